Context: an optimization exercise on an open-source flow, tuned for small area, a short achievable clock period and few clock cycles per item. The choices shown serve that exercise and are no tape-out recipe. Only simulation tests tie the RTL to the original design; equivalence was not proved. Order is by start time. A run may have started before the one above it ended, and the first run may already hold edits. Not every run is shown, and edits may drop behaviour that the tests do not exercise.

==> flow/design.v <==
module ray_triangle_unit #(
    parameter int FP_W    = 32,
    parameter int FP_FRAC = 16
) (
    clk,
    rst,
    req_valid,
    req_ready,
    req_ray,
    req_tri,
    resp_valid,
    resp_ready,
    resp_hit,
    resp_t_hit
);
    typedef struct packed {
        logic signed [FP_W-1:0] x;
        logic signed [FP_W-1:0] y;
        logic signed [FP_W-1:0] z;
    } vec3_t;
    typedef struct packed {
        vec3_t origin;
        vec3_t dir;
        vec3_t inv_dir;
        logic signed [FP_W-1:0] t_min;
        logic signed [FP_W-1:0] t_max;
    } ray_t;
    typedef struct packed {
        vec3_t v0;
        vec3_t v1;
        vec3_t v2;
    } triangle_t;
    input  logic                   clk;
    input  logic                   rst;
    input  logic                   req_valid;
    output logic                   req_ready;
    input  logic [11*FP_W-1:0]     req_ray;
    input  logic [9*FP_W-1:0]      req_tri;
    output logic                   resp_valid;
    input  logic                   resp_ready;
    output logic                   resp_hit;
    output logic signed [FP_W-1:0] resp_t_hit;
    localparam logic signed [FP_W-1:0] EPS    = (1 <<< (FP_FRAC - 8));
    localparam logic signed [FP_W-1:0] ONE_FP = (1 <<< FP_FRAC);
    function automatic logic signed [FP_W-1:0]
      fp_mul (input logic signed [FP_W-1:0] a,
              input logic signed [FP_W-1:0] b);
        logic signed [(2*FP_W)-1:0] prod;
        begin
            prod  = a * b;
            fp_mul = prod >>> FP_FRAC;
        end
    endfunction
    function automatic logic signed [FP_W-1:0]
      fp_inv (input logic signed [FP_W-1:0] x);
        logic signed [63:0] num;
        begin
            if (x == '0) begin
                fp_inv = '0;
            end else begin
                num    = 64'sd1 <<< (2*FP_FRAC);
                fp_inv = num / x;
            end
        end
    endfunction
    function automatic logic [3*FP_W-1:0] vec_sub(input vec3_t a, input vec3_t b);
        vec3_t r;
        begin
            r.x = a.x - b.x;
            r.y = a.y - b.y;
            r.z = a.z - b.z;
            vec_sub = r;
        end
    endfunction
    function automatic logic [3*FP_W-1:0] vec_cross(input vec3_t a, input vec3_t b);
        vec3_t r;
        begin
            r.x = fp_mul(a.y, b.z) - fp_mul(a.z, b.y);
            r.y = fp_mul(a.z, b.x) - fp_mul(a.x, b.z);
            r.z = fp_mul(a.x, b.y) - fp_mul(a.y, b.x);
            vec_cross = r;
        end
    endfunction
    function automatic logic signed [FP_W-1:0]
      vec_dot(input vec3_t a, input vec3_t b);
        logic signed [FP_W-1:0] axbx, ayby, azbz;
        begin
            axbx = fp_mul(a.x, b.x);
            ayby = fp_mul(a.y, b.y);
            azbz = fp_mul(a.z, b.z);
            vec_dot = axbx + ayby + azbz;
        end
    endfunction
    function automatic logic signed [FP_W-1:0]
      fp_abs (input logic signed [FP_W-1:0] x);
        begin
            if (x[FP_W-1] == 1'b1)
                fp_abs = -x;
            else
                fp_abs = x;
        end
    endfunction
    ray_t      ray;
    triangle_t tri_in;
    assign ray    = req_ray;
    assign tri_in = req_tri;
    assign req_ready = (!resp_valid) || (resp_valid && resp_ready);
    vec3_t e1, e2, pvec, tvec, qvec;
    logic signed [FP_W-1:0] det, inv_det;
    logic signed [FP_W-1:0] u, v, t;
    logic                   w_hit;
    always @(*) begin
        e1 = '0; e2 = '0; pvec = '0; tvec = '0; qvec = '0;
        det = '0; inv_det = '0; u = '0; v = '0; t = '0;
        w_hit = 1'b0;
        e1 = vec_sub(tri_in.v1, tri_in.v0);
        e2 = vec_sub(tri_in.v2, tri_in.v0);
        pvec = vec_cross(ray.dir, e2);
        det = vec_dot(e1, pvec);
        if (fp_abs(det) > EPS) begin
            inv_det = fp_inv(det);
            tvec = vec_sub(ray.origin, tri_in.v0);
            u = fp_mul(vec_dot(tvec, pvec), inv_det);
            if (!(u < '0 || u > ONE_FP)) begin
                qvec = vec_cross(tvec, e1);
                v = fp_mul(vec_dot(ray.dir, qvec), inv_det);
                if (!(v < '0 || (u + v) > ONE_FP)) begin
                    t = fp_mul(vec_dot(e2, qvec), inv_det);
                    if (t >= ray.t_min && t <= ray.t_max)
                        w_hit = 1'b1;
                end
            end
        end
    end
    always_ff @(posedge clk or posedge rst) begin
        if (rst) begin
            resp_valid <= 1'b0;
            resp_hit   <= 1'b0;
            resp_t_hit <= '0;
        end else begin
            if (req_valid && req_ready) begin
                resp_valid <= 1'b1;
                resp_hit   <= w_hit;
                resp_t_hit <= t;
            end else if (resp_valid && resp_ready) begin
                resp_valid <= 1'b0;
            end
        end
    end
endmodule
==> flow/run.sh <==
#!/bin/bash
# synth_recipe.tcl (not shown) runs the flow's synth.tcl, then flattens the netlist and writes it again
# the make line also repeats each setting of config.mk as NAME=value (left out here)
make -C /OpenROAD-flow-scripts/flow DESIGN_CONFIG=/design/flow/config.mk WORK_HOME=/design/flow/orfs CLKGATE_MAP_FILE= SYNTH_SCRIPT=/design/flow/synth_recipe.tcl finish
==> flow/config.mk <==
export PLATFORM = sky130hd
export DESIGN_NAME = ray_triangle_unit
export DESIGN_NICKNAME = ray_triangle_unit
export VERILOG_FILES = /design/flow/design.v
export SDC_FILE = /design/flow/constraint.sdc
export NUM_CORES = 8
export LEC_CHECK = 0
export CAP_MARGIN = 20
export CORE_MARGIN = 2
export CORE_UTILIZATION = 40
export SLEW_MARGIN = 20
==> flow/constraint.sdc <==
create_clock -name core_clock -period 350.0 [get_ports {clk}]
set_input_delay 70.0000 -clock core_clock [delete_from_list [all_inputs] [get_ports {clk}]]
set_output_delay 70.0000 -clock core_clock [all_outputs]
set_load 0.01 [all_outputs]
==> flow_metrics.env, run 1 <==
export IMPL_io_pins=679
export IMPL_synthTopCellsByArea="fa_1, inv_1, ha_1, nand2_1, nor2_1"
export IMPL_fp_coreArea_um2=2290000
export IMPL_multi_input_area_um2=812000
export IMPL_yosysWarningCount=1
export IMPL_clk_path_buf_depth=2
export IMPL_required_ns=350.22
export IMPL_drive_above_1_share=0.101
export IMPL_drc=0
export IMPL_final_common_cell="inv_1"
export IMPL_synth_main_ff_cell="dfrtp_1"
export IMPL_worst_pin_slew_ns=1.38
export IMPL_grt_pass1_wl_um=6270000
export IMPL_synth_top_area_frac=0.497
export IMPL_fmax_mhz=3.00
export IMPL_yosysSeqAreaShare=0.000927
export IMPL_vias=801314
export IMPL_cts_tree="done"
export IMPL_outcome="timing/DRC/antenna clean"
export IMPL_reg2reg_slack_ns=345.45
export IMPL_io_buffers=582
export IMPL_first_iter_violations=77667
export IMPL_grt_max_degree=88
export IMPL_wl_um=4490000
export IMPL_antenna_found_initial=794
export IMPL_period_share=0.953
export IMPL_worstSetupPathDepth=1096
export IMPL_cts_hold_buf=0
export IMPL_fill_cells=226347
export IMPL_period_needed_ns=333.43
export IMPL_drv_slew=0
export IMPL_clkLatencyLatePin_ns=0.29
export IMPL_nets=145632
export IMPL_holdWs_ns=0.502
export IMPL_hold_class="flip-flop to flip-flop"
export IMPL_cp_arrival_ns=333.65
export IMPL_synth_top_cell_by_area="fa_1"
export IMPL_seq_area_um2=851
export IMPL_synthCells=110381
export IMPL_worstReg2RegStart="resp_valid"
export IMPL_grt_met3_usage=0.160
export IMPL_clk_pin_slew_ns=0.06
export IMPL_crit_family="compound AO/OA/AOI/OAI gates"
export IMPL_dp_cells=145338
export IMPL_ys_async_sr_fraction=1.00
export IMPL_yosys_cell_types_count=135
export IMPL_min_path_cells=1
export IMPL_die_h_um=1520
export IMPL_root_buffer="clkbuf_16"
export IMPL_skew_ns=0.00751
export IMPL_drtAntennaViolNets=0
export IMPL_worstSetupPathType="input port to flip-flop"
export IMPL_rows=556
export IMPL_crit_end="resp_hit"
export IMPL_cp_buffers_inverters=108
export IMPL_htreeDepth=2
export IMPL_min_from="resp_t_hit[0]"
export IMPL_grt_usage=0.387
export IMPL_drt_pass1_iterations=6
export IMPL_crit_slowest_cell="buf_2"
export IMPL_grt_overflow_total=0
export IMPL_synth_seq_cells=34
export IMPL_dieArea_um2=2310000
export IMPL_cp_max_fo=41
export IMPL_avgSynthCellArea_um2=8.31
export IMPL_reg2reg_depth=15
export IMPL_stdcell_count=146915
export IMPL_dp_hpwl_um=3750000
export IMPL_cap_violations=0
export IMPL_slowest_delay_ns=0.86
export IMPL_place_congestion=1.08
export IMPL_grt_pass1_vias=822319
export IMPL_syn2layout_area_growth_pct=12.7
export IMPL_cp_end_kind="flip-flop"
export IMPL_post_drt_wl_per_cell_um=30.5
export IMPL_start_util=0.401
export IMPL_numCtsBuffers=5
export IMPL_r2r_end="resp_hit"
export IMPL_via_per_inst=5.45
export IMPL_synth_edf_count=0
export IMPL_hold_end="resp_t_hit[0]"
export IMPL_hold_violations=0
export IMPL_final_cell_mix="inv_1, fa_1, nand2_1, buf_4, ha_1"
export IMPL_setup_violations_final=0
export IMPL_cts_sinks=34
export IMPL_met2_usage=0.549
export IMPL_cp_start_kind="input port"
export IMPL_startpoint="req_tri[256]"
export IMPL_netlist_area_um2=917000
export IMPL_tns_ns=0
export IMPL_grt_met1_usage=0.453
export IMPL_die_w_um=1520
export IMPL_grt_busiest_layer="met2"
export IMPL_slew_headroom=0.0708
## cell type report
type	count	share of cell area
inverter	27444	0.0996
timing repair buffer	9473	0.0741
multi-input combinational	78120	0.785
tap	30411	0.0368
clock inverter	2	0.0000363
clock buffer	6	0.000125
antenna	1424	0.00345
sequential	34	0.000823
timing repair inverter	1	0.00000484
## per-stage QoR
stage	utilization	cell area [um2]	setup WS, ns
detailed placement	0.448	1030000	-7.80
floorplan	-	919000	26.10
finish	0.452	1030000	16.57
global route	0.451	1030000	-0.516
global placement	0.448	1030000	-11.36
CTS	0.448	1030000	0.0808
## repair_timing
item	4_1_cts	5_1_grt
gates cloned	0	5
setup endpoints to repair	33	33
resized for setup	87	856
buffers inserted	16	110
pin swaps	14	89
## synthesized netlist by cell type (all sizes together), types with 410 or more instances
cell type,instances
o21ai,2124
fa,22770
nand2,18247
a21oi,2583
nor2,7149
clkbuf,4984
a21o,1555
inv,27439
xnor2,2811
nand3,471
nor3,712
a21boi,447
and2,3856
ha,7139
xor2,1134
nor2b,1006
o21bai,410
o21a,763
nand2b,556
## logic make-up after synthesis
kind of cell,synth area share
simple gates,0.158
buf+inv,0.134
fa+ha+maj,0.594
compound gates,0.0693
xor+xnor,0.0390
mux,0.00409
flops,0.000927
other cells,0.00000819
## metal layers
metal | vias to the layer above | routed length (um)
met3 | 10651 | 590000
met2 | 45390 | 1830000
met1 | 411924 | 1590000
met4 | 330 | 474000
li1 | 333019 | -
met5 | - | 3740
## state kept, by name, indices dropped and copies added, names as in the netlist
name	count
resp_t_hit	32
resp_valid	1
resp_hit	1
Testbench counts, summed over its fixed seeds: cycles 8,008, items 8,000.
Power of run 1 is not shown: the default activity estimate is doubtful for this run.
--- run 2: outline of the changes from run 1 ---
flow/design.v: 150 -> 3435 lines; modules unchanged: 0
  ray_triangle_unit: edited, 150 -> 268 lines
  rt_fa: new, 3 lines
  rt_ha: new, 3 lines
  rt_renc: new, 9 lines
  rt_x3: new, 11 lines
  rt_sub32: new, 9 lines
  rt_add32: new, 8 lines
  rt_ge: new, 10 lines
  rt_divit: new, 14 lines
  rt_dot3: new, 1520 lines, shown in part
  rt_crs2: new, 1107 lines, not shown
  rt_mulq: new, 473 lines, not shown
==> module ray_triangle_unit as of run 2 <==
module ray_triangle_unit #(
    parameter int FP_W    = 32,
    parameter int FP_FRAC = 16
) (
    clk,
    rst,
    req_valid,
    req_ready,
    req_ray,
    req_tri,
    resp_valid,
    resp_ready,
    resp_hit,
    resp_t_hit
);
    input  logic                   clk;
    input  logic                   rst;
    input  logic                   req_valid;
    output logic                   req_ready;
    input  logic [11*FP_W-1:0]     req_ray;
    input  logic [9*FP_W-1:0]      req_tri;
    output logic                   resp_valid;
    input  logic                   resp_ready;
    output logic                   resp_hit;
    output logic signed [FP_W-1:0] resp_t_hit;
    logic [31:0] s0_ox, s0_oy, s0_oz, s0_dx, s0_dy, s0_dz, s0_tmin, s0_tmax;
    logic [31:0] s0_v0x, s0_v0y, s0_v0z, s0_v1x, s0_v1y, s0_v1z, s0_v2x, s0_v2y, s0_v2z;
    always_ff @(posedge clk) begin
        {s0_ox, s0_oy, s0_oz, s0_dx, s0_dy, s0_dz} <= req_ray[351:160];
        {s0_tmin, s0_tmax} <= req_ray[63:0];
        {s0_v0x, s0_v0y, s0_v0z, s0_v1x, s0_v1y, s0_v1z, s0_v2x, s0_v2y, s0_v2z} <= req_tri;
    end
    logic [31:0] e1x, e1y, e1z, e2x, e2y, e2z, tvx, tvy, tvz;
    rt_sub32 u_e1x(s0_v1x, s0_v0x, e1x);
    rt_sub32 u_e1y(s0_v1y, s0_v0y, e1y);
    rt_sub32 u_e1z(s0_v1z, s0_v0z, e1z);
    rt_sub32 u_e2x(s0_v2x, s0_v0x, e2x);
    rt_sub32 u_e2y(s0_v2y, s0_v0y, e2y);
    rt_sub32 u_e2z(s0_v2z, s0_v0z, e2z);
    rt_sub32 u_tvx(s0_ox, s0_v0x, tvx);
    rt_sub32 u_tvy(s0_oy, s0_v0y, tvy);
    rt_sub32 u_tvz(s0_oz, s0_v0z, tvz);
    logic [33:0] x3_dx;
    rt_x3 u_x3_dx(s0_dx, x3_dx);
    logic [33:0] x3_dy;
    rt_x3 u_x3_dy(s0_dy, x3_dy);
    logic [33:0] x3_dz;
    rt_x3 u_x3_dz(s0_dz, x3_dz);
    logic [33:0] x3_tvx;
    rt_x3 u_x3_tvx(tvx, x3_tvx);
    logic [33:0] x3_tvy;
    rt_x3 u_x3_tvy(tvy, x3_tvy);
    logic [33:0] x3_tvz;
    rt_x3 u_x3_tvz(tvz, x3_tvz);
    logic [33:0] x3_e1x;
    rt_x3 u_x3_e1x(e1x, x3_e1x);
    logic [33:0] x3_e1y;
    rt_x3 u_x3_e1y(e1y, x3_e1y);
    logic [33:0] x3_e1z;
    rt_x3 u_x3_e1z(e1z, x3_e1z);
    logic [33:0] x3_e2x;
    rt_x3 u_x3_e2x(e2x, x3_e2x);
    logic [33:0] x3_e2y;
    rt_x3 u_x3_e2y(e2y, x3_e2y);
    logic [33:0] x3_e2z;
    rt_x3 u_x3_e2z(e2z, x3_e2z);
    logic [31:0] px, py, pz, qx, qy, qz, ndet, nxu, nxv, nxt;
    logic [15:0] g_e2x_1, g_e2x_2, g_e2x_3;
    rt_renc #(16) u_enc_e2x(e2x, g_e2x_1, g_e2x_2, g_e2x_3);
    logic [15:0] g_e2y_1, g_e2y_2, g_e2y_3;
    rt_renc #(16) u_enc_e2y(e2y, g_e2y_1, g_e2y_2, g_e2y_3);
    logic [15:0] g_e2z_1, g_e2z_2, g_e2z_3;
    rt_renc #(16) u_enc_e2z(e2z, g_e2z_1, g_e2z_2, g_e2z_3);
    logic [15:0] g_e1x_1, g_e1x_2, g_e1x_3;
    rt_renc #(16) u_enc_e1x(e1x, g_e1x_1, g_e1x_2, g_e1x_3);
    logic [15:0] g_e1y_1, g_e1y_2, g_e1y_3;
    rt_renc #(16) u_enc_e1y(e1y, g_e1y_1, g_e1y_2, g_e1y_3);
    logic [15:0] g_e1z_1, g_e1z_2, g_e1z_3;
    rt_renc #(16) u_enc_e1z(e1z, g_e1z_1, g_e1z_2, g_e1z_3);
    logic [15:0] g_px_1, g_px_2, g_px_3;
    rt_renc #(16) u_enc_px(px, g_px_1, g_px_2, g_px_3);
    logic [15:0] g_py_1, g_py_2, g_py_3;
    rt_renc #(16) u_enc_py(py, g_py_1, g_py_2, g_py_3);
    logic [15:0] g_pz_1, g_pz_2, g_pz_3;
    rt_renc #(16) u_enc_pz(pz, g_pz_1, g_pz_2, g_pz_3);
    logic [15:0] g_qx_1, g_qx_2, g_qx_3;
    rt_renc #(16) u_enc_qx(qx, g_qx_1, g_qx_2, g_qx_3);
    logic [15:0] g_qy_1, g_qy_2, g_qy_3;
    rt_renc #(16) u_enc_qy(qy, g_qy_1, g_qy_2, g_qy_3);
    logic [15:0] g_qz_1, g_qz_2, g_qz_3;
    rt_renc #(16) u_enc_qz(qz, g_qz_1, g_qz_2, g_qz_3);
    rt_crs2 c_px(s0_dy, x3_dy, g_e2z_1, g_e2z_2, g_e2z_3, e2z[31], s0_dz, x3_dz, g_e2y_1, g_e2y_2, g_e2y_3, e2y[31], px);
    rt_crs2 c_py(s0_dz, x3_dz, g_e2x_1, g_e2x_2, g_e2x_3, e2x[31], s0_dx, x3_dx, g_e2z_1, g_e2z_2, g_e2z_3, e2z[31], py);
    rt_crs2 c_pz(s0_dx, x3_dx, g_e2y_1, g_e2y_2, g_e2y_3, e2y[31], s0_dy, x3_dy, g_e2x_1, g_e2x_2, g_e2x_3, e2x[31], pz);
    rt_crs2 c_qx(tvy, x3_tvy, g_e1z_1, g_e1z_2, g_e1z_3, e1z[31], tvz, x3_tvz, g_e1y_1, g_e1y_2, g_e1y_3, e1y[31], qx);
    rt_crs2 c_qy(tvz, x3_tvz, g_e1x_1, g_e1x_2, g_e1x_3, e1x[31], tvx, x3_tvx, g_e1z_1, g_e1z_2, g_e1z_3, e1z[31], qy);
    rt_crs2 c_qz(tvx, x3_tvx, g_e1y_1, g_e1y_2, g_e1y_3, e1y[31], tvy, x3_tvy, g_e1x_1, g_e1x_2, g_e1x_3, e1x[31], qz);
    rt_dot3 d_det(e1x, x3_e1x, g_px_1, g_px_2, g_px_3, px[31], e1y, x3_e1y, g_py_1, g_py_2, g_py_3, py[31], e1z, x3_e1z, g_pz_1, g_pz_2, g_pz_3, pz[31], ndet);
    rt_dot3 d_xu(tvx, x3_tvx, g_px_1, g_px_2, g_px_3, px[31], tvy, x3_tvy, g_py_1, g_py_2, g_py_3, py[31], tvz, x3_tvz, g_pz_1, g_pz_2, g_pz_3, pz[31], nxu);
    rt_dot3 d_xv(s0_dx, x3_dx, g_qx_1, g_qx_2, g_qx_3, qx[31], s0_dy, x3_dy, g_qy_1, g_qy_2, g_qy_3, qy[31], s0_dz, x3_dz, g_qz_1, g_qz_2, g_qz_3, qz[31], nxv);
    rt_dot3 d_xt(e2x, x3_e2x, g_qx_1, g_qx_2, g_qx_3, qx[31], e2y, x3_e2y, g_qy_1, g_qy_2, g_qy_3, qy[31], e2z, x3_e2z, g_qz_1, g_qz_2, g_qz_3, qz[31], nxt);
    logic [31:0] xu, xv, xt;
    assign xu = ~nxu;
    assign xv = ~nxv;
    assign xt = ~nxt;
    logic sg, dok;
    logic [31:0] dnd, ndpre;
    assign sg = ~ndet[31];
    assign ndpre[0] = 1'b1;
    genvar gi;
    generate for (gi = 1; gi < 32; gi = gi + 1) begin : g_abs
        assign ndpre[gi] = ndpre[gi-1] & ndet[gi-1];
    end endgenerate
    assign dnd = ndet ^ ({32{sg}} & ~ndpre);
    assign dok = dnd[31] & (~(&dnd[30:9]) | (~dnd[8] & ~(&dnd[7:0])));
    logic [30:0] dnd0;
    assign dnd0 = dnd[30:0];
    logic dq23; logic [9:0] dr23;
    rt_divit #(10) u_div23(9'd256, dnd0[9:0], ~(&dnd0[30:10]), dq23, dr23);
    logic dq22; logic [10:0] dr22;
    rt_divit #(11) u_div22(dr23, dnd0[10:0], ~(&dnd0[30:11]), dq22, dr22);
    logic dq21; logic [11:0] dr21;
    rt_divit #(12) u_div21(dr22, dnd0[11:0], ~(&dnd0[30:12]), dq21, dr21);
    logic [30:0] s1_nd; logic s1_sg, s1_dok; logic [11:0] s1_r; logic [2:0] s1_q;
    logic [31:0] s1_xu, s1_xv, s1_xt, s1_tmin, s1_tmax;
    always_ff @(posedge clk) begin
        s1_nd <= dnd0; s1_sg <= sg; s1_dok <= dok;
        s1_r <= dr21[11:0]; s1_q <= {dq23, dq22, dq21};
        s1_xu <= xu; s1_xv <= xv; s1_xt <= xt;
        s1_tmin <= s0_tmin; s1_tmax <= s0_tmax;
    end
    logic dq20; logic [12:0] dr20;
    rt_divit #(13) u_div20(s1_r, s1_nd[12:0], ~(&s1_nd[30:13]), dq20, dr20);
    logic dq19; logic [13:0] dr19;
    rt_divit #(14) u_div19(dr20, s1_nd[13:0], ~(&s1_nd[30:14]), dq19, dr19);
    logic dq18; logic [14:0] dr18;
    rt_divit #(15) u_div18(dr19, s1_nd[14:0], ~(&s1_nd[30:15]), dq18, dr18);
    logic dq17; logic [15:0] dr17;
    rt_divit #(16) u_div17(dr18, s1_nd[15:0], ~(&s1_nd[30:16]), dq17, dr17);
    logic dq16; logic [16:0] dr16;
    rt_divit #(17) u_div16(dr17, s1_nd[16:0], ~(&s1_nd[30:17]), dq16, dr16);
    logic dq15; logic [17:0] dr15;
    rt_divit #(18) u_div15(dr16, s1_nd[17:0], ~(&s1_nd[30:18]), dq15, dr15);
    logic dq14; logic [18:0] dr14;
    rt_divit #(19) u_div14(dr15, s1_nd[18:0], ~(&s1_nd[30:19]), dq14, dr14);
    logic dq13; logic [19:0] dr13;
    rt_divit #(20) u_div13(dr14, s1_nd[19:0], ~(&s1_nd[30:20]), dq13, dr13);
    logic [30:0] s2_nd; logic s2_sg, s2_dok; logic [19:0] s2_r; logic [10:0] s2_q;
    logic [31:0] s2_xu, s2_xv, s2_xt, s2_tmin, s2_tmax;
    always_ff @(posedge clk) begin
        s2_nd <= s1_nd; s2_sg <= s1_sg; s2_dok <= s1_dok;
        s2_r <= dr13[19:0]; s2_q <= {s1_q, dq20, dq19, dq18, dq17, dq16, dq15, dq14, dq13};
        s2_xu <= s1_xu; s2_xv <= s1_xv; s2_xt <= s1_xt;
        s2_tmin <= s1_tmin; s2_tmax <= s1_tmax;
    end
    logic dq12; logic [20:0] dr12;
    rt_divit #(21) u_div12(s2_r, s2_nd[20:0], ~(&s2_nd[30:21]), dq12, dr12);
    logic dq11; logic [21:0] dr11;
    rt_divit #(22) u_div11(dr12, s2_nd[21:0], ~(&s2_nd[30:22]), dq11, dr11);
    logic dq10; logic [22:0] dr10;
    rt_divit #(23) u_div10(dr11, s2_nd[22:0], ~(&s2_nd[30:23]), dq10, dr10);
    logic dq9; logic [23:0] dr9;
    rt_divit #(24) u_div9(dr10, s2_nd[23:0], ~(&s2_nd[30:24]), dq9, dr9);
    logic dq8; logic [24:0] dr8;
    rt_divit #(25) u_div8(dr9, s2_nd[24:0], ~(&s2_nd[30:25]), dq8, dr8);
    logic dq7; logic [25:0] dr7;
    rt_divit #(26) u_div7(dr8, s2_nd[25:0], ~(&s2_nd[30:26]), dq7, dr7);
    logic [30:0] s3_nd; logic s3_sg, s3_dok; logic [25:0] s3_r; logic [16:0] s3_q;
    logic [31:0] s3_xu, s3_xv, s3_xt, s3_tmin, s3_tmax;
    always_ff @(posedge clk) begin
        s3_nd <= s2_nd; s3_sg <= s2_sg; s3_dok <= s2_dok;
        s3_r <= dr7[25:0]; s3_q <= {s2_q, dq12, dq11, dq10, dq9, dq8, dq7};
        s3_xu <= s2_xu; s3_xv <= s2_xv; s3_xt <= s2_xt;
        s3_tmin <= s2_tmin; s3_tmax <= s2_tmax;
    end
    logic dq6; logic [26:0] dr6;
    rt_divit #(27) u_div6(s3_r, s3_nd[26:0], ~(&s3_nd[30:27]), dq6, dr6);
    logic dq5; logic [27:0] dr5;
    rt_divit #(28) u_div5(dr6, s3_nd[27:0], ~(&s3_nd[30:28]), dq5, dr5);
    logic dq4; logic [28:0] dr4;
    rt_divit #(29) u_div4(dr5, s3_nd[28:0], ~(&s3_nd[30:29]), dq4, dr4);
    logic dq3; logic [29:0] dr3;
    rt_divit #(30) u_div3(dr4, s3_nd[29:0], ~(&s3_nd[30:30]), dq3, dr3);
    logic dq2; logic [30:0] dr2;
    rt_divit #(31) u_div2(dr3, s3_nd[30:0], 1'b0, dq2, dr2);
    logic [30:0] s4_nd; logic s4_sg, s4_dok; logic [30:0] s4_r; logic [21:0] s4_q;
    logic [31:0] s4_xu, s4_xv, s4_xt, s4_tmin, s4_tmax;
    always_ff @(posedge clk) begin
        s4_nd <= s3_nd; s4_sg <= s3_sg; s4_dok <= s3_dok;
        s4_r <= dr2[30:0]; s4_q <= {s3_q, dq6, dq5, dq4, dq3, dq2};
        s4_xu <= s3_xu; s4_xv <= s3_xv; s4_xt <= s3_xt;
        s4_tmin <= s3_tmin; s4_tmax <= s3_tmax;
    end
    logic dq1; logic [31:0] dr1;
    rt_divit #(32) u_div1(s4_r, {1'b1, s4_nd}, 1'b0, dq1, dr1);
    logic dq0; logic [31:0] dr0;
    rt_divit #(32) u_div0(dr1[30:0], {1'b1, s4_nd}, 1'b0, dq0, dr0);
    logic [23:0] qq;
    assign qq = {s4_q, dq1, dq0};
    logic [11:0] g_q_1, g_q_2, g_q_3;
    rt_renc #(12) u_enc_q(qq, g_q_1, g_q_2, g_q_3);
    logic [33:0] x3_u, x3_v, x3_t;
    rt_x3 u_x3_u(s4_xu, x3_u);
    rt_x3 u_x3_v(s4_xv, x3_v);
    rt_x3 u_x3_t(s4_xt, x3_t);
    logic [31:0] u, v, t, uv;
    rt_mulq m_u(s4_xu, x3_u, g_q_1, g_q_2, g_q_3, s4_sg, u);
    rt_mulq m_v(s4_xv, x3_v, g_q_1, g_q_2, g_q_3, s4_sg, v);
    rt_mulq m_t(s4_xt, x3_t, g_q_1, g_q_2, g_q_3, s4_sg, t);
    rt_add32 a_uv(u, v, uv);
    logic u_gt, uv_gt, t_ge, t_le, ok, f_hit;
    logic [31:0] f_t;
    assign u_gt  = ~u[31] & ((|u[30:17]) | (u[16] & (|u[15:0])));
    assign uv_gt = ~uv[31] & ((|uv[30:17]) | (uv[16] & (|uv[15:0])));
    rt_ge g_min(t, s4_tmin, t_ge);
    rt_ge g_max(s4_tmax, t, t_le);
    assign ok = s4_dok & ~u_gt & ~uv_gt;
    assign f_hit = ok & t_ge & t_le;
    assign f_t = ok ? t : 32'd0;
    logic [4:0] vld;
    logic acc, pop, free, from_f, byp, push;
    logic [2:0] cnt, cnt_n;
    logic rdy;
    assign req_ready = rdy;
    assign acc = req_valid & rdy;
    assign pop = resp_valid & resp_ready;
    assign cnt_n = cnt + {2'd0, acc} - {2'd0, pop};
    always_ff @(posedge clk or posedge rst) begin
        if (rst) begin
            vld <= '0;
            cnt <= '0;
            rdy <= 1'b1;
        end else begin
            vld <= {vld[3:0], acc};
            cnt <= cnt_n;
            rdy <= (cnt_n < 3'd7);
        end
    end
    logic [32:0] fq [6];
    logic [2:0] wp, rp;
    logic [2:0] fn;
    logic in_v;
    logic [32:0] in_d;
    assign in_v = vld[4];
    assign in_d = {f_hit, f_t};
    assign free = ~resp_valid | resp_ready;
    assign from_f = free & (fn != '0);
    assign byp = free & (fn == '0) & in_v;
    assign push = in_v & ~byp;
    always_ff @(posedge clk or posedge rst) begin
        if (rst) begin
            resp_valid <= 1'b0;
            wp <= '0;
            rp <= '0;
            fn <= '0;
        end else begin
            if (free) resp_valid <= from_f | in_v;
            if (push) wp <= (wp == 3'd5) ? '0 : wp + 1'b1;
            if (from_f) rp <= (rp == 3'd5) ? '0 : rp + 1'b1;
            fn <= fn + {2'd0, push} - {2'd0, from_f};
        end
    end
    always_ff @(posedge clk) begin
        if (push) fq[wp] <= in_d;
        if (from_f) {resp_hit, resp_t_hit} <= fq[rp];
        else if (byp) {resp_hit, resp_t_hit} <= in_d;
    end
endmodule
==> module rt_fa as of run 2 <==
module rt_fa(input a, input b, input c, output s, output co);
  assign {co, s} = a + b + c;
endmodule
==> module rt_ha as of run 2 <==
module rt_ha(input a, input b, output s, output co);
  assign {co, s} = a + b;
endmodule
==> module rt_renc as of run 2 <==
module rt_renc #(parameter N = 16) (input [2*N-1:0] b, output [N-1:0] s1,
                                    output [N-1:0] s2, output [N-1:0] s3);
  genvar k;
  generate for (k = 0; k < N; k = k + 1) begin : g
    assign s1[k] = b[2*k] & ~b[2*k+1];
    assign s2[k] = ~b[2*k] & b[2*k+1];
    assign s3[k] = b[2*k] & b[2*k+1];
  end endgenerate
endmodule
==> module rt_x3 as of run 2 <==
module rt_x3(input [31:0] a, output [33:0] y);
  wire [33:0] p = {{2{a[31]}}, a};
  wire [33:0] q = {a[31], a, 1'b0};
  wire [34:0] c;
  assign y[0] = a[0];
  rt_ha h1(p[1], q[1], y[1], c[2]);
  genvar j;
  generate for (j = 2; j < 34; j = j + 1) begin : g
    rt_fa f(p[j], q[j], c[j], y[j], c[j+1]);
  end endgenerate
endmodule
==> module rt_sub32 as of run 2 <==
module rt_sub32(input [31:0] a, input [31:0] b, output [31:0] y);
  wire [32:0] c;
  assign y[0] = a[0] ^ b[0];
  assign c[1] = a[0] | ~b[0];
  genvar j;
  generate for (j = 1; j < 32; j = j + 1) begin : g
    rt_fa f(a[j], ~b[j], c[j], y[j], c[j+1]);
  end endgenerate
endmodule
==> module rt_add32 as of run 2 <==
module rt_add32(input [31:0] a, input [31:0] b, output [31:0] y);
  wire [32:0] c;
  rt_ha h0(a[0], b[0], y[0], c[1]);
  genvar j;
  generate for (j = 1; j < 32; j = j + 1) begin : g
    rt_fa f(a[j], b[j], c[j], y[j], c[j+1]);
  end endgenerate
endmodule
==> module rt_ge as of run 2 <==
module rt_ge(input [31:0] a, input [31:0] b, output ge);
  wire [32:0] c;
  assign c[0] = 1'b1;
  genvar j;
  generate for (j = 0; j < 31; j = j + 1) begin : g
    assign c[j+1] = (a[j] & ~b[j]) | (a[j] & c[j]) | (~b[j] & c[j]);
  end endgenerate
  assign c[32] = (~a[31] & b[31]) | (~a[31] & c[31]) | (b[31] & c[31]);
  assign ge = c[32];
endmodule
==> module rt_divit as of run 2 <==
module rt_divit #(parameter W = 10) (input [W-2:0] r, input [W-1:0] nd, input hi,
                                     output q, output [W-1:0] rn);
  wire [W-1:0] tr = {r, 1'b0};
  wire [W:0] c;
  wire [W-1:0] s;
  assign s[0] = ~nd[0];
  assign c[1] = nd[0];
  genvar j;
  generate for (j = 1; j < W; j = j + 1) begin : g
    rt_fa f(tr[j], nd[j], c[j], s[j], c[j+1]);
  end endgenerate
  assign q = c[W] & ~hi;
  assign rn = q ? s : tr;
endmodule
==> module rt_dot3 as of run 2, first 20 of 1520 lines <==
module rt_dot3(input [31:0] a0, input [33:0] a0x3, input [15:0] d01, input [15:0] d02, input [15:0] d03, input d0b, input [31:0] a1, input [33:0] a1x3, input [15:0] d11, input [15:0] d12, input [15:0] d13, input d1b, input [31:0] a2, input [33:0] a2x3, input [15:0] d21, input [15:0] d22, input [15:0] d23, input d2b, output [31:0] ny);
wire [2807:0] w;
wire [33:0] p0ae = {{2{a0[31]}}, a0};
wire [33:0] p0a2 = {a0[31], a0, 1'b0};
wire [32:0] p0r0 = ~(({33{d01[0]}} & p0ae[32:0]) | ({33{d02[0]}} & p0a2[32:0]) | ({33{d03[0]}} & a0x3[32:0]));
wire p0s0 = (d01[0] | d02[0] | d03[0]) & a0[31];
wire [32:0] p0r1 = ~(({33{d01[1]}} & p0ae[32:0]) | ({33{d02[1]}} & p0a2[32:0]) | ({33{d03[1]}} & a0x3[32:0]));
wire p0s1 = (d01[1] | d02[1] | d03[1]) & a0[31];
wire [32:0] p0r2 = ~(({33{d01[2]}} & p0ae[32:0]) | ({33{d02[2]}} & p0a2[32:0]) | ({33{d03[2]}} & a0x3[32:0]));
wire p0s2 = (d01[2] | d02[2] | d03[2]) & a0[31];
wire [32:0] p0r3 = ~(({33{d01[3]}} & p0ae[32:0]) | ({33{d02[3]}} & p0a2[32:0]) | ({33{d03[3]}} & a0x3[32:0]));
wire p0s3 = (d01[3] | d02[3] | d03[3]) & a0[31];
wire [32:0] p0r4 = ~(({33{d01[4]}} & p0ae[32:0]) | ({33{d02[4]}} & p0a2[32:0]) | ({33{d03[4]}} & a0x3[32:0]));
wire p0s4 = (d01[4] | d02[4] | d03[4]) & a0[31];
wire [32:0] p0r5 = ~(({33{d01[5]}} & p0ae[32:0]) | ({33{d02[5]}} & p0a2[32:0]) | ({33{d03[5]}} & a0x3[32:0]));
wire p0s5 = (d01[5] | d02[5] | d03[5]) & a0[31];
wire [32:0] p0r6 = ~(({33{d01[6]}} & p0ae[32:0]) | ({33{d02[6]}} & p0a2[32:0]) | ({33{d03[6]}} & a0x3[32:0]));
wire p0s6 = (d01[6] | d02[6] | d03[6]) & a0[31];
wire [32:0] p0r7 = ~(({33{d01[7]}} & p0ae[32:0]) | ({33{d02[7]}} & p0a2[32:0]) | ({33{d03[7]}} & a0x3[32:0]));
wire p0s7 = (d01[7] | d02[7] | d03[7]) & a0[31];
removed: flow/run.sh
==> flow/flow/run.sh (new file) <==
#!/bin/bash
set -euo pipefail
W=$(pwd)
F="$W/flow"
export RT_MAP_FILE="$F/rt_map.v"
export RT_ABC_SCRIPT="$F/rt_abc.script"
{
  cat <<'EOS'
set ::rt_mapped 0
proc synth {args} {
  if {!$::rt_mapped} {
    yosys techmap -map $::env(RT_MAP_FILE)
    set ::rt_mapped 1
  }
  yosys synth -nofsm -noshare {*}$args
}
proc abc {args} {
  set i [lsearch -exact $args -script]
  if {$i >= 0} {
    set args [lreplace $args [expr {$i + 1}] [expr {$i + 1}] $::env(RT_ABC_SCRIPT)]
  }
  yosys abc {*}$args
}
EOS
  tail -n +2 synth_recipe.tcl
} > rt_synth.tcl
sed 's#synth_recipe\.tcl#rt_synth.tcl#g' standard.sh > rt_standard.sh
grep -q 'rt_synth\.tcl' rt_standard.sh
bash rt_standard.sh > rt_flow.log 2>&1
==> flow/flow/rt_abc.script (new file) <==
strash; dch; amap; topo
==> flow/flow/rt_map.v (new file) <==
module rt_fa(input a, input b, input c, output s, output co);
  sky130_fd_sc_hd__fa_1 _TECHMAP_REPLACE_ (.A(a), .B(b), .CIN(c), .SUM(s), .COUT(co));
endmodule
module rt_ha(input a, input b, output s, output co);
  sky130_fd_sc_hd__ha_1 _TECHMAP_REPLACE_ (.A(a), .B(b), .SUM(s), .COUT(co));
endmodule
==> flow/standard.sh (new file) <==
#!/bin/bash
# synth_recipe.tcl (not shown) runs the flow's synth.tcl, then flattens the netlist and writes it again
# the make line also repeats each setting of config.mk as NAME=value (left out here)
make -C /OpenROAD-flow-scripts/flow DESIGN_CONFIG=/design/flow/config.mk WORK_HOME=/design/flow/orfs CLKGATE_MAP_FILE= SYNTH_SCRIPT=/design/flow/synth_recipe.tcl "${@:-finish}"
--- a/flow/config.mk
+++ b/flow/config.mk
@@ -5,7 +5,9 @@
 export SDC_FILE = /design/flow/constraint.sdc
 export NUM_CORES = 8
 export LEC_CHECK = 0
+export ABC_AREA = 1
 export CAP_MARGIN = 20
 export CORE_MARGIN = 2
-export CORE_UTILIZATION = 40
+export CORE_UTILIZATION = 55
+export PLACE_DENSITY = 0.65
 export SLEW_MARGIN = 20
==> flow_metrics.env, run 2 <==
export IMPL_outcome="did not finish"
export IMPL_haltStage="global routing"
export IMPL_error="[ERROR GRT-0116] Global routing finished with congestion. Check the congestion regions in the DRC Viewer."
export IMPL_synthTopCellsByArea="fa_1, a222oi_1, dfxtp_1, clkinv_1, edfxtp_1"
export IMPL_synthMostInstantiatedCell="fa_1"
export IMPL_root_buffer="clkbuf_16"
export IMPL_rows=330
export IMPL_yosys_cell_types_count=44
export IMPL_dp_cells=47039
export IMPL_io_pins=679
export IMPL_grt_max_degree=99
export IMPL_dp_hpwl_um=2450000
export IMPL_yosysWarningCount=1
export IMPL_postCtsResizedCells=0
export IMPL_synthCells=32613
export IMPL_cts_hold_buf=0
export IMPL_die_w_um=904
export IMPL_die_h_um=904
export IMPL_cts_sinks=1708
export IMPL_start_util=0.552
export IMPL_ys_async_sr_fraction=0.0111
export IMPL_synth_common_cells="fa_1, a222oi_1, clkinv_1"
export IMPL_synth_top_cell_by_area="fa_1"
export IMPL_postCtsSetupRepairBufs=0
export IMPL_synth_main_ff_cell="dfxtp_1"
export IMPL_clk_path_buf_depth=4
export IMPL_htreeDepth=4
export IMPL_synth_seq_cells=1708
export IMPL_synth_edf_count=231
export IMPL_yosysSeqAreaShare=0.0821
export IMPL_numCtsBuffers=175
export IMPL_io_buffers=582
export IMPL_avgSynthCellArea_um2=13.7
export IMPL_synth_top_area_frac=0.585
export IMPL_netlist_area_um2=446000
export IMPL_place_congestion=1.40
-- run 2: changes by cell type after synthesis, sizes merged, moves of 1925 or more --
cell	change
fa	-9732
clkbuf	-4984
ha	-6619
xnor2	-2811
and2	-3853
clkinv	+2178
o21ai	-1925
nand2	-17472
a222oi	+11439
a21oi	-2321
inv	-27439
nor2	-5827
-- run 2: worst max path at each step --
stage	cells after the start	end	slack [ns]
2_1_floorplan	4	resp_hit	276.13
3_3_place_gp	11	resp_t_hit[1]	277.09
3_5_place_dp	11	resp_t_hit[25]	277.05
4_1_cts	1	req_ready	277.85
-- run 2: kinds of logic after synthesis --
group           count (synthesis)  share of synthesized area
compound gates              12870                      0.279
buf+inv                      2183                     0.0184
xor+xnor                        3                  0.0000589
other cells                     2                  0.0000168
simple gates                 2289                     0.0203
fa+ha+maj                   13558                      0.600
flops                        1708                     0.0821
-- run 2: stage by stage --
step                      area [um2]  worst slack [ns]
after global placement        496000            277.09
after floorplan               446000            276.13
after detailed placement      496000            277.05
after CTS                     502000            277.85
Testbench counts for the RTL of run 2, summed over its fixed seeds: cycles 8,048, items 8,000.
==> inputs of run 3 (changes only) <==
--- a/flow/flow/run.sh
+++ b/flow/flow/run.sh
@@ -24,6 +24,9 @@
 EOS
   tail -n +2 synth_recipe.tcl
 } > rt_synth.tcl
-sed 's#synth_recipe\.tcl#rt_synth.tcl#g' standard.sh > rt_standard.sh
+sed -e 's#synth_recipe\.tcl#rt_synth.tcl#g' \
+    -e 's#CLKGATE_MAP_FILE= #CLKGATE_MAP_FILE= "BUFFER_PORTS_ARGS=-buffer_cell sky130_fd_sc_hd__buf_1" #' \
+    standard.sh > rt_standard.sh
 grep -q 'rt_synth\.tcl' rt_standard.sh
+grep -q 'BUFFER_PORTS_ARGS' rt_standard.sh
 bash rt_standard.sh > rt_flow.log 2>&1
--- a/flow/config.mk
+++ b/flow/config.mk
@@ -8,6 +8,5 @@
 export ABC_AREA = 1
 export CAP_MARGIN = 20
 export CORE_MARGIN = 2
-export CORE_UTILIZATION = 55
-export PLACE_DENSITY = 0.65
+export CORE_UTILIZATION = 42
 export SLEW_MARGIN = 20
==> flow_metrics.env, run 3 <==
export IMPL_postCtsSetupRepairBufs=0
export IMPL_synth_top_area_frac=0.585
export IMPL_root_buffer="clkbuf_16"
export IMPL_synth_top_cell_by_area="fa_1"
export IMPL_rows=378
export IMPL_synthCells=32613
export IMPL_io_buffers=582
export IMPL_io_pins=679
export IMPL_cts_sinks=1708
export IMPL_synthTopCellsByArea="fa_1, a222oi_1, dfxtp_1, clkinv_1, edfxtp_1"
export IMPL_ys_async_sr_fraction=0.0111
export IMPL_die_h_um=1030
export IMPL_synth_seq_cells=1708
export IMPL_avgSynthCellArea_um2=13.7
export IMPL_yosysWarningCount=1
export IMPL_start_util=0.421
export IMPL_place_congestion=1.33
export IMPL_synth_common_cells="fa_1, a222oi_1, clkinv_1"
export IMPL_dp_cells=50824
export IMPL_yosys_cell_types_count=44
export IMPL_die_w_um=1030
export IMPL_dp_hpwl_um=2920000
export IMPL_outcome="did not finish"
export IMPL_haltStage="global routing"
export IMPL_postCtsResizedCells=0
export IMPL_pre_cts_ws_ns=277.24
export IMPL_synth_main_ff_cell="dfxtp_1"
export IMPL_yosysSeqAreaShare=0.0821
export IMPL_htreeDepth=4
export IMPL_synth_edf_count=231
export IMPL_clk_path_buf_depth=5
export IMPL_error="[ERROR GRT-0116] Global routing finished with congestion. Check the congestion regions in the DRC Viewer."
export IMPL_cts_hold_buf=0
export IMPL_synthMostInstantiatedCell="fa_1"
export IMPL_numCtsBuffers=191
export IMPL_grt_max_degree=123
export IMPL_netlist_area_um2=446000
-- run 3: stage by stage --
| step | area, um2 | util |
|---|---|---|
| floorplan | 446000 | - |
| global placement | 500000 | 0.473 |
| detailed placement | 501000 | 0.473 |
| CTS | 507000 | 0.479 |
-- run 3: kinds of logic after synthesis --
logic type | count (synthesis) | synth area share
xor+xnor | 3 | 0.0000589
other cells | 2 | 0.0000168
simple gates | 2289 | 0.0203
flops | 1708 | 0.0821
buf+inv | 2183 | 0.0184
compound gates | 12870 | 0.279
fa+ha+maj | 13558 | 0.600
-- run 3: how the worst max path moves through the flow --
| stage | endpoint |
|---|---|
| after CTS | resp_t_hit[10] |
| after detailed placement | resp_t_hit[13] |
| after global placement | resp_t_hit[13] |
| after floorplan | resp_hit |
==> inputs of run 4 (changes only) <==
==> flow/run.sh (new file) <==
#!/bin/bash
# synth_recipe.tcl (not shown) runs the flow's synth.tcl, then flattens the netlist and writes it again
# the make line also repeats each setting of config.mk as NAME=value (left out here)
make -C /OpenROAD-flow-scripts/flow DESIGN_CONFIG=/design/flow/config.mk WORK_HOME=/design/flow/orfs CLKGATE_MAP_FILE= SYNTH_SCRIPT=/design/flow/synth_recipe.tcl finish
--- a/flow/config.mk
+++ b/flow/config.mk
@@ -8,5 +8,5 @@
 export ABC_AREA = 1
 export CAP_MARGIN = 20
 export CORE_MARGIN = 2
-export CORE_UTILIZATION = 42
+export CORE_UTILIZATION = 40
 export SLEW_MARGIN = 20
removed: flow/flow/run.sh
removed: flow/flow/rt_abc.script
removed: flow/flow/rt_map.v
removed: flow/standard.sh
==> flow_metrics.env, run 4 <==
export IMPL_start_util=0.401
export IMPL_cts_sinks=1708
export IMPL_synth_top_area_frac=0.481
export IMPL_ys_async_sr_fraction=0.0111
export IMPL_synth_edf_count=231
export IMPL_yosys_cell_types_count=57
export IMPL_synth_compound_area_frac=0.233
export IMPL_synth_top_cell_by_area="fa_1"
export IMPL_yosys_area_share_simple=0.0773
export IMPL_error="[ERROR GRT-0116] Global routing finished with congestion. Check the congestion regions in the DRC Viewer."
export IMPL_yosysWarningCount=1
export IMPL_muxShareOfSynthArea=0.00161
export IMPL_place_congestion=1.32
export IMPL_clk_path_buf_depth=5
export IMPL_synthTopCellsByArea="fa_1, o221ai_1, nand2_1, o22ai_1, dfxtp_1"
export IMPL_postCtsResizedCells=0
export IMPL_io_buffers=582
export IMPL_numCtsBuffers=201
export IMPL_htreeDepth=4
export IMPL_synth_seq_cells=1708
export IMPL_synth_common_cells="fa_1, nand2_1, inv_1"
export IMPL_synth_fa_ha_area_frac=0.502
export IMPL_synthCells=58070
export IMPL_dp_hpwl_um=3550000
export IMPL_yosysSeqAreaShare=0.0709
export IMPL_haltStage="global routing"
export IMPL_synthMostInstantiatedCell="fa_1"
export IMPL_synth_xor_area_frac=0.00828
export IMPL_rows=417
export IMPL_outcome="did not finish"
export IMPL_synth_top_family_by_area="adder cells"
export IMPL_avgSynthCellArea_um2=8.89
export IMPL_die_h_um=1140
export IMPL_postCtsSetupRepairBufs=0
export IMPL_netlist_area_um2=516000
export IMPL_synth_main_ff_cell="dfxtp_1"
export IMPL_die_w_um=1140
export IMPL_io_pins=679
export IMPL_root_buffer="clkbuf_16"
export IMPL_grt_max_degree=85
export IMPL_cts_hold_buf=0
-- run 4: cell types whose count changed after synthesis, moves of 288 or more --
cell / change
ha_1: +380
clkinv_1: -1954
o21ai_0: +374
inv_1: +7030
o22ai_1: +4642
nand2_1: +7787
buf_1: +876
a222oi_1: -11442
clkbuf_1: +6140
a21oi_1: +4617
xor2_1: +288
o221ai_1: +6567
fa_1: -645
-- run 4: cell families after synthesis --
logic type                 count (synthesis)
muxes                                     83
and+or+nand+nor                        10375
adders and majority gates              13293
xor gates and xnor gates                 488
DFF                                     1708
buffers and inverters                  14579
AOI/OAI and AO/OA                      17544
-- run 4: worst max-delay path by stage --
stage,endpoint,slack (ns),cells after the start
2_1_floorplan,fq[0][0],276.68,7
3_3_place_gp,resp_t_hit[27],276.56,9
3_5_place_dp,resp_t_hit[27],276.55,9
4_1_cts,resp_t_hit[7],277.51,1
-- run 4: through the flow --
stage | utilization | setup WS (ns) | area (um2) | hold WS (ns) | std cells
CTS | 0.434 | 277.51 | 559000 | 0.262 | 73226
detailed placement | 0.429 | 276.55 | 553000 | 0.312 | 72869
global placement | 0.429 | 276.56 | 553000 | 0.310 | 72863
floorplan | - | 276.68 | 516000 | 0.310 | 58070
--- run 5: outline of the changes from run 4 ---
flow/design.v: 3435 -> 4414 lines; modules unchanged: 10
  ray_triangle_unit: edited, 268 -> 229 lines
  rt_div4: new, 29 lines
  rt_fin: new, 1462 lines, shown in part
  removed: rt_mulq
==> module ray_triangle_unit as of run 5 <==
module ray_triangle_unit #(
    parameter int FP_W    = 32,
    parameter int FP_FRAC = 16
) (
    clk,
    rst,
    req_valid,
    req_ready,
    req_ray,
    req_tri,
    resp_valid,
    resp_ready,
    resp_hit,
    resp_t_hit
);
    input  logic                   clk;
    input  logic                   rst;
    input  logic                   req_valid;
    output logic                   req_ready;
    input  logic [11*FP_W-1:0]     req_ray;
    input  logic [9*FP_W-1:0]      req_tri;
    output logic                   resp_valid;
    input  logic                   resp_ready;
    output logic                   resp_hit;
    output logic signed [FP_W-1:0] resp_t_hit;
    logic [31:0] s0_ox, s0_oy, s0_oz, s0_dx, s0_dy, s0_dz, s0_tmin, s0_tmax;
    logic [31:0] s0_v0x, s0_v0y, s0_v0z, s0_v1x, s0_v1y, s0_v1z, s0_v2x, s0_v2y, s0_v2z;
    always_ff @(posedge clk) begin
        {s0_ox, s0_oy, s0_oz, s0_dx, s0_dy, s0_dz} <= req_ray[351:160];
        {s0_tmin, s0_tmax} <= req_ray[63:0];
        {s0_v0x, s0_v0y, s0_v0z, s0_v1x, s0_v1y, s0_v1z, s0_v2x, s0_v2y, s0_v2z} <= req_tri;
    end
    logic [31:0] e1x, e1y, e1z, e2x, e2y, e2z, tvx, tvy, tvz;
    rt_sub32 u_e1x(s0_v1x, s0_v0x, e1x);
    rt_sub32 u_e1y(s0_v1y, s0_v0y, e1y);
    rt_sub32 u_e1z(s0_v1z, s0_v0z, e1z);
    rt_sub32 u_e2x(s0_v2x, s0_v0x, e2x);
    rt_sub32 u_e2y(s0_v2y, s0_v0y, e2y);
    rt_sub32 u_e2z(s0_v2z, s0_v0z, e2z);
    rt_sub32 u_tvx(s0_ox, s0_v0x, tvx);
    rt_sub32 u_tvy(s0_oy, s0_v0y, tvy);
    rt_sub32 u_tvz(s0_oz, s0_v0z, tvz);
    logic [33:0] x3_dx;
    rt_x3 u_x3_dx(s0_dx, x3_dx);
    logic [33:0] x3_dy;
    rt_x3 u_x3_dy(s0_dy, x3_dy);
    logic [33:0] x3_dz;
    rt_x3 u_x3_dz(s0_dz, x3_dz);
    logic [33:0] x3_tvx;
    rt_x3 u_x3_tvx(tvx, x3_tvx);
    logic [33:0] x3_tvy;
    rt_x3 u_x3_tvy(tvy, x3_tvy);
    logic [33:0] x3_tvz;
    rt_x3 u_x3_tvz(tvz, x3_tvz);
    logic [33:0] x3_e1x;
    rt_x3 u_x3_e1x(e1x, x3_e1x);
    logic [33:0] x3_e1y;
    rt_x3 u_x3_e1y(e1y, x3_e1y);
    logic [33:0] x3_e1z;
    rt_x3 u_x3_e1z(e1z, x3_e1z);
    logic [33:0] x3_e2x;
    rt_x3 u_x3_e2x(e2x, x3_e2x);
    logic [33:0] x3_e2y;
    rt_x3 u_x3_e2y(e2y, x3_e2y);
    logic [33:0] x3_e2z;
    rt_x3 u_x3_e2z(e2z, x3_e2z);
    logic [31:0] px, py, pz, qx, qy, qz, ndet, nxu, nxv, nxt;
    logic [15:0] g_e2x_1, g_e2x_2, g_e2x_3;
    rt_renc #(16) u_enc_e2x(e2x, g_e2x_1, g_e2x_2, g_e2x_3);
    logic [15:0] g_e2y_1, g_e2y_2, g_e2y_3;
    rt_renc #(16) u_enc_e2y(e2y, g_e2y_1, g_e2y_2, g_e2y_3);
    logic [15:0] g_e2z_1, g_e2z_2, g_e2z_3;
    rt_renc #(16) u_enc_e2z(e2z, g_e2z_1, g_e2z_2, g_e2z_3);
    logic [15:0] g_e1x_1, g_e1x_2, g_e1x_3;
    rt_renc #(16) u_enc_e1x(e1x, g_e1x_1, g_e1x_2, g_e1x_3);
    logic [15:0] g_e1y_1, g_e1y_2, g_e1y_3;
    rt_renc #(16) u_enc_e1y(e1y, g_e1y_1, g_e1y_2, g_e1y_3);
    logic [15:0] g_e1z_1, g_e1z_2, g_e1z_3;
    rt_renc #(16) u_enc_e1z(e1z, g_e1z_1, g_e1z_2, g_e1z_3);
    logic [15:0] g_px_1, g_px_2, g_px_3;
    rt_renc #(16) u_enc_px(px, g_px_1, g_px_2, g_px_3);
    logic [15:0] g_py_1, g_py_2, g_py_3;
    rt_renc #(16) u_enc_py(py, g_py_1, g_py_2, g_py_3);
    logic [15:0] g_pz_1, g_pz_2, g_pz_3;
    rt_renc #(16) u_enc_pz(pz, g_pz_1, g_pz_2, g_pz_3);
    logic [15:0] g_qx_1, g_qx_2, g_qx_3;
    rt_renc #(16) u_enc_qx(qx, g_qx_1, g_qx_2, g_qx_3);
    logic [15:0] g_qy_1, g_qy_2, g_qy_3;
    rt_renc #(16) u_enc_qy(qy, g_qy_1, g_qy_2, g_qy_3);
    logic [15:0] g_qz_1, g_qz_2, g_qz_3;
    rt_renc #(16) u_enc_qz(qz, g_qz_1, g_qz_2, g_qz_3);
    rt_crs2 c_px(s0_dy, x3_dy, g_e2z_1, g_e2z_2, g_e2z_3, e2z[31], s0_dz, x3_dz, g_e2y_1, g_e2y_2, g_e2y_3, e2y[31], px);
    rt_crs2 c_py(s0_dz, x3_dz, g_e2x_1, g_e2x_2, g_e2x_3, e2x[31], s0_dx, x3_dx, g_e2z_1, g_e2z_2, g_e2z_3, e2z[31], py);
    rt_crs2 c_pz(s0_dx, x3_dx, g_e2y_1, g_e2y_2, g_e2y_3, e2y[31], s0_dy, x3_dy, g_e2x_1, g_e2x_2, g_e2x_3, e2x[31], pz);
    rt_crs2 c_qx(tvy, x3_tvy, g_e1z_1, g_e1z_2, g_e1z_3, e1z[31], tvz, x3_tvz, g_e1y_1, g_e1y_2, g_e1y_3, e1y[31], qx);
    rt_crs2 c_qy(tvz, x3_tvz, g_e1x_1, g_e1x_2, g_e1x_3, e1x[31], tvx, x3_tvx, g_e1z_1, g_e1z_2, g_e1z_3, e1z[31], qy);
    rt_crs2 c_qz(tvx, x3_tvx, g_e1y_1, g_e1y_2, g_e1y_3, e1y[31], tvy, x3_tvy, g_e1x_1, g_e1x_2, g_e1x_3, e1x[31], qz);
    rt_dot3 d_det(e1x, x3_e1x, g_px_1, g_px_2, g_px_3, px[31], e1y, x3_e1y, g_py_1, g_py_2, g_py_3, py[31], e1z, x3_e1z, g_pz_1, g_pz_2, g_pz_3, pz[31], ndet);
    rt_dot3 d_xu(tvx, x3_tvx, g_px_1, g_px_2, g_px_3, px[31], tvy, x3_tvy, g_py_1, g_py_2, g_py_3, py[31], tvz, x3_tvz, g_pz_1, g_pz_2, g_pz_3, pz[31], nxu);
    rt_dot3 d_xv(s0_dx, x3_dx, g_qx_1, g_qx_2, g_qx_3, qx[31], s0_dy, x3_dy, g_qy_1, g_qy_2, g_qy_3, qy[31], s0_dz, x3_dz, g_qz_1, g_qz_2, g_qz_3, qz[31], nxv);
    rt_dot3 d_xt(e2x, x3_e2x, g_qx_1, g_qx_2, g_qx_3, qx[31], e2y, x3_e2y, g_qy_1, g_qy_2, g_qy_3, qy[31], e2z, x3_e2z, g_qz_1, g_qz_2, g_qz_3, qz[31], nxt);
    logic [31:0] xu, xv, xt;
    assign xu = ~nxu;
    assign xv = ~nxv;
    assign xt = ~nxt;
    logic sg, dok;
    logic [31:0] dnd, ndpre;
    assign sg = ~ndet[31];
    assign ndpre[0] = 1'b1;
    genvar gi;
    generate for (gi = 1; gi < 32; gi = gi + 1) begin : g_abs
        assign ndpre[gi] = ndpre[gi-1] & ndet[gi-1];
    end endgenerate
    assign dnd = ndet ^ ({32{sg}} & ~ndpre);
    assign dok = dnd[31] & (~(&dnd[30:9]) | (~dnd[8] & ~(&dnd[7:0])));
    logic [30:0] dd;
    logic [33:0] dd3;
    assign dd = ~dnd[30:0];
    logic [32:0] dd3x;
    rt_x3 u_dd3({1'b0, dd}, dd3);
    assign dd3x = dd3[32:0];
    logic dg1_0, dg2_0, dg3_0; logic [10:0] dr_0;
    rt_div4 #(11) u_dv0(9'd256, ~dd[10:0], {~dd[9:0], 1'b1}, ~dd3x[10:0], (|dd[30:11]), (|dd[30:10]), (|dd3x[32:11]), dg1_0, dg2_0, dg3_0, dr_0);
    logic dg1_1, dg2_1, dg3_1; logic [12:0] dr_1;
    rt_div4 #(13) u_dv1(dr_0, ~dd[12:0], {~dd[11:0], 1'b1}, ~dd3x[12:0], (|dd[30:13]), (|dd[30:12]), (|dd3x[32:13]), dg1_1, dg2_1, dg3_1, dr_1);
    logic [30:0] s1_d; logic [32:0] s1_d3; logic s1_sg, s1_dok; logic [12:0] s1_r; logic [3:0] s1_q;
    logic [31:0] s1_xu, s1_xv, s1_xt, s1_tmin, s1_tmax;
    always_ff @(posedge clk) begin
        s1_d <= dd; s1_d3 <= dd3x; s1_sg <= sg; s1_dok <= dok;
        s1_r <= dr_1[12:0]; s1_q <= {dg2_0, dg3_0 | (dg1_0 & ~dg2_0), dg2_1, dg3_1 | (dg1_1 & ~dg2_1)};
        s1_xu <= xu; s1_xv <= xv; s1_xt <= xt;
        s1_tmin <= s0_tmin; s1_tmax <= s0_tmax;
    end
    logic dg1_2, dg2_2, dg3_2; logic [14:0] dr_2;
    rt_div4 #(15) u_dv2(s1_r, ~s1_d[14:0], {~s1_d[13:0], 1'b1}, ~s1_d3[14:0], (|s1_d[30:15]), (|s1_d[30:14]), (|s1_d3[32:15]), dg1_2, dg2_2, dg3_2, dr_2);
    logic dg1_3, dg2_3, dg3_3; logic [16:0] dr_3;
    rt_div4 #(17) u_dv3(dr_2, ~s1_d[16:0], {~s1_d[15:0], 1'b1}, ~s1_d3[16:0], (|s1_d[30:17]), (|s1_d[30:16]), (|s1_d3[32:17]), dg1_3, dg2_3, dg3_3, dr_3);
    logic dg1_4, dg2_4, dg3_4; logic [18:0] dr_4;
    rt_div4 #(19) u_dv4(dr_3, ~s1_d[18:0], {~s1_d[17:0], 1'b1}, ~s1_d3[18:0], (|s1_d[30:19]), (|s1_d[30:18]), (|s1_d3[32:19]), dg1_4, dg2_4, dg3_4, dr_4);
    logic dg1_5, dg2_5, dg3_5; logic [20:0] dr_5;
    rt_div4 #(21) u_dv5(dr_4, ~s1_d[20:0], {~s1_d[19:0], 1'b1}, ~s1_d3[20:0], (|s1_d[30:21]), (|s1_d[30:20]), (|s1_d3[32:21]), dg1_5, dg2_5, dg3_5, dr_5);
    logic dg1_6, dg2_6, dg3_6; logic [22:0] dr_6;
    rt_div4 #(23) u_dv6(dr_5, ~s1_d[22:0], {~s1_d[21:0], 1'b1}, ~s1_d3[22:0], (|s1_d[30:23]), (|s1_d[30:22]), (|s1_d3[32:23]), dg1_6, dg2_6, dg3_6, dr_6);
    logic dg1_7, dg2_7, dg3_7; logic [24:0] dr_7;
    rt_div4 #(25) u_dv7(dr_6, ~s1_d[24:0], {~s1_d[23:0], 1'b1}, ~s1_d3[24:0], (|s1_d[30:25]), (|s1_d[30:24]), (|s1_d3[32:25]), dg1_7, dg2_7, dg3_7, dr_7);
    logic dg1_8, dg2_8, dg3_8; logic [26:0] dr_8;
    rt_div4 #(27) u_dv8(dr_7, ~s1_d[26:0], {~s1_d[25:0], 1'b1}, ~s1_d3[26:0], (|s1_d[30:27]), (|s1_d[30:26]), (|s1_d3[32:27]), dg1_8, dg2_8, dg3_8, dr_8);
    logic [30:0] s2_d; logic [32:0] s2_d3; logic s2_sg, s2_dok; logic [26:0] s2_r; logic [17:0] s2_q;
    logic [31:0] s2_xu, s2_xv, s2_xt, s2_tmin, s2_tmax;
    always_ff @(posedge clk) begin
        s2_d <= s1_d; s2_d3 <= s1_d3; s2_sg <= s1_sg; s2_dok <= s1_dok;
        s2_r <= dr_8[26:0]; s2_q <= {s1_q, dg2_2, dg3_2 | (dg1_2 & ~dg2_2), dg2_3, dg3_3 | (dg1_3 & ~dg2_3), dg2_4, dg3_4 | (dg1_4 & ~dg2_4), dg2_5, dg3_5 | (dg1_5 & ~dg2_5), dg2_6, dg3_6 | (dg1_6 & ~dg2_6), dg2_7, dg3_7 | (dg1_7 & ~dg2_7), dg2_8, dg3_8 | (dg1_8 & ~dg2_8)};
        s2_xu <= s1_xu; s2_xv <= s1_xv; s2_xt <= s1_xt;
        s2_tmin <= s1_tmin; s2_tmax <= s1_tmax;
    end
    logic dg1_9, dg2_9, dg3_9; logic [28:0] dr_9;
    rt_div4 #(29) u_dv9(s2_r, ~s2_d[28:0], {~s2_d[27:0], 1'b1}, ~s2_d3[28:0], (|s2_d[30:29]), (|s2_d[30:28]), (|s2_d3[32:29]), dg1_9, dg2_9, dg3_9, dr_9);
    logic dg1_10, dg2_10, dg3_10; logic [30:0] dr_10;
    rt_div4 #(31) u_dv10(dr_9, ~s2_d[30:0], {~s2_d[29:0], 1'b1}, ~s2_d3[30:0], 1'b0, (|s2_d[30:30]), (|s2_d3[32:31]), dg1_10, dg2_10, dg3_10, dr_10);
    logic dg1_11, dg2_11, dg3_11; logic [32:0] dr_11;
    rt_div4 #(33) u_dv11(dr_10, {{2{1'b1}}, ~s2_d[30:0]}, {{{1{1'b1}}, ~s2_d[30:0]}, 1'b1}, ~s2_d3[32:0], 1'b0, 1'b0, 1'b0, dg1_11, dg2_11, dg3_11, dr_11);
    logic [23:0] qq;
    assign qq = {s2_q, dg2_9, dg3_9 | (dg1_9 & ~dg2_9), dg2_10, dg3_10 | (dg1_10 & ~dg2_10), dg2_11, dg3_11 | (dg1_11 & ~dg2_11)};
    logic [11:0] g_q_1, g_q_2, g_q_3;
    rt_renc #(12) u_enc_q(qq, g_q_1, g_q_2, g_q_3);
    logic [33:0] x3_u, x3_v, x3_t;
    rt_x3 u_x3_u(s2_xu, x3_u);
    rt_x3 u_x3_v(s2_xv, x3_v);
    rt_x3 u_x3_t(s2_xt, x3_t);
    logic [31:0] u, t, uv;
    rt_fin m_fin(s2_xu, x3_u, s2_xv, x3_v, s2_xt, x3_t, g_q_1, g_q_2, g_q_3, s2_sg, u, uv, t);
    logic u_gt, uv_gt, t_ge, t_le, ok, f_hit;
    logic [31:0] f_t;
    assign u_gt  = ~u[31] & ((|u[30:17]) | (u[16] & (|u[15:0])));
    assign uv_gt = ~uv[31] & ((|uv[30:17]) | (uv[16] & (|uv[15:0])));
    rt_ge g_min(t, s2_tmin, t_ge);
    rt_ge g_max(s2_tmax, t, t_le);
    assign ok = s2_dok & ~u_gt & ~uv_gt;
    assign f_hit = ok & t_ge & t_le;
    assign f_t = ok ? t : 32'd0;
    logic [2:0] vld;
    logic acc, pop, free, from_f, byp, push;
    logic [2:0] cnt, cnt_n;
    logic busy;
    assign req_ready = ~busy;
    assign acc = req_valid & ~busy;
    assign pop = resp_valid & resp_ready;
    assign cnt_n = cnt + {2'd0, acc} - {2'd0, pop};
    always_ff @(posedge clk or posedge rst) begin
        if (rst) begin
            vld <= '0;
            cnt <= '0;
            busy <= 1'b0;
        end else begin
            vld <= {vld[1:0], acc};
            cnt <= cnt_n;
            busy <= (cnt_n >= 3'd5);
        end
    end
    logic [32:0] fq [4];
    logic [1:0] wp, rp;
    logic [2:0] fn;
    logic in_v;
    logic [32:0] in_d;
    assign in_v = vld[2];
    assign in_d = {f_hit, f_t};
    assign free = ~resp_valid | resp_ready;
    assign from_f = free & (fn != '0);
    assign byp = free & (fn == '0) & in_v;
    assign push = in_v & ~byp;
    always_ff @(posedge clk or posedge rst) begin
        if (rst) begin
            resp_valid <= 1'b0;
            wp <= '0;
            rp <= '0;
            fn <= '0;
        end else begin
            if (free) resp_valid <= from_f | in_v;
            if (push) wp <= (wp == 2'd3) ? '0 : wp + 1'b1;
            if (from_f) rp <= (rp == 2'd3) ? '0 : rp + 1'b1;
            fn <= fn + {2'd0, push} - {2'd0, from_f};
        end
    end
    always_ff @(posedge clk) begin
        if (push) fq[wp] <= in_d;
        if (from_f) {resp_hit, resp_t_hit} <= fq[rp];
        else if (byp) {resp_hit, resp_t_hit} <= in_d;
    end
endmodule
==> module rt_div4 as of run 5 <==
module rt_div4 #(parameter W = 11) (input [W-3:0] r, input [W-1:0] n1, input [W-1:0] n2,
                                    input [W-1:0] n3, input h1, input h2, input h3,
                                    output g1, output g2, output g3, output [W-1:0] rn);
  wire [W-1:0] f = {r, 2'b00};
  wire [W:0] c1, c2, c3;
  wire [W-1:0] t1, t2, t3;
  assign t1[0] = ~n1[0];
  assign t2[0] = ~n2[0];
  assign t3[0] = ~n3[0];
  assign c1[1] = n1[0];
  assign c2[1] = n2[0];
  assign c3[1] = n3[0];
  assign t1[1] = n1[1] ^ c1[1];
  assign t2[1] = n2[1] ^ c2[1];
  assign t3[1] = n3[1] ^ c3[1];
  assign c1[2] = n1[1] & c1[1];
  assign c2[2] = n2[1] & c2[1];
  assign c3[2] = n3[1] & c3[1];
  genvar j;
  generate for (j = 2; j < W; j = j + 1) begin : g
    rt_fa f1(f[j], n1[j], c1[j], t1[j], c1[j+1]);
    rt_fa f2(f[j], n2[j], c2[j], t2[j], c2[j+1]);
    rt_fa f3(f[j], n3[j], c3[j], t3[j], c3[j+1]);
  end endgenerate
  assign g1 = c1[W] & ~h1;
  assign g2 = c2[W] & ~h2;
  assign g3 = c3[W] & ~h3;
  assign rn = g3 ? t3 : (g2 ? t2 : (g1 ? t1 : f));
endmodule
==> module rt_fin as of run 5, first 23 of 1462 lines <==
module rt_fin(input [31:0] a0, input [33:0] a0x3, input [31:0] a1, input [33:0] a1x3, input [31:0] a2, input [33:0] a2x3, input [11:0] d1, input [11:0] d2, input [11:0] d3, input sg, output [31:0] u, output [31:0] uv, output [31:0] t);
wire [2422:0] w;
wire nsg = ~sg;
wire [33:0] p0ae = {{2{a0[31]}}, a0};
wire [33:0] p0a2 = {a0[31], a0, 1'b0};
wire [32:0] p0r0 = ~(({33{d1[0]}} & p0ae[32:0]) | ({33{d2[0]}} & p0a2[32:0]) | ({33{d3[0]}} & a0x3[32:0]));
wire p0s0 = (d1[0] | d2[0] | d3[0]) & a0[31];
wire [32:0] p0r1 = ~(({33{d1[1]}} & p0ae[32:0]) | ({33{d2[1]}} & p0a2[32:0]) | ({33{d3[1]}} & a0x3[32:0]));
wire p0s1 = (d1[1] | d2[1] | d3[1]) & a0[31];
wire [32:0] p0r2 = ~(({33{d1[2]}} & p0ae[32:0]) | ({33{d2[2]}} & p0a2[32:0]) | ({33{d3[2]}} & a0x3[32:0]));
wire p0s2 = (d1[2] | d2[2] | d3[2]) & a0[31];
wire [32:0] p0r3 = ~(({33{d1[3]}} & p0ae[32:0]) | ({33{d2[3]}} & p0a2[32:0]) | ({33{d3[3]}} & a0x3[32:0]));
wire p0s3 = (d1[3] | d2[3] | d3[3]) & a0[31];
wire [32:0] p0r4 = ~(({33{d1[4]}} & p0ae[32:0]) | ({33{d2[4]}} & p0a2[32:0]) | ({33{d3[4]}} & a0x3[32:0]));
wire p0s4 = (d1[4] | d2[4] | d3[4]) & a0[31];
wire [32:0] p0r5 = ~(({33{d1[5]}} & p0ae[32:0]) | ({33{d2[5]}} & p0a2[32:0]) | ({33{d3[5]}} & a0x3[32:0]));
wire p0s5 = (d1[5] | d2[5] | d3[5]) & a0[31];
wire [32:0] p0r6 = ~(({33{d1[6]}} & p0ae[32:0]) | ({33{d2[6]}} & p0a2[32:0]) | ({33{d3[6]}} & a0x3[32:0]));
wire p0s6 = (d1[6] | d2[6] | d3[6]) & a0[31];
wire [32:0] p0r7 = ~(({33{d1[7]}} & p0ae[32:0]) | ({33{d2[7]}} & p0a2[32:0]) | ({33{d3[7]}} & a0x3[32:0]));
wire p0s7 = (d1[7] | d2[7] | d3[7]) & a0[31];
wire [31:0] p0r8 = ~(({32{d1[8]}} & p0ae[31:0]) | ({32{d2[8]}} & p0a2[31:0]) | ({32{d3[8]}} & a0x3[31:0]));
wire [29:0] p0r9 = ~(({30{d1[9]}} & p0ae[29:0]) | ({30{d2[9]}} & p0a2[29:0]) | ({30{d3[9]}} & a0x3[29:0]));
removed: flow/run.sh
==> flow/flow/run.sh (new file) <==
#!/bin/bash
set -euo pipefail
W=$(pwd)
F="$W/flow"
export RT_MAP_FILE="$F/rt_map.v"
export RT_ABC_SCRIPT="$F/rt_abc.script"
{
  cat <<'EOS'
set ::rt_mapped 0
proc synth {args} {
  if {!$::rt_mapped} {
    yosys techmap -map $::env(RT_MAP_FILE)
    set ::rt_mapped 1
  }
  yosys synth -nofsm -noshare {*}$args
}
proc abc {args} {
  set i [lsearch -exact $args -script]
  if {$i >= 0} {
    set args [lreplace $args [expr {$i + 1}] [expr {$i + 1}] $::env(RT_ABC_SCRIPT)]
  }
  yosys abc {*}$args
}
EOS
  tail -n +2 synth_recipe.tcl
} > rt_synth.tcl
sed -e 's#synth_recipe\.tcl#rt_synth.tcl#g' \
    -e 's#CLKGATE_MAP_FILE= #CLKGATE_MAP_FILE= "BUFFER_PORTS_ARGS=-buffer_cell sky130_fd_sc_hd__buf_1" #' \
    standard.sh > rt_standard.sh
grep -q 'rt_synth\.tcl' rt_standard.sh
grep -q 'BUFFER_PORTS_ARGS' rt_standard.sh
bash rt_standard.sh > rt_flow.log 2>&1
==> flow/flow/rt_abc.script (new file) <==
strash; dch; map -B 0.9; topo
==> flow/flow/rt_map.v (new file) <==
module rt_fa(input a, input b, input c, output s, output co);
  sky130_fd_sc_hd__fa_1 _TECHMAP_REPLACE_ (.A(a), .B(b), .CIN(c), .SUM(s), .COUT(co));
endmodule
module rt_ha(input a, input b, output s, output co);
  sky130_fd_sc_hd__ha_1 _TECHMAP_REPLACE_ (.A(a), .B(b), .SUM(s), .COUT(co));
endmodule
==> flow/standard.sh (new file) <==
#!/bin/bash
# synth_recipe.tcl (not shown) runs the flow's synth.tcl, then flattens the netlist and writes it again
# the make line also repeats each setting of config.mk as NAME=value (left out here)
make -C /OpenROAD-flow-scripts/flow DESIGN_CONFIG=/design/flow/config.mk WORK_HOME=/design/flow/orfs CLKGATE_MAP_FILE= SYNTH_SCRIPT=/design/flow/synth_recipe.tcl "${@:-finish}"
--- a/flow/config.mk
+++ b/flow/config.mk
@@ -8,5 +8,6 @@
 export ABC_AREA = 1
 export CAP_MARGIN = 20
 export CORE_MARGIN = 2
-export CORE_UTILIZATION = 40
+export CORE_UTILIZATION = 27
+export PLACE_DENSITY = 0.35
 export SLEW_MARGIN = 20
==> flow_metrics.env, run 5 <==
export IMPL_outcome="failed layout checks"
export IMPL_check_faults="antenna violations, max-capacitance violations, max-slew violations"
export IMPL_muxShareOfSynthArea=0.000338
export IMPL_hold_class="flip-flop to flip-flop"
export IMPL_slew_headroom=-0.00673
export IMPL_slowest_delay_ns=0.42
export IMPL_cp_arrival_ns=1.78
export IMPL_crit_family="flip-flops"
export IMPL_die_w_um=1310
export IMPL_synth_top_cell_by_area="fa_1"
export IMPL_fmax_mhz=13.9
export IMPL_synth_seq_cells=1236
export IMPL_tns_ns=0
export IMPL_fp_coreArea_um2=1710000
export IMPL_nets=65222
export IMPL_cts_sinks=1236
export IMPL_cap_violations=2
export IMPL_dieArea_um2=1720000
export IMPL_rsz0062_at_grt="false"
export IMPL_drtAntennaViolNets=1
export IMPL_synth_top_area_frac=0.577
export IMPL_grt_usage=0.605
export IMPL_period_share=0.205
export IMPL_netlist_area_um2=462000
export IMPL_synthMostInstantiatedCell="fa_1"
export IMPL_worstReg2RegStart="s1_d[1]"
export IMPL_postCtsSetupRepairBufs=0
export IMPL_worst_pin_slew_ns=1.51
export IMPL_hold_violations=0
export IMPL_cts_hold_buf=0
export IMPL_clk_pin_slew_ns=0.07
export IMPL_synth_common_cells="fa_1, a21oi_1, o22ai_1"
export IMPL_post_drt_wl_per_cell_um=72.3
export IMPL_ys_async_sr_fraction=0.0121
export IMPL_grt_pass1_vias=555478
export IMPL_dp_hpwl_um=4110000
export IMPL_min_from="s1_xt[22]"
export IMPL_htreeDepth=4
export IMPL_skew_ns=0.334
export IMPL_seq_area_um2=26700
export IMPL_cts_tree="done"
export IMPL_worstSetupPathType="flip-flop to output pin"
export IMPL_grt_overflow_total=0
export IMPL_synthCells=45661
export IMPL_final_common_cell="fa_1"
export IMPL_place_congestion=1.18
export IMPL_postCtsResizedCells=0
export IMPL_cp_end_kind="output pin"
export IMPL_reg_top3="fq (132), s1_d3 (33), s2_d3 (33)"
export IMPL_synth_edf_count=165
export IMPL_syn2layout_area_growth_pct=16.7
export IMPL_synth_compound_area_frac=0.293
export IMPL_numCtsBuffers=169
export IMPL_yosysSeqAreaShare=0.0573
export IMPL_start_util=0.271
export IMPL_startpoint="resp_t_hit[29]"
export IMPL_drc=0
export IMPL_synth_top_family_by_area="adder cells"
export IMPL_yosysWarningCount=1
export IMPL_required_ns=280.00
export IMPL_rows=480
export IMPL_synth_main_ff_cell="dfxtp_1"
export IMPL_clkLatencyLatePin_ns=1.41
export IMPL_root_buffer="clkbuf_16"
export IMPL_avgSynthCellArea_um2=10.1
export IMPL_regMostFlops="fq"
export IMPL_crit_chain="buf_1"
export IMPL_synth_xor_area_frac=0.00129
export IMPL_cp_buffers_inverters=1
export IMPL_fill_cells=178060
export IMPL_vias=594693
export IMPL_synth_fa_ha_area_frac=0.591
export IMPL_setup_violations_final=0
export IMPL_wl_um=5400000
export IMPL_final_cell_mix="fa_1, a21oi_1, o22ai_1, buf_4, clkinv_1"
export IMPL_grt_pass1_wl_um=6690000
export IMPL_via_per_inst=7.97
export IMPL_antenna_found_initial=831
export IMPL_io_pins=679
export IMPL_drt_pass1_iterations=17
export IMPL_multi_input_area_um2=428000
export IMPL_cp_start_kind="flip-flop"
export IMPL_yosys_area_share_simple=0.0287
export IMPL_first_iter_violations=127085
export IMPL_yosys_cell_types_count=44
export IMPL_cp_max_fo=1
export IMPL_synthTopCellsByArea="fa_1, o22ai_1, a21oi_1, dfxtp_1, clkinv_1"
export IMPL_clk_path_buf_depth=5
export IMPL_die_h_um=1310
export IMPL_crit_slowest_cell="edfxtp_1"
export IMPL_io_buffers=582
export IMPL_largest_reg_flops=132
export IMPL_period_needed_ns=71.78
export IMPL_drv_slew=2
export IMPL_drive_above_1_share=0.123
export IMPL_grt_max_degree=69
## run 5: path summary, 6_finish.rpt
path	end	slack (ns)	cells past startpoint
setup / recovery	resp_t_hit[29]	278.22	1
hold / removal	s2_xt[22]	0.08	0
setup reg to reg	s2_r[7]	284.66	172
hold reg to reg	s2_xt[22]	0.08	0
max in group asynchronous	busy	280.93	2
min in group asynchronous	rp[0]	68.77	2
## run 5: layout make-up
class	count	area share
multi-input cells	41005	0.793
well taps	22654	0.0525
diodes	1142	0.00530
clock inverters	61	0.00136
repair buffers	4869	0.0654
inverters	3451	0.0241
clock buffers	229	0.00892
flip-flops and latches	1236	0.0495
## run 5: kinds of logic (layout without fill, tap and decap cells)
family                   after synthesis  count (layout)
AO/OA/AOI/OAI                      23629           23629
XOR/XNOR                              68              68
adder cells (fa/ha/maj)            13846           13846
buffers and inverters               3451            8610
flip-flops                          1236            1236
multiplexers                          15              15
other                                  2            1175
AND/OR/NAND/NOR                     3414            3414
## run 5: stage by stage
stage	cells	area, um2	util	setup slack, ns	hold WS, ns
after global routing	73921	538000	0.315	278.18	0.117
after detailed placement	73207	531000	0.311	277.82	0.312
after global placement	73198	531000	0.311	277.79	0.313
final	74647	540000	0.316	278.22	0.0829
after CTS	73497	536000	0.314	278.16	0.0888
after floorplan	45692	462000	-	277.07	0.310
## run 5: layer usage
layer / vias to the layer above / global-route usage / share of wire / wire length (um)
met5: - / 0.136 / 0.0049 / 26400
li1: 183465 / - / - / -
met3: 28300 / 0.431 / 0.17 / 943000
met4: 451 / 0.612 / 0.13 / 728000
met1: 306407 / 0.619 / 0.32 / 1730000
met2: 76070 / 0.766 / 0.36 / 1970000
## run 5: worst reg2reg max path, delay by kind of cell (launching register included)
family / cells / cell delay, ns
adders and majority gates: 132 / 54.46
buffers and inverters: 15 / 4.91
and+or+nand+nor: 18 / 3.43
AOI/OAI and AO/OA: 7 / 1.97
DFF: 1 / 0.40
Testbench counts for the RTL of run 5, summed over its fixed seeds: cycles 8,032, items 8,000.
Power of run 5 is not shown: default switching activity piles up to over one toggle a cycle in this logic, so the estimate is an artifact.
==> inputs of run 6 (changes only) <==
--- a/flow/flow/run.sh
+++ b/flow/flow/run.sh
@@ -25,7 +25,7 @@
   tail -n +2 synth_recipe.tcl
 } > rt_synth.tcl
 sed -e 's#synth_recipe\.tcl#rt_synth.tcl#g' \
-    -e 's#CLKGATE_MAP_FILE= #CLKGATE_MAP_FILE= "BUFFER_PORTS_ARGS=-buffer_cell sky130_fd_sc_hd__buf_1" #' \
+    -e 's#CLKGATE_MAP_FILE= #CLKGATE_MAP_FILE= NUM_CORES=16 "BUFFER_PORTS_ARGS=-buffer_cell sky130_fd_sc_hd__buf_1" #' \
     standard.sh > rt_standard.sh
 grep -q 'rt_synth\.tcl' rt_standard.sh
 grep -q 'BUFFER_PORTS_ARGS' rt_standard.sh
--- a/flow/config.mk
+++ b/flow/config.mk
@@ -6,8 +6,8 @@
 export NUM_CORES = 8
 export LEC_CHECK = 0
 export ABC_AREA = 1
-export CAP_MARGIN = 20
+export CAP_MARGIN = 35
 export CORE_MARGIN = 2
-export CORE_UTILIZATION = 27
-export PLACE_DENSITY = 0.35
-export SLEW_MARGIN = 20
+export CORE_UTILIZATION = 25
+export PLACE_DENSITY = 0.32
+export SLEW_MARGIN = 35
==> flow_metrics.env, run 6 <==
export IMPL_worstSetupPathType="flip-flop to output pin"
export IMPL_clk_pin_slew_ns=0.06
export IMPL_root_buffer="clkbuf_16"
export IMPL_fmax_mhz=13.9
export IMPL_cts_sinks=1236
export IMPL_cp_start_kind="flip-flop"
export IMPL_worst_pin_slew_ns=1.23
export IMPL_rsz0062_at_grt="false"
export IMPL_numCtsBuffers=168
export IMPL_hold_end="s1_tmin[3]"
export IMPL_nets=65458
export IMPL_postCtsSetupRepairBufs=0
export IMPL_synthMostInstantiatedCell="fa_1"
export IMPL_period_needed_ns=71.85
export IMPL_drc=0
export IMPL_drtAntennaViolNets=1
export IMPL_yosysSeqAreaShare=0.0573
export IMPL_yosys_area_share_simple=0.0287
export IMPL_slew_headroom=0.178
export IMPL_final_common_cell="fa_1"
export IMPL_ys_async_sr_fraction=0.0121
export IMPL_check_faults="antenna violations"
export IMPL_fp_coreArea_um2=1840000
export IMPL_outcome="failed layout checks"
export IMPL_yosysWarningCount=1
export IMPL_worstReg2RegStart="s1_d3[0]"
export IMPL_post_drt_wl_per_cell_um=72.8
export IMPL_start_util=0.251
export IMPL_syn2layout_area_growth_pct=18.0
export IMPL_setup_violations_final=0
export IMPL_cp_end_kind="output pin"
export IMPL_clkLatencyLatePin_ns=1.39
export IMPL_vias=591136
export IMPL_reg_top3="fq (132), s1_d3 (33), s2_d3 (33)"
export IMPL_cp_max_fo=1
export IMPL_largest_reg_flops=132
export IMPL_grt_pass1_wl_um=6870000
export IMPL_dieArea_um2=1860000
export IMPL_cp_arrival_ns=1.85
export IMPL_fill_cells=194154
export IMPL_synth_fa_ha_area_frac=0.591
export IMPL_synth_common_cells="fa_1, a21oi_1, o22ai_1"
export IMPL_avgSynthCellArea_um2=10.1
export IMPL_cts_hold_buf=0
export IMPL_min_path_cells=0
export IMPL_drt_pass1_iterations=17
export IMPL_netlist_area_um2=462000
export IMPL_antenna_found_initial=824
export IMPL_synth_top_family_by_area="adder cells"
export IMPL_period_share=0.205
export IMPL_skew_ns=0.308
export IMPL_cp_buffers_inverters=1
export IMPL_wl_um=5590000
export IMPL_grt_max_degree=71
export IMPL_reg2reg_depth=178
export IMPL_final_cell_mix="fa_1, a21oi_1, o22ai_1, buf_4, clkinv_1"
export IMPL_hold_violations=0
export IMPL_via_per_inst=7.70
export IMPL_postCtsResizedCells=0
export IMPL_grt_overflow_total=0
export IMPL_synth_compound_area_frac=0.293
export IMPL_grt_usage=0.581
export IMPL_dp_hpwl_um=4300000
export IMPL_reg2reg_slack_ns=285.44
export IMPL_synth_seq_cells=1236
export IMPL_r2r_end="s2_r[16]"
export IMPL_die_w_um=1360
export IMPL_synth_xor_area_frac=0.00129
export IMPL_crit_slowest_cell="edfxtp_1"
export IMPL_cap_violations=0
export IMPL_place_congestion=1.15
export IMPL_required_ns=280.00
export IMPL_slowest_delay_ns=0.48
export IMPL_grt_pass1_vias=551295
export IMPL_muxShareOfSynthArea=0.000338
export IMPL_synthTopCellsByArea="fa_1, o22ai_1, a21oi_1, dfxtp_1, clkinv_1"
export IMPL_synth_top_cell_by_area="fa_1"
export IMPL_crit_chain="buf_1"
export IMPL_synthCells=45661
export IMPL_io_pins=679
export IMPL_min_from="s0_tmin[3]"
export IMPL_synth_edf_count=165
export IMPL_io_buffers=582
export IMPL_regMostFlops="fq"
export IMPL_first_iter_violations=122745
export IMPL_hold_class="flip-flop to flip-flop"
export IMPL_clk_path_buf_depth=5
export IMPL_synth_top_area_frac=0.577
export IMPL_die_h_um=1360
export IMPL_yosys_cell_types_count=44
export IMPL_drv_slew=0
export IMPL_cts_tree="done"
export IMPL_drive_above_1_share=0.131
export IMPL_rows=499
export IMPL_synth_main_ff_cell="dfxtp_1"
export IMPL_crit_family="flip-flops"
export IMPL_tns_ns=0
export IMPL_htreeDepth=4
run 6: cell types whose count changed in the layout (fill, tap and decap cells not counted), moves of 23 or more:
cell / delta
fa_1: -114
buf_12: +28
inv_2: -36
a21oi_2: +49
buf_4: +182
fa_4: +58
o21ai_1: +32
o21ai_0: -38
fa_2: +56
a21oi_1: -55
clkinv_2: +23
run 6: area by class of cell:
class	instances	area, um2	area share
multi-input combinational	41005	429000	0.787
clock buffer	211	4630	0.00848
tap	24549	30700	0.0563
antenna	1163	2910	0.00534
timing repair buffer	5106	37600	0.0689
inverter	3451	13000	0.0239
clock inverter	78	790	0.00145
sequential	1236	26700	0.0490
run 6: per-layer routing:
metal  share of wire  GRT usage  vias up  wire length (um)
met5          0.0046      0.114        -             25700
met4            0.13      0.568      425            708000
met3            0.17      0.400    25273            948000
met2            0.37      0.737    72829           2050000
met1            0.33      0.610   308658           1860000
li1                -          -   183951                 -
run 6: worst max path at each step:
| stage | from | to | slack (ns) | cells past startpoint |
|---|---|---|---|---|
| final | resp_t_hit[9] | resp_t_hit[9] | 278.15 | 1 |
| after global routing | resp_t_hit[9] | resp_t_hit[9] | 278.11 | 1 |
| after CTS | resp_t_hit[26] | resp_t_hit[26] | 278.09 | 1 |
| after detailed placement | resp_ready | resp_hit | 277.10 | 8 |
| after global placement | resp_ready | resp_hit | 277.15 | 8 |
| after floorplan | resp_ready | resp_hit | 277.07 | 5 |
run 6: metrics by stage:
step	cells	area, um2	worst slack, ns	util	hold slack, ns
after detailed placement	75335	536000	277.10	0.291	0.312
after floorplan	45692	462000	277.07	-	0.310
final	76799	545000	278.15	0.296	0.247
after global placement	75295	535000	277.15	0.290	0.313
after CTS	75624	542000	278.09	0.294	0.232
after global routing	76047	544000	278.11	0.295	0.244
run 6: kinds of logic (layout without fill, tap and decap cells):
group / after synthesis / after routing
xor+xnor: 68 / 68
other cells: 2 / 1196
flops: 1236 / 1236
simple gates: 3414 / 3414
compound gates: 23629 / 23629
fa+ha+maj: 13846 / 13846
buf+inv: 3451 / 8846
mux: 15 / 15
Power of run 6 is left out for the same reason.

-- port drivers added, routing unchanged --
How much do the figures lean on ideal ports? The routed layouts below were timed once more, with nothing changed but the port constraints.
Step 1 assumes that a clkbuf_16 drives the clock port and a buf_2 every other input.
Step 2, shift: input delay + t, output delay - t, t = (earliest + latest rising clock arrival at the registers) / 2. This alone moves slack from input paths to output paths.
Three values: no drivers, after step 1, after step 2; two values: the first two.
run | t (ns) | slack for setup (ns) | hold WS [ns] | clock arrival spread, ns | worst slew at a driven data input, ns
run 1 | 0.319 | 16.570 / 16.238 / 15.919 | 0.502 / 0.502 / 0.502 | 0.008 / 0.008 | 0.79
run 5 | 1.472 | 278.224 / 277.976 / 277.802 | 0.083 / 0.083 / 0.083 | 0.371 / 0.371 | 0.43
run 6 | 1.473 | 278.150 / 277.909 / 277.509 | 0.247 / 0.247 / 0.247 | 0.308 / 0.308 | 0.19
In run 5 the clock reaches the registers at very different times; t lies between them, and the last value is a rough guide only. For run 1, which loses most, drivers alone change the setup slack by -0.332 ns; drivers and shift together by -0.651 ns.
